What follows belongs to an exercise in optimizing a design on an open flow for small area and a short achievable clock period; a production flow would make more cautious choices.
Where RTL was checked, it was by simulation tests only, not by an equivalence proof against the original.
Runs are listed by start time; runs that overlapped did not see each other's results, and the first one shown may already differ from the original design.
The series may have gaps, and a smaller design here may also do less where the tests do not look.
Function not checked in run 4: the RTL went through the layout flow alone.

==> flow/design.v <==
module integrator(out,funct,InitialOut,dt,clk,reset);
	output [17:0] out; 		 
	input signed [17:0] funct;       
	input [3:0] dt ;		       
	input clk, reset;
	input signed [17:0] InitialOut;   
	wire signed	[17:0] out, v1new ;
	reg signed	[17:0] v1 ;
	always @ (posedge clk) 
	begin
		if (reset==0)  
			v1 <= InitialOut ; 
		else 
			v1 <= v1new ;	
	end
	assign v1new = v1 + (funct>>>dt) ;
	assign out = v1 ;
endmodule
module signed_mult (out, a, b);
	output 		[17:0]	out;
	input 	signed	[17:0] 	a;
	input 	signed	[17:0] 	b;
	wire	signed	[17:0]	out;
	wire 	signed	[35:0]	mult_out;
	assign mult_out = a * b;
	assign out = {mult_out[35], mult_out[32:16]};
endmodule
module euler_ode_solver
(
  input  signed [17:0] k1, k13, k2, k23, km, km3, D1, D2, 
  input  signed [17:0] init_v1, init_v2,
  input  signed [17:0] init_x1, init_x2,
  input                clk, reset, 
  input          [3:0] dt,
  output signed [17:0] x1, x2 
);
  wire signed [17:0] v1, v2;
  wire signed [17:0] functv1, functv2;
  wire signed [17:0] leftwall, rightwall;
  wire signed [17:0] sp1_f, sp2_f, spm_f;
  wire signed [17:0] k1x1, k13x13, k2x2, k23x23, kmxd, km3xd3;
  wire signed [17:0] x12, x13, x22, x23, xd2, xd3;
  wire signed [17:0] x1left, x2right, temp;
  wire signed [17:0] v1d1, v2d2;
  assign leftwall  = -18'sd65535;             
  assign rightwall =  18'sd65536;             
  assign x1left=x1-leftwall;
  signed_mult k1x1mul   (k1x1,   k1,          x1left); 
  signed_mult k1square  (x12,    x1left,      x1left); 
  signed_mult k1cube    (x13,    x12,         x1left); 
  signed_mult k13x13mul (k13x13, k13,         x13   );
  assign sp1_f = k1x1 + k13x13;
  assign x2right=rightwall-x2;
  signed_mult k2x2mul   (k2x2,   k2,           x2right); 
  signed_mult k2square  (x22,    x2right,      x2right); 
  signed_mult k2cube    (x23,    x22,          x2right); 
  signed_mult k23x23mul (k23x23, k23,          x23    );
  assign sp2_f = k2x2 + k23x23;
  assign temp=x2-x1;
  signed_mult kmxdmul   (kmxd,   km,           temp); 
  signed_mult xdsquare  (xd2,    temp,         temp); 
  signed_mult xdcube    (xd3,    xd2,          temp); 
  signed_mult km3xd3mul (km3xd3, km3,          xd3 );
  assign spm_f = kmxd + km3xd3;
  signed_mult v1damping (v1d1,   v1,           D1);
  signed_mult v2damping (v2d2,   v2,           D2);
  integrator x1int (.out(x1), .funct(v1),      .dt(dt), .clk(clk), .reset(reset), .InitialOut(init_x1));
  assign functv1 = -sp1_f - v1d1 + spm_f;
  integrator v1int (.out(v1), .funct(functv1), .dt(dt), .clk(clk), .reset(reset), .InitialOut(init_v1));
  integrator x2int (.out(x2), .funct(v2),      .dt(dt), .clk(clk), .reset(reset), .InitialOut(init_x2));
  assign functv2 = sp2_f - v2d2 - spm_f;
  integrator v2int (.out(v2), .funct(functv2), .dt(dt), .clk(clk), .reset(reset), .InitialOut(init_v2));
endmodule
==> flow/run.sh <==
#!/bin/bash
# synth_recipe.tcl (not shown) runs the flow's synth.tcl, then flattens the netlist and writes it again
# the make line also repeats each setting of config.mk as NAME=value (left out here)
make -C /OpenROAD-flow-scripts/flow DESIGN_CONFIG=/design/flow/config.mk WORK_HOME=/design/flow/orfs CLKGATE_MAP_FILE= SYNTH_SCRIPT=/design/flow/synth_recipe.tcl finish
==> flow/config.mk <==
export PLATFORM = sky130hd
export DESIGN_NAME = euler_ode_solver
export DESIGN_NICKNAME = euler_ode_solver
export VERILOG_FILES = /design/flow/design.v
export SDC_FILE = /design/flow/constraint.sdc
export NUM_CORES = 4
export LEC_CHECK = 0
export CAP_MARGIN = 20
export CORE_MARGIN = 2
export CORE_UTILIZATION = 40
export SLEW_MARGIN = 20
==> flow/constraint.sdc <==
create_clock -name core_clock -period 30.0 [get_ports {clk}]
set_input_delay 6.0000 -clock core_clock [delete_from_list [all_inputs] [get_ports {clk}]]
set_output_delay 6.0000 -clock core_clock [all_outputs]
set_load 0.01 [all_outputs]
==> notes.md, run 1 <==
CTS Sinks 72; delay-heaviest family, CP adder cells; Worst slew margin 14.2%; gpl congestion 0.943; most used cell, CP fa_1; worst reg2reg startpoint x2int.v1[0]; post-DP HPWL 401 mm; layout cell share with drive strength beyond 1 4.81%; Hold Crit Start x1int.v1[1]; fin crit period a little under 30 ns; Die ar. ~420000 µm²; Post-DRT Antenna Nets 0; core area roughly 420000 µm²; largest net degree at the start of global routing 70; clk slew on worst S/H paths 0.07 ns; DRT Wirelength 477 mm; final number of setup-violating endpoints 0; crit path DAT 29.10 ns; register area share after synthesis 0.862%; Max Slew Vio Count 0; R2R depth 136; port bufs 257; worst-path maximum fanout 4; WL per Instance about 20 µm; vias per cell 4.99; synthesized area 167000 µm²; Tcrit/Tclk final between 90% and 100%; WHS Path Cells 3; worst hold path type flop to flop; TritonRoute pass-1 iters 6; GR Overflow Total 0; drt drc 0; synthesis-stage register bit count 72; crit end category flop; CTS tree built; ys async rst share 0%; final hold viol count 0; routed vias 119000; met3 usage 3.48%; P&R area growth vs syn 7.26%; worst hold slack 0.724 ns; Clock Tree Buf Depth 2; worst path buffer plus inverter count 19; worst hold path endpoint x1int.v1[1]; Yosys top cell area share 54.8%; nets@finish 24500; initial antenna violation count 58; syn_area_per_cell 9.15 µm²; ys flop type dfxtp_1; clock skew 0.0133 ns; Worst setup SP type flop; Starting Density 40.2%; Critical Path Max Stage Delay 0.59 ns; FF-to-FF setup slack 1.19 ns; DRT iter0 DRCs 7552; Clock Latency Late Sink 0.40 ns; Top Ports 258; htree depth 3; gr usage total 23.4%; total CTS buffers 9; Max Cap Viol 0; Worst EP required a little over 30 ns; first-pass GRT wire length 765 mm; fmax roughly 0.035 GHz; reg2reg end v2int.v1[16]; GRT met1 Usage 31.1%; die width 650 µm; GR peak layer met2; Cells after Synth 18300; met2 Use GR 39.4%; Setup CP Type flop to flop; cell taking the most area after synthesis fa_1; Syn. warnings 1; vias in the first global route between 100k and 150k; outcome finished clean; Root Driver clkbuf_16; die height 650 µm; slowest CP cell fa_1; cell row count 237; post-synthesis cell type count 89; largest cells by area after synthesis fa_1, inv_1, ha_1; Worst-Margin Slew between 1 and 1.5 ns; Post-synth EDFFs 0
-- worst max-delay path by stage --
| stage | cells after the start | start | end |
|---|---|---|---|
| 6_report | 136 | x2int.v1[0] | v2int.v1[16] |
| 3_3_place_gp | 133 | x1int.v1[2] | v2int.v1[17] |
| 4_1_cts | 137 | x1int.v1[1] | v2int.v1[16] |
| 2_1_floorplan | 135 | x2int.v1[0] | v2int.v1[17] |
| 3_5_place_dp | 134 | x1int.v1[2] | v2int.v1[16] |
| 5_1_grt | 134 | x2int.v1[0] | v2int.v1[17] |
-- stage by stage --
stage | util (%) | setup TNS (ns) | instance area, µm² | cells | setup WS (ns)
final | 43.1 | 0 | 179000 | 23900 | 1.19
after global routing | 43.1 | -0.722 | 179000 | 23900 | -0.205
after CTS | 42.9 | 0 | 179000 | 23800 | 0.0459
after detailed placement | 42.8 | -0.746 | 178000 | 23800 | -0.260
after global placement | 42.8 | -0.112 | 178000 | 23800 | -0.0562
after floorplan | - | 0 | 167000 | 18300 | 0.543
-- registers in the layout, summed over array words and instances, names as in the netlist --
name,count
v2int.v1,18
x1int.v1,18
v1int.v1,18
x2int.v1,18
-- repair_timing --
action,in CTS,in global routing
hold endpoints to repair,0,0
pin swaps,1,49
endpoints found under the setup margin,6,29
gates resized for setup,10,124
buffers inserted,2,16
hold buffers,0,0
gates cloned,1,1
-- Yosys cell counts (10+ instances only) --
cell and instances:
nor2b_1 104, xor2_1 143, and3_1 37, o21ai_0 167, ha_1 1400, nor4_1 14, buf_1 81, mux4_2 20
mux2_2 85, nand3_1 60, inv_1 4914, o21bai_1 41, a31oi_1 18, nand2b_1 263, and4_1 18, a211oi_1 40
nand2_1 2531, nand4_1 30, o211ai_1 17, nor2_1 760, and2_1 899, xnor2_1 407, clkinv_1 11, or2_2 51
fa_1 4573, o21a_1 85, a21oi_1 302, mux2i_1 56, clkbuf_1 628, dfxtp_1 72, a31o_2 10, nor3_1 98
or3_1 14, a21o_1 171
-- layout make-up --
| class | count | area (µm²) |
|---|---|---|
| Fill cell | 41100 | 237000 |
| Multi-Input combinational cell | 12600 | 146000 |
| Inverter | 4934 | 18500 |
| Tap cell | 5497 | 6880 |
| Timing Repair Buffer | 773 | 6530 |
| Sequential cell | 72 | 1450 |
| Clock buffer | 10 | 229 |
| Clock inverter | 6 | 92.6 |
| Antenna cell | 26 | 65.1 |
-- worst reg2reg max path, delay by kind of cell, from the launching register on --
| family | cells | cell delay, ns |
|---|---|---|
| adder cells (fa/ha/maj) | 29 | 12.24 |
| multiplexers | 2 | 0.80 |
| XOR/XNOR | 10 | 1.84 |
| AND/OR/NAND/NOR | 19 | 2.59 |
| buffers and inverters | 19 | 1.68 |
| flip-flops | 1 | 0.32 |
| AO/OA/AOI/OAI | 57 | 9.19 |
-- layout by cell type (no fill, tap or decap), types with 30 or more instances in the layout --
master	count
nand2_1	2528
mux2_2	85
clkdlybuf4s50_1	252
o21a_1	85
a211oi_1	38
nand4_1	30
inv_1	4908
and2_1	899
nor2b_1	103
a21oi_1	275
xnor2_2	41
buf_4	502
o21ai_0	154
and3_1	36
nand2b_1	263
ha_1	1389
dfxtp_1	70
nand3_1	60
xor2_1	125
nor2_1	755
a21o_1	169
nor3_1	95
mux2i_1	55
fa_1	4570
o21bai_1	38
xnor2_1	366
or2_2	51
-- kinds of logic after synthesis --
kind of cell	count (synthesis)	share of synthesized area, %
and+or+nand+nor	4909	13.4
adders and majority gates	5973	65.2
DFF	72	0.862
xor gates and xnor gates	554	2.93
muxes	161	1.18
AOI/OAI and AO/OA	960	3.70
buffers and inverters	5651	12.7
-- routing by layer --
metal	wire, µm	part of all wire (%)
met5	135	0.028
met4	17600	3.7
met3	31100	6.5
met2	231000	48
met1	198000	41
Power of run 1 is not shown: default switching activity piles up to over one toggle a cycle in this logic, so the estimate is an artifact.
==> run 2: too many edits to list; what changed since run 1 <==
flow/design.v: 73 -> 2647 lines; modules unchanged: 0
  smul18: new, 1088 lines, shown in part
  cube18: new, 1028 lines, not shown
  sq18: new, 484 lines
  euler_ode_solver: edited, 46 -> 47 lines
  removed: integrator, signed_mult
==> module smul18 as of run 2, first 142 of 1088 lines <==
module smul18(input [17:0] a, input [17:0] b, output [17:0] y);
  wire t1;
  wire t2;
  wire t3;
  wire t4;
  wire t5;
  wire t6;
  wire t7;
  wire t8;
  wire t9;
  wire t10;
  wire t11;
  wire t12;
  wire t13;
  wire t14;
  wire t15;
  wire t16;
  wire t17;
  wire t18;
  wire t19;
  wire t20;
  wire t21;
  wire t22;
  wire t23;
  wire t24;
  wire t25;
  wire t26;
  wire t27;
  wire t28;
  wire t29;
  wire t30;
  wire t31;
  wire t32;
  wire t33;
  wire t34;
  wire t35;
  wire t36;
  wire t37;
  wire t38;
  wire t39;
  wire t40;
  wire t41;
  wire t42;
  wire t43;
  wire t44;
  wire t45;
  wire t46;
  wire t47;
  wire t48;
  wire t49;
  wire t50;
  wire t51;
  wire t52;
  wire t53;
  wire t54;
  wire t55;
  wire t56;
  wire t57;
  wire t58;
  wire t59;
  wire t60;
  wire t61;
  wire t62;
  wire t63;
  wire t64;
  wire t65;
  wire t66;
  wire t67;
  wire t68;
  wire t69;
  wire t70;
  wire t71;
  wire t72;
  wire t73;
  wire t74;
  wire t75;
  wire t76;
  wire t77;
  wire t78;
  wire t79;
  wire t80;
  wire t81;
  wire t82;
  wire t83;
  wire t84;
  wire t85;
  wire t86;
  wire t87;
  wire t88;
  wire t89;
  wire t90;
  wire t91;
  wire t92;
  wire t93;
  wire t94;
  wire t95;
  wire t96;
  wire t97;
  wire t98;
  wire t99;
  wire t100;
  wire t101;
  wire t102;
  wire t103;
  wire t104;
  wire t105;
  wire t106;
  wire t107;
  wire t108;
  wire t109;
  wire t110;
  wire t111;
  wire t112;
  wire t113;
  wire t114;
  wire t115;
  wire t116;
  wire t117;
  wire t118;
  wire t119;
  wire t120;
  wire t121;
  wire t122;
  wire t123;
  wire t124;
  wire t125;
  wire t126;
  wire t127;
  wire t128;
  wire t129;
  wire t130;
  wire t131;
  wire t132;
  wire t133;
  wire t134;
  wire t135;
  wire t136;
  wire t137;
  wire t138;
  wire t139;
  wire t140;
  wire t141;
==> module sq18 as of run 2 <==
module sq18(input [17:0] a, output [16:0] y);
  wire t1;
  wire t2;
  wire t3;
  wire t4;
  wire t5;
  wire t6;
  wire t7;
  wire t8;
  wire t9;
  wire t10;
  wire t11;
  wire t12;
  wire t13;
  wire t14;
  wire t15;
  wire t16;
  wire t17;
  wire t18;
  wire t19;
  wire t20;
  wire t21;
  wire t22;
  wire t23;
  wire t24;
  wire t25;
  wire t26;
  wire t27;
  wire t28;
  wire t29;
  wire t30;
  wire t31;
  wire t32;
  wire t33;
  wire t34;
  wire t35;
  wire t36;
  wire t37;
  wire t38;
  wire t39;
  wire t40;
  wire t41;
  wire t42;
  wire t43;
  wire t44;
  wire t45;
  wire t46;
  wire t47;
  wire t48;
  wire t49;
  wire t50;
  wire t51;
  wire t52;
  wire t53;
  wire t54;
  wire t55;
  wire t56;
  wire t57;
  wire t58;
  wire t59;
  wire t60;
  wire t61;
  wire t62;
  wire t63;
  wire t64;
  wire t65;
  wire t66;
  wire t67;
  wire t68;
  wire t69;
  wire t70;
  wire t71;
  wire t72;
  wire t73;
  wire t74;
  wire t75;
  wire t76;
  wire t77;
  wire t78;
  wire t79;
  wire t80;
  wire t81;
  wire t82;
  wire t83;
  wire t84;
  wire t85;
  wire t86;
  wire t87;
  wire t88;
  wire t89;
  wire t90;
  wire t91;
  wire t92;
  wire t93;
  wire t94;
  wire t95;
  wire t96;
  wire t97;
  wire t98;
  wire t99;
  wire t100;
  wire t101;
  wire t102;
  wire t103;
  wire t104;
  wire t105;
  wire t106;
  wire t107;
  wire t108;
  wire t109;
  wire t110;
  wire t111;
  wire t112;
  wire t113;
  wire t114;
  wire t115;
  wire t116;
  wire t117;
  wire t118;
  wire t119;
  wire t120;
  wire t121;
  wire t122;
  wire t123;
  wire t124;
  wire t125;
  wire t126;
  wire t127;
  wire t128;
  wire t129;
  wire t130;
  wire t131;
  wire t132;
  wire t133;
  wire t134;
  wire t135;
  wire t136;
  wire t137;
  wire t138;
  wire t139;
  wire t140;
  wire t141;
  wire t142;
  wire t143;
  wire t144;
  wire t145;
  wire t146;
  wire t147;
  wire t148;
  wire t149;
  wire t150;
  wire t151;
  wire t152;
  wire t153;
  wire t154;
  wire t155;
  wire t156;
  wire t157;
  wire t158;
  wire t159;
  wire t160;
  wire t161;
  wire t162;
  wire t163;
  wire t164;
  wire t165;
  wire t166;
  wire t167;
  wire t168;
  wire t169;
  wire t170;
  wire t171;
  wire t172;
  wire t173;
  wire t174;
  wire t175;
  wire t176;
  wire t177;
  wire t178;
  wire t179;
  wire t180;
  wire t181;
  wire t182;
  wire t183;
  wire t184;
  wire t185;
  wire t186;
  wire t187;
  wire t188;
  wire t189;
  wire t190;
  wire t191;
  wire t192;
  wire t193;
  wire t194;
  wire t195;
  wire t196;
  wire t197;
  wire t198;
  wire t199;
  wire t200;
  wire t201;
  wire t202;
  wire t203;
  wire t204;
  wire t205;
  wire t206;
  wire t207;
  wire t208;
  wire t209;
  wire t210;
  wire t211;
  wire t212;
  wire t213;
  wire t214;
  wire t215;
  wire t216;
  wire t217;
  wire t218;
  wire t219;
  wire t220;
  wire t221;
  wire t222;
  wire t223;
  wire t224;
  wire t225;
  wire t226;
  wire t227;
  wire t228;
  wire t229;
  wire t230;
  wire t231;
  wire t232;
  wire t233;
  wire t234;
  wire t235;
  wire t236;
  wire t237;
  wire t238;
  wire t239;
  wire t240;
  assign t1 = 1'b1 ^ ~(a[0] & a[17]) ^ (a[1] & a[16]);
  assign t2 = (1'b1 & ~(a[0] & a[17])) | (1'b1 & (a[1] & a[16])) | (~(a[0] & a[17]) & (a[1] & a[16]));
  assign t3 = (a[0] & a[11]) ^ (a[1] & a[10]);
  assign t4 = (a[0] & a[11]) & (a[1] & a[10]);
  assign t5 = (a[0] & a[12]) ^ (a[1] & a[11]);
  assign t6 = (a[0] & a[12]) & (a[1] & a[11]);
  assign t7 = (a[0] & a[13]) ^ (a[1] & a[12]) ^ (a[2] & a[11]);
  assign t8 = ((a[0] & a[13]) & (a[1] & a[12])) | ((a[0] & a[13]) & (a[2] & a[11])) | ((a[1] & a[12]) & (a[2] & a[11]));
  assign t9 = (a[3] & a[10]) ^ (a[4] & a[9]);
  assign t10 = (a[3] & a[10]) & (a[4] & a[9]);
  assign t11 = (a[0] & a[14]) ^ (a[1] & a[13]) ^ (a[2] & a[12]);
  assign t12 = ((a[0] & a[14]) & (a[1] & a[13])) | ((a[0] & a[14]) & (a[2] & a[12])) | ((a[1] & a[13]) & (a[2] & a[12]));
  assign t13 = (a[3] & a[11]) ^ (a[4] & a[10]);
  assign t14 = (a[3] & a[11]) & (a[4] & a[10]);
  assign t15 = (a[0] & a[15]) ^ (a[1] & a[14]) ^ (a[2] & a[13]);
  assign t16 = ((a[0] & a[15]) & (a[1] & a[14])) | ((a[0] & a[15]) & (a[2] & a[13])) | ((a[1] & a[14]) & (a[2] & a[13]));
  assign t17 = (a[3] & a[12]) ^ (a[4] & a[11]) ^ (a[5] & a[10]);
  assign t18 = ((a[3] & a[12]) & (a[4] & a[11])) | ((a[3] & a[12]) & (a[5] & a[10])) | ((a[4] & a[11]) & (a[5] & a[10]));
  assign t19 = (a[6] & a[9]) ^ (a[7] & a[8]);
  assign t20 = (a[6] & a[9]) & (a[7] & a[8]);
  assign t21 = (a[0] & a[16]) ^ (a[1] & a[15]) ^ (a[2] & a[14]);
  assign t22 = ((a[0] & a[16]) & (a[1] & a[15])) | ((a[0] & a[16]) & (a[2] & a[14])) | ((a[1] & a[15]) & (a[2] & a[14]));
  assign t23 = (a[3] & a[13]) ^ (a[4] & a[12]) ^ (a[5] & a[11]);
  assign t24 = ((a[3] & a[13]) & (a[4] & a[12])) | ((a[3] & a[13]) & (a[5] & a[11])) | ((a[4] & a[12]) & (a[5] & a[11]));
  assign t25 = (a[6] & a[10]) ^ (a[7] & a[9]);
  assign t26 = (a[6] & a[10]) & (a[7] & a[9]);
  assign t27 = (a[2] & a[15]) ^ (a[3] & a[14]) ^ (a[4] & a[13]);
  assign t28 = ((a[2] & a[15]) & (a[3] & a[14])) | ((a[2] & a[15]) & (a[4] & a[13])) | ((a[3] & a[14]) & (a[4] & a[13]));
  assign t29 = (a[5] & a[12]) ^ (a[6] & a[11]) ^ (a[7] & a[10]);
  assign t30 = ((a[5] & a[12]) & (a[6] & a[11])) | ((a[5] & a[12]) & (a[7] & a[10])) | ((a[6] & a[11]) & (a[7] & a[10]));
  assign t31 = (a[8] & a[9]) ^ a[9] ^ t1;
  assign t32 = ((a[8] & a[9]) & a[9]) | ((a[8] & a[9]) & t1) | (a[9] & t1);
  assign t33 = ~(a[1] & a[17]) ^ (a[2] & a[16]) ^ (a[3] & a[15]);
  assign t34 = (~(a[1] & a[17]) & (a[2] & a[16])) | (~(a[1] & a[17]) & (a[3] & a[15])) | ((a[2] & a[16]) & (a[3] & a[15]));
  assign t35 = (a[4] & a[14]) ^ (a[5] & a[13]) ^ (a[6] & a[12]);
  assign t36 = ((a[4] & a[14]) & (a[5] & a[13])) | ((a[4] & a[14]) & (a[6] & a[12])) | ((a[5] & a[13]) & (a[6] & a[12]));
  assign t37 = (a[7] & a[11]) ^ (a[8] & a[10]) ^ t2;
  assign t38 = ((a[7] & a[11]) & (a[8] & a[10])) | ((a[7] & a[11]) & t2) | ((a[8] & a[10]) & t2);
  assign t39 = ~(a[2] & a[17]) ^ (a[3] & a[16]) ^ (a[4] & a[15]);
  assign t40 = (~(a[2] & a[17]) & (a[3] & a[16])) | (~(a[2] & a[17]) & (a[4] & a[15])) | ((a[3] & a[16]) & (a[4] & a[15]));
  assign t41 = (a[5] & a[14]) ^ (a[6] & a[13]) ^ (a[7] & a[12]);
  assign t42 = ((a[5] & a[14]) & (a[6] & a[13])) | ((a[5] & a[14]) & (a[7] & a[12])) | ((a[6] & a[13]) & (a[7] & a[12]));
  assign t43 = (a[8] & a[11]) ^ (a[9] & a[10]) ^ a[10];
  assign t44 = ((a[8] & a[11]) & (a[9] & a[10])) | ((a[8] & a[11]) & a[10]) | ((a[9] & a[10]) & a[10]);
  assign t45 = ~(a[3] & a[17]) ^ (a[4] & a[16]) ^ (a[5] & a[15]);
  assign t46 = (~(a[3] & a[17]) & (a[4] & a[16])) | (~(a[3] & a[17]) & (a[5] & a[15])) | ((a[4] & a[16]) & (a[5] & a[15]));
  assign t47 = (a[6] & a[14]) ^ (a[7] & a[13]) ^ (a[8] & a[12]);
  assign t48 = ((a[6] & a[14]) & (a[7] & a[13])) | ((a[6] & a[14]) & (a[8] & a[12])) | ((a[7] & a[13]) & (a[8] & a[12]));
  assign t49 = ~(a[4] & a[17]) ^ (a[5] & a[16]) ^ (a[6] & a[15]);
  assign t50 = (~(a[4] & a[17]) & (a[5] & a[16])) | (~(a[4] & a[17]) & (a[6] & a[15])) | ((a[5] & a[16]) & (a[6] & a[15]));
  assign t51 = (a[7] & a[14]) ^ (a[8] & a[13]) ^ (a[9] & a[12]);
  assign t52 = ((a[7] & a[14]) & (a[8] & a[13])) | ((a[7] & a[14]) & (a[9] & a[12])) | ((a[8] & a[13]) & (a[9] & a[12]));
  assign t53 = ~(a[5] & a[17]) ^ (a[6] & a[16]) ^ (a[7] & a[15]);
  assign t54 = (~(a[5] & a[17]) & (a[6] & a[16])) | (~(a[5] & a[17]) & (a[7] & a[15])) | ((a[6] & a[16]) & (a[7] & a[15]));
  assign t55 = ~(a[6] & a[17]) ^ (a[7] & a[16]) ^ (a[8] & a[15]);
  assign t56 = (~(a[6] & a[17]) & (a[7] & a[16])) | (~(a[6] & a[17]) & (a[8] & a[15])) | ((a[7] & a[16]) & (a[8] & a[15]));
  assign t57 = (a[0] & a[7]) ^ (a[1] & a[6]);
  assign t58 = (a[0] & a[7]) & (a[1] & a[6]);
  assign t59 = (a[0] & a[8]) ^ (a[1] & a[7]);
  assign t60 = (a[0] & a[8]) & (a[1] & a[7]);
  assign t61 = (a[0] & a[9]) ^ (a[1] & a[8]) ^ (a[2] & a[7]);
  assign t62 = ((a[0] & a[9]) & (a[1] & a[8])) | ((a[0] & a[9]) & (a[2] & a[7])) | ((a[1] & a[8]) & (a[2] & a[7]));
  assign t63 = (a[3] & a[6]) ^ (a[4] & a[5]);
  assign t64 = (a[3] & a[6]) & (a[4] & a[5]);
  assign t65 = (a[0] & a[10]) ^ (a[1] & a[9]) ^ (a[2] & a[8]);
  assign t66 = ((a[0] & a[10]) & (a[1] & a[9])) | ((a[0] & a[10]) & (a[2] & a[8])) | ((a[1] & a[9]) & (a[2] & a[8]));
  assign t67 = (a[3] & a[7]) ^ (a[4] & a[6]);
  assign t68 = (a[3] & a[7]) & (a[4] & a[6]);
  assign t69 = (a[2] & a[9]) ^ (a[3] & a[8]) ^ (a[4] & a[7]);
  assign t70 = ((a[2] & a[9]) & (a[3] & a[8])) | ((a[2] & a[9]) & (a[4] & a[7])) | ((a[3] & a[8]) & (a[4] & a[7]));
  assign t71 = (a[5] & a[6]) ^ a[6] ^ t3;
  assign t72 = ((a[5] & a[6]) & a[6]) | ((a[5] & a[6]) & t3) | (a[6] & t3);
  assign t73 = (a[2] & a[10]) ^ (a[3] & a[9]) ^ (a[4] & a[8]);
  assign t74 = ((a[2] & a[10]) & (a[3] & a[9])) | ((a[2] & a[10]) & (a[4] & a[8])) | ((a[3] & a[9]) & (a[4] & a[8]));
  assign t75 = (a[5] & a[7]) ^ t5 ^ t4;
  assign t76 = ((a[5] & a[7]) & t5) | ((a[5] & a[7]) & t4) | (t5 & t4);
  assign t77 = (a[5] & a[8]) ^ (a[6] & a[7]) ^ a[7];
  assign t78 = ((a[5] & a[8]) & (a[6] & a[7])) | ((a[5] & a[8]) & a[7]) | ((a[6] & a[7]) & a[7]);
  assign t79 = t7 ^ t9 ^ t6;
  assign t80 = (t7 & t9) | (t7 & t6) | (t9 & t6);
  assign t81 = (a[5] & a[9]) ^ (a[6] & a[8]) ^ t11;
  assign t82 = ((a[5] & a[9]) & (a[6] & a[8])) | ((a[5] & a[9]) & t11) | ((a[6] & a[8]) & t11);
  assign t83 = t13 ^ t8 ^ t10;
  assign t84 = (t13 & t8) | (t13 & t10) | (t8 & t10);
  assign t85 = a[8] ^ t15 ^ t17;
  assign t86 = (a[8] & t15) | (a[8] & t17) | (t15 & t17);
  assign t87 = t19 ^ t12 ^ t14;
  assign t88 = (t19 & t12) | (t19 & t14) | (t12 & t14);
  assign t89 = t21 ^ t23 ^ t25;
  assign t90 = (t21 & t23) | (t21 & t25) | (t23 & t25);
  assign t91 = t16 ^ t18 ^ t20;
  assign t92 = (t16 & t18) | (t16 & t20) | (t18 & t20);
  assign t93 = t27 ^ t29 ^ t31;
  assign t94 = (t27 & t29) | (t27 & t31) | (t29 & t31);
  assign t95 = t22 ^ t24 ^ t26;
  assign t96 = (t22 & t24) | (t22 & t26) | (t24 & t26);
  assign t97 = t33 ^ t35 ^ t37;
  assign t98 = (t33 & t35) | (t33 & t37) | (t35 & t37);
  assign t99 = t28 ^ t30 ^ t32;
  assign t100 = (t28 & t30) | (t28 & t32) | (t30 & t32);
  assign t101 = t39 ^ t41 ^ t43;
  assign t102 = (t39 & t41) | (t39 & t43) | (t41 & t43);
  assign t103 = t34 ^ t36 ^ t38;
  assign t104 = (t34 & t36) | (t34 & t38) | (t36 & t38);
  assign t105 = (a[9] & a[11]) ^ t45 ^ t47;
  assign t106 = ((a[9] & a[11]) & t45) | ((a[9] & a[11]) & t47) | (t45 & t47);
  assign t107 = t40 ^ t42 ^ t44;
  assign t108 = (t40 & t42) | (t40 & t44) | (t42 & t44);
  assign t109 = (a[10] & a[11]) ^ a[11] ^ t49;
  assign t110 = ((a[10] & a[11]) & a[11]) | ((a[10] & a[11]) & t49) | (a[11] & t49);
  assign t111 = t51 ^ t46 ^ t48;
  assign t112 = (t51 & t46) | (t51 & t48) | (t46 & t48);
  assign t113 = (a[8] & a[14]) ^ (a[9] & a[13]) ^ (a[10] & a[12]);
  assign t114 = ((a[8] & a[14]) & (a[9] & a[13])) | ((a[8] & a[14]) & (a[10] & a[12])) | ((a[9] & a[13]) & (a[10] & a[12]));
  assign t115 = t53 ^ t50 ^ t52;
  assign t116 = (t53 & t50) | (t53 & t52) | (t50 & t52);
  assign t117 = (a[9] & a[14]) ^ (a[10] & a[13]) ^ (a[11] & a[12]);
  assign t118 = ((a[9] & a[14]) & (a[10] & a[13])) | ((a[9] & a[14]) & (a[11] & a[12])) | ((a[10] & a[13]) & (a[11] & a[12]));
  assign t119 = a[12] ^ t55 ^ t54;
  assign t120 = (a[12] & t55) | (a[12] & t54) | (t55 & t54);
  assign t121 = ~(a[7] & a[17]) ^ (a[8] & a[16]) ^ (a[9] & a[15]);
  assign t122 = (~(a[7] & a[17]) & (a[8] & a[16])) | (~(a[7] & a[17]) & (a[9] & a[15])) | ((a[8] & a[16]) & (a[9] & a[15]));
  assign t123 = (a[10] & a[14]) ^ (a[11] & a[13]) ^ t56;
  assign t124 = ((a[10] & a[14]) & (a[11] & a[13])) | ((a[10] & a[14]) & t56) | ((a[11] & a[13]) & t56);
  assign t125 = ~(a[8] & a[17]) ^ (a[9] & a[16]) ^ (a[10] & a[15]);
  assign t126 = (~(a[8] & a[17]) & (a[9] & a[16])) | (~(a[8] & a[17]) & (a[10] & a[15])) | ((a[9] & a[16]) & (a[10] & a[15]));
  assign t127 = (a[11] & a[14]) ^ (a[12] & a[13]) ^ a[13];
  assign t128 = ((a[11] & a[14]) & (a[12] & a[13])) | ((a[11] & a[14]) & a[13]) | ((a[12] & a[13]) & a[13]);
  assign t129 = ~(a[9] & a[17]) ^ (a[10] & a[16]) ^ (a[11] & a[15]);
  assign t130 = (~(a[9] & a[17]) & (a[10] & a[16])) | (~(a[9] & a[17]) & (a[11] & a[15])) | ((a[10] & a[16]) & (a[11] & a[15]));
  assign t131 = ~(a[10] & a[17]) ^ (a[11] & a[16]) ^ (a[12] & a[15]);
  assign t132 = (~(a[10] & a[17]) & (a[11] & a[16])) | (~(a[10] & a[17]) & (a[12] & a[15])) | ((a[11] & a[16]) & (a[12] & a[15]));
  assign t133 = (a[0] & a[5]) ^ (a[1] & a[4]);
  assign t134 = (a[0] & a[5]) & (a[1] & a[4]);
  assign t135 = (a[0] & a[6]) ^ (a[1] & a[5]);
  assign t136 = (a[0] & a[6]) & (a[1] & a[5]);
  assign t137 = (a[2] & a[5]) ^ (a[3] & a[4]) ^ a[4];
  assign t138 = ((a[2] & a[5]) & (a[3] & a[4])) | ((a[2] & a[5]) & a[4]) | ((a[3] & a[4]) & a[4]);
  assign t139 = (a[2] & a[6]) ^ (a[3] & a[5]) ^ t59;
  assign t140 = ((a[2] & a[6]) & (a[3] & a[5])) | ((a[2] & a[6]) & t59) | ((a[3] & a[5]) & t59);
  assign t141 = a[5] ^ t61 ^ t63;
  assign t142 = (a[5] & t61) | (a[5] & t63) | (t61 & t63);
  assign t143 = t65 ^ t67 ^ t62;
  assign t144 = (t65 & t67) | (t65 & t62) | (t67 & t62);
  assign t145 = t69 ^ t71 ^ t66;
  assign t146 = (t69 & t71) | (t69 & t66) | (t71 & t66);
  assign t147 = t73 ^ t75 ^ t70;
  assign t148 = (t73 & t75) | (t73 & t70) | (t75 & t70);
  assign t149 = t77 ^ t79 ^ t74;
  assign t150 = (t77 & t79) | (t77 & t74) | (t79 & t74);
  assign t151 = t81 ^ t83 ^ t78;
  assign t152 = (t81 & t83) | (t81 & t78) | (t83 & t78);
  assign t153 = t85 ^ t87 ^ t82;
  assign t154 = (t85 & t87) | (t85 & t82) | (t87 & t82);
  assign t155 = t89 ^ t91 ^ t86;
  assign t156 = (t89 & t91) | (t89 & t86) | (t91 & t86);
  assign t157 = t93 ^ t95 ^ t90;
  assign t158 = (t93 & t95) | (t93 & t90) | (t95 & t90);
  assign t159 = t97 ^ t99 ^ t94;
  assign t160 = (t97 & t99) | (t97 & t94) | (t99 & t94);
  assign t161 = t101 ^ t103 ^ t98;
  assign t162 = (t101 & t103) | (t101 & t98) | (t103 & t98);
  assign t163 = t105 ^ t107 ^ t102;
  assign t164 = (t105 & t107) | (t105 & t102) | (t107 & t102);
  assign t165 = t109 ^ t111 ^ t106;
  assign t166 = (t109 & t111) | (t109 & t106) | (t111 & t106);
  assign t167 = t113 ^ t115 ^ t110;
  assign t168 = (t113 & t115) | (t113 & t110) | (t115 & t110);
  assign t169 = t117 ^ t119 ^ t114;
  assign t170 = (t117 & t119) | (t117 & t114) | (t119 & t114);
  assign t171 = t121 ^ t123 ^ t118;
  assign t172 = (t121 & t123) | (t121 & t118) | (t123 & t118);
  assign t173 = t125 ^ t127 ^ t122;
  assign t174 = (t125 & t127) | (t125 & t122) | (t127 & t122);
  assign t175 = (a[12] & a[14]) ^ t129 ^ t126;
  assign t176 = ((a[12] & a[14]) & t129) | ((a[12] & a[14]) & t126) | (t129 & t126);
  assign t177 = (a[13] & a[14]) ^ a[14] ^ t131;
  assign t178 = ((a[13] & a[14]) & a[14]) | ((a[13] & a[14]) & t131) | (a[14] & t131);
  assign t179 = ~(a[11] & a[17]) ^ (a[12] & a[16]) ^ (a[13] & a[15]);
  assign t180 = (~(a[11] & a[17]) & (a[12] & a[16])) | (~(a[11] & a[17]) & (a[13] & a[15])) | ((a[12] & a[16]) & (a[13] & a[15]));
  assign t181 = ~(a[12] & a[17]) ^ (a[13] & a[16]) ^ (a[14] & a[15]);
  assign t182 = (~(a[12] & a[17]) & (a[13] & a[16])) | (~(a[12] & a[17]) & (a[14] & a[15])) | ((a[13] & a[16]) & (a[14] & a[15]));
  assign t183 = (a[0] & a[3]) ^ (a[1] & a[2]);
  assign t184 = (a[0] & a[3]) & (a[1] & a[2]);
  assign t185 = (a[0] & a[4]) ^ (a[1] & a[3]);
  assign t186 = (a[0] & a[4]) & (a[1] & a[3]);
  assign t187 = (a[2] & a[3]) ^ a[3] ^ t133;
  assign t188 = ((a[2] & a[3]) & a[3]) | ((a[2] & a[3]) & t133) | (a[3] & t133);
  assign t189 = (a[2] & a[4]) ^ t135 ^ t134;
  assign t190 = ((a[2] & a[4]) & t135) | ((a[2] & a[4]) & t134) | (t135 & t134);
  assign t191 = t57 ^ t137 ^ t136;
  assign t192 = (t57 & t137) | (t57 & t136) | (t137 & t136);
  assign t193 = t58 ^ t139 ^ t138;
  assign t194 = (t58 & t139) | (t58 & t138) | (t139 & t138);
  assign t195 = t60 ^ t141 ^ t140;
  assign t196 = (t60 & t141) | (t60 & t140) | (t141 & t140);
  assign t197 = t64 ^ t143 ^ t142;
  assign t198 = (t64 & t143) | (t64 & t142) | (t143 & t142);
  assign t199 = t68 ^ t145 ^ t144;
  assign t200 = (t68 & t145) | (t68 & t144) | (t145 & t144);
  assign t201 = t72 ^ t147 ^ t146;
  assign t202 = (t72 & t147) | (t72 & t146) | (t147 & t146);
  assign t203 = t76 ^ t149 ^ t148;
  assign t204 = (t76 & t149) | (t76 & t148) | (t149 & t148);
  assign t205 = t80 ^ t151 ^ t150;
  assign t206 = (t80 & t151) | (t80 & t150) | (t151 & t150);
  assign t207 = t84 ^ t153 ^ t152;
  assign t208 = (t84 & t153) | (t84 & t152) | (t153 & t152);
  assign t209 = t88 ^ t155 ^ t154;
  assign t210 = (t88 & t155) | (t88 & t154) | (t155 & t154);
  assign t211 = t92 ^ t157 ^ t156;
  assign t212 = (t92 & t157) | (t92 & t156) | (t157 & t156);
  assign t213 = t96 ^ t159 ^ t158;
  assign t214 = (t96 & t159) | (t96 & t158) | (t159 & t158);
  assign t215 = t100 ^ t161 ^ t160;
  assign t216 = (t100 & t161) | (t100 & t160) | (t161 & t160);
  assign t217 = t104 ^ t163 ^ t162;
  assign t218 = (t104 & t163) | (t104 & t162) | (t163 & t162);
  assign t219 = t108 ^ t165 ^ t164;
  assign t220 = (t108 & t165) | (t108 & t164) | (t165 & t164);
  assign t221 = t112 ^ t167 ^ t166;
  assign t222 = (t112 & t167) | (t112 & t166) | (t167 & t166);
  assign t223 = t116 ^ t169 ^ t168;
  assign t224 = (t116 & t169) | (t116 & t168) | (t169 & t168);
  assign t225 = t120 ^ t171 ^ t170;
  assign t226 = (t120 & t171) | (t120 & t170) | (t171 & t170);
  assign t227 = t124 ^ t173 ^ t172;
  assign t228 = (t124 & t173) | (t124 & t172) | (t173 & t172);
  assign t229 = t128 ^ t175 ^ t174;
  assign t230 = (t128 & t175) | (t128 & t174) | (t175 & t174);
  assign t231 = t130 ^ t177 ^ t176;
  assign t232 = (t130 & t177) | (t130 & t176) | (t177 & t176);
  assign t233 = t132 ^ t179 ^ t178;
  assign t234 = (t132 & t179) | (t132 & t178) | (t179 & t178);
  assign t235 = a[15] ^ t181 ^ t180;
  assign t236 = (a[15] & t181) | (a[15] & t180) | (t181 & t180);
  assign t237 = ~(a[13] & a[17]) ^ (a[14] & a[16]) ^ t182;
  assign t238 = (~(a[13] & a[17]) & (a[14] & a[16])) | (~(a[13] & a[17]) & t182) | ((a[14] & a[16]) & t182);
  assign t239 = ~(a[14] & a[17]) ^ (a[15] & a[16]) ^ a[16];
  assign t240 = (~(a[14] & a[17]) & (a[15] & a[16])) | (~(a[14] & a[17]) & a[16]) | ((a[15] & a[16]) & a[16]);
  wire [32:0] p = {t239, t237, t235, t233, t231, t229, t227, t225, t223, t221, t219, t217, t215, t213, t211, t209, t207, t205, t203, t201, t199, t197, t195, t193, t191, t189, t187, t185, a[2], (a[0] & a[2]), (a[0] & a[1]), 1'b0, a[0]} + {t238, t236, t234, t232, t230, t228, t226, t224, t222, t220, t218, t216, t214, t212, t210, t208, t206, t204, t202, t200, t198, t196, t194, t192, t190, t188, t186, t184, t183, 1'b0, a[1], 1'b0, 1'b0};
  assign y = p[32:16];
endmodule
==> module euler_ode_solver as of run 2 <==
module euler_ode_solver
(
  input  signed [17:0] k1, k13, k2, k23, km, km3, D1, D2,
  input  signed [17:0] init_v1, init_v2,
  input  signed [17:0] init_x1, init_x2,
  input                clk, reset,
  input          [3:0] dt,
  output signed [17:0] x1, x2
);
  reg signed [17:0] x1r, x2r, v1, v2, l, r, d;
  reg        [16:0] l2, r2, d2;
  assign x1 = x1r;
  assign x2 = x2r;
  wire signed [17:0] dx1 = v1 >>> dt;
  wire signed [17:0] dx2 = v2 >>> dt;
  wire signed [17:0] x1n = reset ? x1r + dx1 : init_x1;
  wire signed [17:0] x2n = reset ? x2r + dx2 : init_x2;
  wire signed [17:0] ln  = reset ? l + dx1 : init_x1 + 18'sd65535;
  wire signed [17:0] rn  = reset ? r - dx2 : 18'sd65536 - init_x2;
  wire signed [17:0] dn  = reset ? d + dx2 - dx1 : init_x2 - init_x1;
  wire [16:0] l2n, r2n, d2n;
  sq18 sql (.a(ln), .y(l2n));
  sq18 sqr (.a(rn), .y(r2n));
  sq18 sqd (.a(dn), .y(d2n));
  wire signed [17:0] l3, r3, d3;
  cube18 cbl (.a(l2), .b(l), .y(l3));
  cube18 cbr (.a(r2), .b(r), .y(r3));
  cube18 cbd (.a(d2), .b(d), .y(d3));
  wire signed [17:0] k1l, k13l3, k2r, k23r3, kmd, km3d3, d1v1, d2v2;
  smul18 m0 (.a(k1),  .b(l),  .y(k1l));
  smul18 m1 (.a(k13), .b(l3), .y(k13l3));
  smul18 m2 (.a(k2),  .b(r),  .y(k2r));
  smul18 m3 (.a(k23), .b(r3), .y(k23r3));
  smul18 m4 (.a(km),  .b(d),  .y(kmd));
  smul18 m5 (.a(km3), .b(d3), .y(km3d3));
  smul18 m6 (.a(v1),  .b(D1), .y(d1v1));
  smul18 m7 (.a(v2),  .b(D2), .y(d2v2));
  wire signed [17:0] f1 = kmd + km3d3 - k1l - k13l3 - d1v1;
  wire signed [17:0] f2 = k2r + k23r3 - d2v2 - kmd - km3d3;
  wire signed [17:0] v1n = reset ? v1 + (f1 >>> dt) : init_v1;
  wire signed [17:0] v2n = reset ? v2 + (f2 >>> dt) : init_v2;
  always @(posedge clk) begin
    x1r <= x1n; x2r <= x2n; v1 <= v1n; v2 <= v2n;
    l <= ln; r <= rn; d <= dn;
    l2 <= l2n; r2 <= r2n; d2 <= d2n;
  end
endmodule
==> notes.md, run 2 <==
main combinational cell family by area after synthesis adder cells (unchanged); DRT iter0 DRCs 6672 (was 7552); Starting Density 40.2% (about the same); Critical Path Max Stage Delay 0.88 ns (was 0.59 ns); fin cells 19100 (was 23900); Syn. warnings 1 (unchanged); Worst-Margin Slew 1.21 ns (was 1.28 ns); Synth Area in Simple Gates 19.3% (was 13.4%); die width 574 µm (was 650 µm); Root Driver clkbuf_16 (unchanged); most common cell after layout, fill and taps aside inv_1 (unchanged); worst hold slack 0.629 ns (was 0.724 ns); Top Ports 258 (unchanged); outcome finished clean (unchanged); most used cell, CP fa_1 (unchanged); setup TNS 0 ns (unchanged); Tcrit/Tclk final 70.1% (was 96.0%); compound-cell area share of the yosys netlist 5.81% (was 3.69%); gpl congestion 0.923 (was 0.943); post-DP HPWL 309 mm (was 401 mm); cell row count 209 (was 237); Placed Cells 19000 (was 23800); largest cells by area after synthesis fa_1, and2_1, inv_1 (was fa_1, inv_1, ha_1); Yosys top cell area share 48.3% (was 54.8%); most frequent cells in the layout inv_1, fa_1, and2_1, nand2_1, ha_1 (was inv_1, fa_1, nand2_1, ha_1, and2_1); clock skew 0.0361 ns (was 0.0133 ns); Cells after Synth 14900 (was 18300); vias per cell 5.19 (was 4.99); cell taking the most area after synthesis fa_1 (unchanged); layout cell share with drive strength beyond 1 3.68% (was 4.81%); Worst setup SP type flop (unchanged); Max Cap Viol 0 (unchanged); CTS tree built (unchanged); CTS-repair resized insts 0 (was 10); Post CTS Setup Buffer Count 0 (was 2); CTS Sinks 177 (was 72); layout filler cell count 32300 (was 41100); core area 324000 µm² (was 416000 µm²); fmax 0.0476 GHz (was 0.0347 GHz); DRT Wirelength 406 mm (was 477 mm); placed inst area 138000 µm² (was 178000 µm²); fin crit period 21.02 ns (was 28.81 ns); first-pass GRT wire length 643 mm (was 765 mm); crit path DAT 21.49 ns (was 29.10 ns); TritonRoute pass-1 iters 24 (was 6); largest net degree at the start of global routing 89 (was 70); port bufs 257 (unchanged); clk slew on worst S/H paths 0.11 ns (was 0.07 ns); worst hold path type flop to flop (unchanged); register area share after synthesis 2.72% (was 0.862%); vias in the first global route 108000 (was 130000); nets@finish 18900 (was 24500); ys flop type dfxtp_1 (unchanged); drt drc 0 (unchanged); Synth Area in XOR/XNOR 3.04% (was 2.93%); Post-synth EDFFs 0 (unchanged); Clock Tree Buf Depth 2 (unchanged); GR Overflow Total 0 (unchanged); htree depth 4 (was 3); P&R area growth vs syn 6.55% (was 7.26%); RSZ-0062 raised after global routing false; Setup CP Type flop to flop (unchanged); final hold viol count 0 (unchanged); post-route cell area 139000 µm² (was 179000 µm²); routed vias 99200 (was 119000); Post-DRT Antenna Nets 0 (unchanged); hold_buf cts 0 (unchanged); Worst slew margin 19.0% (was 14.2%); total CTS buffers 17 (was 9); slowest CP cell dfxtp_1 (was fa_1); gr usage total 25.4% (was 23.4%); mux share of post-synthesis cell area 1.35% (was 1.18%); synthesis-stage register bit count 177 (was 72); crit end category flop (unchanged); final number of setup-violating endpoints 0 (unchanged); initial antenna violation count 60 (was 58); post-synthesis cell type count 94 (was 89); syn_area_per_cell 8.75 µm² (was 9.15 µm²); worst-path maximum fanout 19 (was 4); synthesized area 130000 µm² (was 167000 µm²); die height 574 µm (was 650 µm); ys async rst share 0% (unchanged); top-count cell post-synth inv_1 (unchanged); Synth Area in Adders 56.3% (was 65.2%); Clock Latency Late Sink 0.60 ns (was 0.40 ns); Worst EP required 30.47 ns (was 30.29 ns); commonest cells in the netlist inv_1, fa_1, and2_1 (was inv_1, fa_1, nand2_1); Max Slew Vio Count 0 (unchanged); WL per Instance 21.3 µm (was 20.0 µm); Die ar. 330000 µm² (was 423000 µm²)
-- run 2: per-stage QoR --
stage / util (%) / worst slack, ns
after global placement: 42.6 / 8.99
after detailed placement: 42.6 / 8.77
after floorplan: - / 10.66
final: 42.8 / 8.98
after global routing: 42.8 / 7.51
after CTS: 42.8 / 9.13
-- run 2: final cells by class --
class                      count  area, µm²  share of cell area, %
antenna                       23       57.6                 0.0415
clock buffer                  17        425                  0.307
clock inverter                15        215                  0.155
inverter                    3200      12000                   8.67
multi-input combinational  10700     112000                   80.6
sequential                   177       3560                   2.57
tap                         4325       5410                   3.90
timing repair buffer         606       5180                   3.74
-- run 2: worst max-delay path, delay by kind of cell (launching register included) --
family / cells / cell delay (ns)
compound gates: 30 / 6.94
xor+xnor: 3 / 0.70
fa+ha+maj: 19 / 9.08
buf+inv: 5 / 0.51
flops: 1 / 0.88
mux: 3 / 0.77
simple gates: 9 / 1.96
-- run 2: metal layers --
layer / vias to the layer above / wire (µm) / GRT usage (%)
li1: 43800 / - / -
met1: 51200 / 166000 / 32.8
met2: 3424 / 192000 / 42.2
met3: 696 / 31400 / 4.66
met4: 60 / 17200 / 9.52
met5: - / 366 / 0
-- run 2: cells by family after synthesis --
family | Yosys count
buf+inv | 3961
mux | 161
simple gates | 5004
xor+xnor | 445
flops | 177
compound gates | 1155
fa+ha+maj | 3974
-- run 2: final timing paths --
path | start | to | slack (ns) | cells past startpoint
hold / removal | x2r[0] | x2r[0] | 0.63 | 2
setup reg to reg | l2[7] | v1[16] | 8.98 | 69
hold reg to reg | x2r[0] | x2r[0] | 0.63 | 2
setup / recovery | l2[7] | v1[16] | 8.98 | 69
Power of run 2 is left out for the same reason.
==> run 3: changes to the inputs <==
--- a/flow/design.v
+++ b/flow/design.v
@@ -2607,10 +2607,15 @@
   input          [3:0] dt,
   output signed [17:0] x1, x2
 );
-  reg signed [17:0] x1r, x2r, v1, v2, l, r, d;
+  reg signed [17:0] x1r, x2r, l, r, d;
   reg        [16:0] l2, r2, d2;
+  reg signed [17:0] vb1, vb2, f1r, f2r;
+  reg         [3:0] dtr;
+  reg               rr;
   assign x1 = x1r;
   assign x2 = x2r;
+  wire signed [17:0] v1 = vb1 + (rr ? (f1r >>> dtr) : 18'sd0);
+  wire signed [17:0] v2 = vb2 + (rr ? (f2r >>> dtr) : 18'sd0);
   wire signed [17:0] dx1 = v1 >>> dt;
   wire signed [17:0] dx2 = v2 >>> dt;
   wire signed [17:0] x1n = reset ? x1r + dx1 : init_x1;
@@ -2637,10 +2642,11 @@
   smul18 m7 (.a(v2),  .b(D2), .y(d2v2));
   wire signed [17:0] f1 = kmd + km3d3 - k1l - k13l3 - d1v1;
   wire signed [17:0] f2 = k2r + k23r3 - d2v2 - kmd - km3d3;
-  wire signed [17:0] v1n = reset ? v1 + (f1 >>> dt) : init_v1;
-  wire signed [17:0] v2n = reset ? v2 + (f2 >>> dt) : init_v2;
+  wire signed [17:0] vb1n = reset ? v1 : init_v1;
+  wire signed [17:0] vb2n = reset ? v2 : init_v2;
   always @(posedge clk) begin
-    x1r <= x1n; x2r <= x2n; v1 <= v1n; v2 <= v2n;
+    x1r <= x1n; x2r <= x2n;
+    vb1 <= vb1n; vb2 <= vb2n; f1r <= f1; f2r <= f2; dtr <= dt; rr <= reset;
     l <= ln; r <= rn; d <= dn;
     l2 <= l2n; r2 <= r2n; d2 <= d2n;
   end
==> flow/flow/run.sh (new file) <==
#!/bin/bash
# Standard ORFS layout, except that Yosys's generic synth skips its internal
# "abc -fast" step (synth -noabc), so the explicit full-adder trees in the RTL
# reach extract_fa unchanged. Technology mapping (final abc), flip-flop mapping,
# flattening and renaming are exactly as in synth_recipe.tcl.
set -euo pipefail
here=$(pwd)
sed 's/^proc synth {args} { yosys synth -nofsm -noshare {\*}\$args }$/proc synth {args} { yosys synth -nofsm -noshare -noabc {*}$args }/' \
  synth_recipe.tcl > flow_synth.tcl
grep -q -- '-noabc' flow_synth.tcl
bash standard.sh SYNTH_SCRIPT="$here/flow_synth.tcl" finish > flow_make.log 2>&1
test -f out/final.def
==> flow/standard.sh (new file) <==
#!/bin/bash
# synth_recipe.tcl (not shown) runs the flow's synth.tcl, then flattens the netlist and writes it again
# the make line also repeats each setting of config.mk as NAME=value (left out here)
make -C /OpenROAD-flow-scripts/flow DESIGN_CONFIG=/design/flow/config.mk WORK_HOME=/design/flow/orfs CLKGATE_MAP_FILE= SYNTH_SCRIPT=/design/flow/synth_recipe.tcl "${@:-finish}"
removed: flow/run.sh
==> notes.md, run 3 <==
synthesis-stage register bit count 218 (was 177); worst hold path type flop to flop (unchanged); fmax 0.0562 GHz (was 0.0476 GHz); Worst-Margin Slew 1.16 ns (was 1.21 ns); post-route setup slack 12.20 ns (was 8.98 ns); syn_area_per_cell 9.99 µm² (was 8.75 µm²); most frequent cells in the layout fa_1, and2_1, ha_1, inv_1, nand2_1 (was inv_1, fa_1, and2_1, nand2_1, ha_1); ys async rst share 0% (unchanged); Post-DRT Antenna Nets 0 (unchanged); gpl congestion 0.927 (was 0.923); port bufs 257 (unchanged); delay-heaviest family, CP adder cells (unchanged); Worst slew margin 22.8% (was 19.0%); most common cell after layout, fill and taps aside fa_1 (was inv_1); TritonRoute pass-1 iters 6 (was 24); Clock Latency Late Sink 0.62 ns (was 0.60 ns); cell row count 205 (was 209); CTS tree built (unchanged); die height 563 µm (was 574 µm); Clock Tree Buf Depth 3 (was 2); Starting Density 40.1% (was 40.2%); drt drc 0 (unchanged); routed vias 91900 (was 99200); gr usage total 25.5% (was 25.4%); Setup CP Type flop to flop (unchanged); cell taking the most area after synthesis fa_1 (unchanged); layout filler cell count 30100 (was 32300); Worst EP required 30.46 ns (was 30.47 ns); register area share after synthesis 3.49% (was 2.72%); CTS-repair resized insts 0 (unchanged); top-count cell post-synth fa_1 (was inv_1); core area 312000 µm² (was 324000 µm²); Post-synth EDFFs 0 (unchanged); crit path DAT 18.25 ns (was 21.49 ns); crit end category flop (unchanged); fin crit period 17.80 ns (was 21.02 ns); placed inst area 133000 µm² (was 138000 µm²); worst-path maximum fanout 27 (was 19); post-synthesis cell type count 95 (was 94); htree depth 2 (was 4); die width 563 µm (was 574 µm); post-route cell area 134000 µm² (was 139000 µm²); ys flop type dfxtp_1 (unchanged); layout cell share with drive strength beyond 1 4.57% (was 3.68%); final number of setup-violating endpoints 0 (unchanged); final hold viol count 0 (unchanged); most used cell, CP fa_1 (unchanged); Place WS 12.44 ns (was 8.77 ns); P&R area growth vs syn 7.48% (was 6.55%); Post CTS Setup Buffer Count 0 (unchanged); Yosys top cell area share 50.7% (was 48.3%); clock skew 0.0490 ns (was 0.0361 ns); vias in the first global route 99500 (was 108000); largest net degree at the start of global routing 72 (was 89); nets@finish 16700 (was 18900); RSZ-0062 raised after global routing false (unchanged); DRT Wirelength 396 mm (was 406 mm); Worst setup SP type flop (unchanged); commonest cells in the netlist fa_1, and2_1, ha_1 (was inv_1, fa_1, and2_1); CTS Sinks 218 (was 177); Syn. warnings 1 (unchanged); initial antenna violation count 41 (was 60); Max Slew Vio Count 0 (unchanged); GR Overflow Total 0 (unchanged); synthesized area 125000 µm² (was 130000 µm²); Die ar. 317000 µm² (was 330000 µm²); WL per Instance 23.7 µm (was 21.3 µm); worst path buffer plus inverter count 2 (was 5); post-DP HPWL 296 mm (was 309 mm); Tcrit/Tclk final 59.3% (was 70.1%); first-pass GRT wire length 617 mm (was 643 mm); total CTS buffers 34 (was 17); DRT iter0 DRCs 6350 (was 6672); Cells after Synth 12500 (was 14900); largest cells by area after synthesis fa_1, and2_1, ha_1 (was fa_1, and2_1, inv_1); setup TNS 0 ns (unchanged); Top Ports 258 (unchanged); outcome finished clean (unchanged); hold_buf cts 0 (unchanged); vias per cell 5.51 (was 5.19); Max Cap Viol 0 (unchanged); clk slew on worst S/H paths 0.06 ns (was 0.11 ns); Root Driver clkbuf_16 (unchanged); Critical Path Max Stage Delay 0.79 ns (was 0.88 ns); slowest CP cell a21boi_0 (was dfxtp_1)
## run 3: final timing paths
path,from,to,slack (ns),depth (start not counted)
hold / removal,x1r[17],x1r[17],0.69,3
hold reg to reg,x1r[17],x1r[17],0.69,3
setup / recovery,l[10],f1r[17],12.20,51
setup reg to reg,l[10],f1r[17],12.20,51
## run 3: final cells by class
class	instances	area, µm²	area share [%]
Inverter	817	3070	2.28
Sequential cell	218	4370	3.25
Clock inverter	14	220	0.164
Multi-Input combinational cell	10800	116000	86.0
Clock buffer	48	973	0.724
Antenna cell	20	50.0	0.0372
Tap cell	4140	5180	3.85
Timing Repair Buffer	580	4990	3.71
## run 3: layer usage
layer  track usage (%)  routed length [µm]
met5                 0                 136
met4              8.56               15400
met3              3.80               26900
met2              41.7              186000
met1              34.7              167000
## run 3: per-stage QoR
step / util, % / hold WS (ns) / cells
global placement: 42.7 / 0.675 / 16600
floorplan: - / 0.620 / 12500
finish: 43.1 / 0.693 / 16700
global route: 43.1 / 0.767 / 16700
detailed placement: 42.7 / 0.682 / 16600
CTS: 43.1 / 0.702 / 16700
## run 3: cells by family (layout without fill, tap and decap cells)
group,Yosys count,in the layout,share of synthesized area [%]
AND/OR/NAND/NOR,5094,5094,22.5
adder cells (fa/ha/maj),3995,3995,59.0
buffers and inverters,1457,1459,4.40
AO/OA/AOI/OAI,1186,1186,6.21
XOR/XNOR,409,409,2.93
flip-flops,218,218,3.49
multiplexers,162,162,1.56
other,0,20,0
## run 3: worst register-to-register path: cells and delay by family, from the launching register on
kind	cells	cell delay (ns)
simple gates	6	1.35
fa+ha+maj	18	8.29
buf+inv	2	0.46
flops	1	0.58
xor+xnor	4	0.63
compound gates	21	6.32
Power of run 3 is left out for the same reason.
==> run 4: too many edits to list; what changed since run 3 <==
flow/design.v: 2653 -> 4662 lines; modules unchanged: 0
  a21oi_cell: new, 3 lines
  o21ai_cell: new, 3 lines
  nand2_cell: new, 3 lines
  nor2_cell: new, 3 lines
  inv_cell: new, 3 lines
  xor2_cell: new, 3 lines
  xnor2_cell: new, 3 lines
  fa_cell: new, 4 lines
  ha_cell: new, 4 lines
  smul18: edited, 1088 -> 1213 lines, not shown
  cube18: edited, 1028 -> 1168 lines, not shown
  sq18: edited, 484 -> 760 lines, not shown
  euler_ode_solver: edited, 53 -> 1492 lines, shown in part
==> module a21oi_cell as of run 4 <==
module a21oi_cell (input a1, input a2, input b1, output y);
  assign y = ~((a1 & a2) | b1);
endmodule
==> module o21ai_cell as of run 4 <==
module o21ai_cell (input a1, input a2, input b1, output y);
  assign y = ~((a1 | a2) & b1);
endmodule
==> module nand2_cell as of run 4 <==
module nand2_cell (input a, input b, output y);
  assign y = ~(a & b);
endmodule
==> module nor2_cell as of run 4 <==
module nor2_cell (input a, input b, output y);
  assign y = ~(a | b);
endmodule
==> module inv_cell as of run 4 <==
module inv_cell (input a, output y);
  assign y = ~a;
endmodule
==> module xor2_cell as of run 4 <==
module xor2_cell (input a, input b, output y);
  assign y = a ^ b;
endmodule
==> module xnor2_cell as of run 4 <==
module xnor2_cell (input a, input b, output y);
  assign y = ~(a ^ b);
endmodule
==> module fa_cell as of run 4 <==
module fa_cell (input a, input b, input c, output s, output co);
  assign s = a ^ b ^ c;
  assign co = (a & b) | (a & c) | (b & c);
endmodule
==> module ha_cell as of run 4 <==
module ha_cell (input a, input b, output s, output co);
  assign s = a ^ b;
  assign co = a & b;
endmodule
==> module euler_ode_solver, changes in run 4, first 82 of 1463 lines <==
@@ -20,9 +20,868 @@
   wire signed [17:0] dx2 = v2 >>> dt;
   wire signed [17:0] x1n = reset ? x1r + dx1 : init_x1;
   wire signed [17:0] x2n = reset ? x2r + dx2 : init_x2;
-  wire signed [17:0] ln  = reset ? l + dx1 : init_x1 + 18'sd65535;
-  wire signed [17:0] rn  = reset ? r - dx2 : 18'sd65536 - init_x2;
-  wire signed [17:0] dn  = reset ? d + dx2 - dx1 : init_x2 - init_x1;
+  wire signed [17:0] sx1 = reset ? dx1 : 18'sd0;
+  wire signed [17:0] sx2 = reset ? dx2 : 18'sd0;
+  wire signed [17:0] lb  = reset ? l : init_x1 + 18'sd65535;
+  wire signed [17:0] rb  = reset ? r : 18'sd65536 - init_x2;
+  wire signed [17:0] db  = reset ? d : init_x2 - init_x1;
+  wire [17:0] nsx1 = ~sx1, nsx2 = ~sx2;
+  wire [17:0] sd, cd;
+  genvar gj;
+  generate for (gj = 0; gj < 18; gj = gj + 1) begin : csd
+    fa_cell ad (.a(db[gj]), .b(sx2[gj]), .c(nsx1[gj]), .s(sd[gj]), .co(cd[gj]));
+  end endgenerate
+  wire xa1;
+  wire xa2;
+  wire xa3;
+  wire xa4;
+  wire xa5;
+  wire xa6;
+  wire xa7;
+  wire xa8;
+  wire xa9;
+  wire xa10;
+  wire xa11;
+  wire xa12;
+  wire xa13;
+  wire xa14;
+  wire xa15;
+  wire xa16;
+  wire xa17;
+  wire xa18;
+  wire xa19;
+  wire xa20;
+  wire xa21;
+  wire xa22;
+  wire xa23;
+  wire xa24;
+  wire xa25;
+  wire xa26;
+  wire xa27;
+  wire xa28;
+  wire xa29;
+  wire xa30;
+  wire xa31;
+  wire xa32;
+  wire xa33;
+  wire xa34;
+  wire xa35;
+  wire xa36;
+  wire xa37;
+  wire xa38;
+  wire xa39;
+  wire xa40;
+  wire xa41;
+  wire xa42;
+  wire xa43;
+  wire xa44;
+  wire xa45;
+  wire xa46;
+  wire xa47;
+  wire xa48;
+  wire xa49;
+  wire xa50;
+  wire xa51;
+  wire xa52;
+  wire xa53;
+  wire xa54;
+  wire xa55;
+  wire xa56;
+  wire xa57;
+  wire xa58;
+  wire xa59;
+  wire xa60;
+  wire xa61;
+  wire xa62;
+  wire xa63;
+  wire xa64;
==> flow/flow/run.sh (replaced) <==
#!/bin/bash
# Standard ORFS layout (standard.sh) with two changes to synthesis only:
#  * Yosys's generic synth skips its internal "abc -fast" (synth -noabc), so the
#    explicit adder trees of the RTL are not restructured before mapping;
#  * instances of the RTL's cell wrapper modules (fa_cell, ha_cell, a21oi_cell, ...:
#    plain gates with behavioural bodies) are mapped straight onto the same library cells
#    (flow/cells_map.v), right after elaboration.
# Everything else (flip-flop mapping, final abc, flattening, renaming, and all
# later steps) is the standard flow.
# Timing repair (after CTS and after global routing) aims for 18 ns of setup
# slack on the worst 5% of endpoints, so critical paths get upsized/buffered.
set -euo pipefail
here=$(pwd)
map="$here/flow/cells_map.v"
sed "0,/^hierarchy -check -top \$::env(DESIGN_NAME)\$/s||hierarchy -check -top \$::env(DESIGN_NAME)\ntechmap -map $map|" \
  "$FLOW_HOME/scripts/synth.tcl" > orfs_synth.tcl
grep -q "^techmap -map $map\$" orfs_synth.tcl
sed -e 's/^proc synth {args} { yosys synth -nofsm -noshare {\*}\$args }$/proc synth {args} { yosys synth -nofsm -noshare -noabc {*}$args }/' \
    -e "s|^source \$::env(SCRIPTS_DIR)/synth.tcl\$|source $here/orfs_synth.tcl|" synth_recipe.tcl > flow_synth.tcl
grep -q -- '-noabc' flow_synth.tcl
grep -q "^source $here/orfs_synth.tcl\$" flow_synth.tcl
bash standard.sh SYNTH_SCRIPT="$here/flow_synth.tcl" SETUP_SLACK_MARGIN=18 TNS_END_PERCENT=5 finish > flow_make.log 2>&1
test -f out/final.def
==> flow/flow/cells_map.v (new file) <==
module fa_cell (input a, input b, input c, output s, output co);
  sky130_fd_sc_hd__fa_1 _TECHMAP_REPLACE_ (.A(a), .B(b), .CIN(c), .SUM(s), .COUT(co));
endmodule
module ha_cell (input a, input b, output s, output co);
  sky130_fd_sc_hd__ha_1 _TECHMAP_REPLACE_ (.A(a), .B(b), .SUM(s), .COUT(co));
endmodule
module a21oi_cell (input a1, input a2, input b1, output y);
  sky130_fd_sc_hd__a21oi_1 _TECHMAP_REPLACE_ (.A1(a1), .A2(a2), .B1(b1), .Y(y));
endmodule

module o21ai_cell (input a1, input a2, input b1, output y);
  sky130_fd_sc_hd__o21ai_1 _TECHMAP_REPLACE_ (.A1(a1), .A2(a2), .B1(b1), .Y(y));
endmodule

module nand2_cell (input a, input b, output y);
  sky130_fd_sc_hd__nand2_1 _TECHMAP_REPLACE_ (.A(a), .B(b), .Y(y));
endmodule

module nor2_cell (input a, input b, output y);
  sky130_fd_sc_hd__nor2_1 _TECHMAP_REPLACE_ (.A(a), .B(b), .Y(y));
endmodule

module inv_cell (input a, output y);
  sky130_fd_sc_hd__inv_1 _TECHMAP_REPLACE_ (.A(a), .Y(y));
endmodule

module xor2_cell (input a, input b, output y);
  sky130_fd_sc_hd__xor2_1 _TECHMAP_REPLACE_ (.A(a), .B(b), .X(y));
endmodule

module xnor2_cell (input a, input b, output y);
  sky130_fd_sc_hd__xnor2_1 _TECHMAP_REPLACE_ (.A(a), .B(b), .Y(y));
endmodule
==> notes.md, run 4 <==
worst-path maximum fanout 8 (was 27); final number of setup-violating endpoints 0 (unchanged); TritonRoute pass-1 iters 8 (was 6); vias in the first global route 110000 (was 99500); Root Driver clkbuf_16 (unchanged); vias per cell 5.72 (was 5.51); worst hold path type flop to flop (unchanged); worst path buffer plus inverter count 4 (was 2); crit path DAT 13.70 ns (was 18.25 ns); layout cell share with drive strength beyond 1 14.4% (was 4.57%); ys async rst share 0% (unchanged); first-pass GRT wire length 685 mm (was 617 mm); register area share after synthesis 3.54% (was 3.49%); post-synthesis cell type count 80 (was 95); port bufs 257 (unchanged); largest net degree at the start of global routing 71 (was 72); htree depth 2 (unchanged); gpl congestion 0.983 (was 0.927); post-DP HPWL 324 mm (was 296 mm); Setup CP Type primary input to flop (was flop to flop); ys flop type dfxtp_1 (unchanged); Max Cap Viol 0 (unchanged); GR Overflow Total 0 (unchanged); RSZ-0062 raised after global routing true (was false); Starting Density 40.2% (was 40.1%); delay-heaviest family, CP adder cells (unchanged); Post-synth EDFFs 0 (unchanged); Top Ports 258 (unchanged); Critical Path Max Stage Delay 0.58 ns (was 0.79 ns); Max Slew Vio Count 0 (unchanged); most common cell after layout, fill and taps aside nand2_1 (was fa_1); routed vias 103000 (was 91900); setup TNS 0 ns (unchanged); Worst EP required 30.48 ns (was 30.46 ns); commonest cells in the netlist nand2_1, fa_1, ha_1 (was fa_1, and2_1, ha_1); crit end category flop (unchanged); nets@finish 18100 (was 16700); Cells after Synth 13700 (was 12500); die width 559 µm (was 563 µm); hold_buf cts 0 (unchanged); cell row count 203 (was 205); Worst setup SP type primary input (was flop); synthesis-stage register bit count 218 (unchanged); slowest CP cell fa_1 (was a21boi_0); outcome finished clean (unchanged); most frequent cells in the layout nand2_1, fa_1, and2_1, ha_1, inv_1 (was fa_1, and2_1, ha_1, inv_1, nand2_1); syn_area_per_cell 9.02 µm² (was 9.99 µm²); Post-DRT Antenna Nets 0 (unchanged); Placed Cells 17500 (was 16600); CTS Sinks 218 (unchanged); drt drc 0 (unchanged); total CTS buffers 34 (unchanged); Worst-Margin Slew 1.18 ns (was 1.16 ns); top-count cell post-synth nand2_1 (was fa_1); clk slew on worst S/H paths 0.06 ns (about the same); Tcrit/Tclk final 44.0% (was 59.3%); fin crit period 13.21 ns (was 17.80 ns); cell taking the most area after synthesis fa_1 (unchanged); Worst slew margin 21.2% (was 22.8%); gr usage total 28.6% (was 25.5%); Clock Tree Buf Depth 3 (unchanged); WL per Instance 24.8 µm (was 23.7 µm); Yosys top cell area share 51.9% (was 50.7%); initial antenna violation count 46 (was 41); Die ar. 313000 µm² (was 317000 µm²); Clock Latency Late Sink 0.64 ns (was 0.62 ns); CTS tree built (unchanged); DRT iter0 DRCs 9070 (was 6350); Syn. warnings 1 (unchanged); fin cells 18000 (was 16700); synthesized area 123000 µm² (was 125000 µm²); largest cells by area after synthesis fa_1, nand2_1, ha_1 (was fa_1, and2_1, ha_1); DRT Wirelength 446 mm (was 396 mm); P&R area growth vs syn 15.8% (was 7.48%); clock skew 0.0477 ns (was 0.0490 ns); die height 559 µm (was 563 µm); core area 306000 µm² (was 312000 µm²); final hold viol count 0 (unchanged); fmax 0.0757 GHz (was 0.0562 GHz)
-- run 4: changes by cell type after synthesis, sizes merged, moves of 50 or more --
cell / previous run / this run
o21ai: 225 / 640
and3: 73 / 16
nor2b: 112 / 11
nand3: 83 / 33
nor3: 115 / 45
buf: 16 / 146
a21o: 131 / 33
a21oi: 345 / 808
and2: 2991 / 753
nor2: 694 / 510
o21a: 73 / 20
inv: 815 / 740
nand2: 764 / 3906
clkbuf: 623 / 785
-- run 4: per-layer routing --
metal / GRT usage, % / up-vias / wire (µm)
met1: 38.0 / 53600 / 175000
met4: 13.7 / 24 / 25200
li1: - / 43300 / -
met3: 5.47 / 1028 / 41500
met2: 45.1 / 4977 / 204000
met5: 0 / - / 150
-- run 4: worst paths after layout --
check	startpoint	endpoint	slack, ns	cells past startpoint
setup / recovery	init_x2[4]	d2[16]	16.79	32
hold / removal	x2r[0]	x2r[0]	0.60	2
setup reg to reg	r[14]	f2r[17]	17.07	43
hold reg to reg	x2r[0]	x2r[0]	0.60	2
-- run 4: logic make-up (layout without fill, tap and decap cells) --
kind of cell             after synthesis  count (layout)  synth area share, %
AND/OR/NAND/NOR                     5450            5450                 18.7
flip-flops                           218             218                 3.54
XOR/XNOR                             413             413                 2.94
AO/OA/AOI/OAI                       1720            1720                 7.68
buffers and inverters               1677            1879                 5.11
multiplexers                         140             140                 1.55
other                                  2              45              0.00609
adder cells (fa/ha/maj)             4043            4043                 60.5
-- run 4: final cells by class --
type                       count  area, µm²
multi-input combinational  11800     118000
timing repair buffer        1070      10900
timing repair inverter         2       12.5
tap                         4100       5130
antenna                       21       52.6
fill                       29200     164000
clock inverter                20        263
clock buffer                  41        897
inverter                     746       2850
sequential                   218       4460
-- run 4: tightest hold or removal path: stages, from the launching register on --
cell and delay (ns):
dfxtp_1 0.34, ha_1 0.13, a21o_1 0.10
-- run 4: repair_timing --
action	4_1_cts	5_1_grt
pin swaps	348	327
resized for setup	1171	558
setup endpoints to repair	87	87
cloned	14	10
setup buffers	303	142
-- run 4: stage by stage --
stage	area, µm²	setup WS [ns]	hold WS (ns)	utilization, %
6_report	143000	16.79	0.602	46.6
4_1_cts	139000	16.81	0.604	45.5
3_5_place_dp	131000	14.76	0.581	42.9
5_1_grt	143000	16.59	0.655	46.6
3_3_place_gp	131000	14.79	0.584	42.9
2_1_floorplan	124000	16.84	0.620	-
Power of run 4 is left out for the same reason.
## Run 5: large edit since run 4, in outline
flow/design.v: 4662 -> 5457 lines; modules unchanged: 9
  a22oi_cell: new, 3 lines
  or2_cell: new, 3 lines
  smul18: edited, 1213 -> 1585 lines, shown in part
  cube18: edited, 1168 -> 1585 lines, not shown
  sq18: edited, 760 -> 760 lines
  euler_ode_solver: edited, 1492 -> 1492 lines
==> module a22oi_cell as of run 5 <==
module a22oi_cell (input a1, input a2, input b1, input b2, output y);
  assign y = ~((a1 & a2) | (b1 & b2));
endmodule
==> module or2_cell as of run 5 <==
module or2_cell (input a, input b, output y);
  assign y = a | b;
endmodule
==> module smul18 as of run 5, first 142 of 1585 lines <==
module smul18(input [17:0] a, input [17:0] b, output [17:0] y);
  wire t1;
  wire t2;
  wire t3;
  wire t4;
  wire t5;
  wire t6;
  wire t7;
  wire t8;
  wire t9;
  wire t10;
  wire t11;
  wire t12;
  wire t13;
  wire t14;
  wire t15;
  wire t16;
  wire t17;
  wire t18;
  wire t19;
  wire t20;
  wire t21;
  wire t22;
  wire t23;
  wire t24;
  wire t25;
  wire t26;
  wire t27;
  wire t28;
  wire t29;
  wire t30;
  wire t31;
  wire t32;
  wire t33;
  wire t34;
  wire t35;
  wire t36;
  wire t37;
  wire t38;
  wire t39;
  wire t40;
  wire t41;
  wire t42;
  wire t43;
  wire t44;
  wire t45;
  wire t46;
  wire t47;
  wire t48;
  wire t49;
  wire t50;
  wire t51;
  wire t52;
  wire t53;
  wire t54;
  wire t55;
  wire t56;
  wire t57;
  wire t58;
  wire t59;
  wire t60;
  wire t61;
  wire t62;
  wire t63;
  wire t64;
  wire t65;
  wire t66;
  wire t67;
  wire t68;
  wire t69;
  wire t70;
  wire t71;
  wire t72;
  wire t73;
  wire t74;
  wire t75;
  wire t76;
  wire t77;
  wire t78;
  wire t79;
  wire t80;
  wire t81;
  wire t82;
  wire t83;
  wire t84;
  wire t85;
  wire t86;
  wire t87;
  wire t88;
  wire t89;
  wire t90;
  wire t91;
  wire t92;
  wire t93;
  wire t94;
  wire t95;
  wire t96;
  wire t97;
  wire t98;
  wire t99;
  wire t100;
  wire t101;
  wire t102;
  wire t103;
  wire t104;
  wire t105;
  wire t106;
  wire t107;
  wire t108;
  wire t109;
  wire t110;
  wire t111;
  wire t112;
  wire t113;
  wire t114;
  wire t115;
  wire t116;
  wire t117;
  wire t118;
  wire t119;
  wire t120;
  wire t121;
  wire t122;
  wire t123;
  wire t124;
  wire t125;
  wire t126;
  wire t127;
  wire t128;
  wire t129;
  wire t130;
  wire t131;
  wire t132;
  wire t133;
  wire t134;
  wire t135;
  wire t136;
  wire t137;
  wire t138;
  wire t139;
  wire t140;
  wire t141;
==> module sq18, changes in run 5 <==
@@ -446,24 +446,24 @@
   wire t445;
   wire t446;
   ha_cell ut1 (.a((a[0] & a[17])), .b(~(a[1] & a[16])), .s(t1), .co(t2));
-  assign t3 = ~(~(a[0] & a[11]) ^ ~(a[1] & a[10]));
-  assign t4 = ~(a[0] & a[11]) | ~(a[1] & a[10]);
-  assign t5 = ~(~(a[0] & a[12]) ^ ~(a[1] & a[11]));
-  assign t6 = ~(a[0] & a[12]) | ~(a[1] & a[11]);
+  xnor2_cell ut3 (.a(~(a[0] & a[11])), .b(~(a[1] & a[10])), .y(t3));
+  or2_cell ut4 (.a(~(a[0] & a[11])), .b(~(a[1] & a[10])), .y(t4));
+  xnor2_cell ut5 (.a(~(a[0] & a[12])), .b(~(a[1] & a[11])), .y(t5));
+  or2_cell ut6 (.a(~(a[0] & a[12])), .b(~(a[1] & a[11])), .y(t6));
   fa_cell ut7 (.a(~(a[0] & a[13])), .b(~(a[1] & a[12])), .c(~(a[2] & a[11])), .s(t7), .co(t8));
-  assign t9 = ~(~(a[3] & a[10]) ^ ~(a[4] & a[9]));
-  assign t10 = ~(a[3] & a[10]) | ~(a[4] & a[9]);
+  xnor2_cell ut9 (.a(~(a[3] & a[10])), .b(~(a[4] & a[9])), .y(t9));
+  or2_cell ut10 (.a(~(a[3] & a[10])), .b(~(a[4] & a[9])), .y(t10));
   fa_cell ut11 (.a(~(a[0] & a[14])), .b(~(a[1] & a[13])), .c(~(a[2] & a[12])), .s(t11), .co(t12));
-  assign t13 = ~(~(a[3] & a[11]) ^ ~(a[4] & a[10]));
-  assign t14 = ~(a[3] & a[11]) | ~(a[4] & a[10]);
+  xnor2_cell ut13 (.a(~(a[3] & a[11])), .b(~(a[4] & a[10])), .y(t13));
+  or2_cell ut14 (.a(~(a[3] & a[11])), .b(~(a[4] & a[10])), .y(t14));
   fa_cell ut15 (.a(~(a[0] & a[15])), .b(~(a[1] & a[14])), .c(~(a[2] & a[13])), .s(t15), .co(t16));
   fa_cell ut17 (.a(~(a[3] & a[12])), .b(~(a[4] & a[11])), .c(~(a[5] & a[10])), .s(t17), .co(t18));
-  assign t19 = ~(~(a[6] & a[9]) ^ ~(a[7] & a[8]));
-  assign t20 = ~(a[6] & a[9]) | ~(a[7] & a[8]);
+  xnor2_cell ut19 (.a(~(a[6] & a[9])), .b(~(a[7] & a[8])), .y(t19));
+  or2_cell ut20 (.a(~(a[6] & a[9])), .b(~(a[7] & a[8])), .y(t20));
   fa_cell ut21 (.a(~(a[0] & a[16])), .b(~(a[1] & a[15])), .c(~(a[2] & a[14])), .s(t21), .co(t22));
   fa_cell ut23 (.a(~(a[3] & a[13])), .b(~(a[4] & a[12])), .c(~(a[5] & a[11])), .s(t23), .co(t24));
-  assign t25 = ~(~(a[6] & a[10]) ^ ~(a[7] & a[9]));
-  assign t26 = ~(a[6] & a[10]) | ~(a[7] & a[9]);
+  xnor2_cell ut25 (.a(~(a[6] & a[10])), .b(~(a[7] & a[9])), .y(t25));
+  or2_cell ut26 (.a(~(a[6] & a[10])), .b(~(a[7] & a[9])), .y(t26));
   fa_cell ut27 (.a(~(a[2] & a[15])), .b(~(a[3] & a[14])), .c(~(a[4] & a[13])), .s(t27), .co(t28));
   fa_cell ut29 (.a(~(a[5] & a[12])), .b(~(a[6] & a[11])), .c(~(a[7] & a[10])), .s(t29), .co(t30));
   fa_cell ut31 (.a(~(a[8] & a[9])), .b(~a[9]), .c(t1), .s(t31), .co(t32));
@@ -479,16 +479,16 @@
   fa_cell ut51 (.a(~(a[7] & a[14])), .b(~(a[8] & a[13])), .c(~(a[9] & a[12])), .s(t51), .co(t52));
   fa_cell ut53 (.a((a[5] & a[17])), .b(~(a[6] & a[16])), .c(~(a[7] & a[15])), .s(t53), .co(t54));
   fa_cell ut55 (.a((a[6] & a[17])), .b(~(a[7] & a[16])), .c(~(a[8] & a[15])), .s(t55), .co(t56));
-  assign t57 = ~(~(a[0] & a[7]) ^ ~(a[1] & a[6]));
-  assign t58 = ~(a[0] & a[7]) | ~(a[1] & a[6]);
-  assign t59 = ~(~(a[0] & a[8]) ^ ~(a[1] & a[7]));
-  assign t60 = ~(a[0] & a[8]) | ~(a[1] & a[7]);
+  xnor2_cell ut57 (.a(~(a[0] & a[7])), .b(~(a[1] & a[6])), .y(t57));
+  or2_cell ut58 (.a(~(a[0] & a[7])), .b(~(a[1] & a[6])), .y(t58));
+  xnor2_cell ut59 (.a(~(a[0] & a[8])), .b(~(a[1] & a[7])), .y(t59));
+  or2_cell ut60 (.a(~(a[0] & a[8])), .b(~(a[1] & a[7])), .y(t60));
   fa_cell ut61 (.a(~(a[0] & a[9])), .b(~(a[1] & a[8])), .c(~(a[2] & a[7])), .s(t61), .co(t62));
-  assign t63 = ~(~(a[3] & a[6]) ^ ~(a[4] & a[5]));
-  assign t64 = ~(a[3] & a[6]) | ~(a[4] & a[5]);
+  xnor2_cell ut63 (.a(~(a[3] & a[6])), .b(~(a[4] & a[5])), .y(t63));
+  or2_cell ut64 (.a(~(a[3] & a[6])), .b(~(a[4] & a[5])), .y(t64));
   fa_cell ut65 (.a(~(a[0] & a[10])), .b(~(a[1] & a[9])), .c(~(a[2] & a[8])), .s(t65), .co(t66));
-  assign t67 = ~(~(a[3] & a[7]) ^ ~(a[4] & a[6]));
-  assign t68 = ~(a[3] & a[7]) | ~(a[4] & a[6]);
+  xnor2_cell ut67 (.a(~(a[3] & a[7])), .b(~(a[4] & a[6])), .y(t67));
+  or2_cell ut68 (.a(~(a[3] & a[7])), .b(~(a[4] & a[6])), .y(t68));
   fa_cell ut69 (.a(~(a[2] & a[9])), .b(~(a[3] & a[8])), .c(~(a[4] & a[7])), .s(t69), .co(t70));
   fa_cell ut71 (.a(~(a[5] & a[6])), .b(~a[6]), .c(t3), .s(t71), .co(t72));
   fa_cell ut73 (.a(~(a[2] & a[10])), .b(~(a[3] & a[9])), .c(~(a[4] & a[8])), .s(t73), .co(t74));
@@ -521,10 +521,10 @@
   fa_cell ut127 (.a(~(a[11] & a[14])), .b(~(a[12] & a[13])), .c(~a[13]), .s(t127), .co(t128));
   fa_cell ut129 (.a((a[9] & a[17])), .b(~(a[10] & a[16])), .c(~(a[11] & a[15])), .s(t129), .co(t130));
   fa_cell ut131 (.a((a[10] & a[17])), .b(~(a[11] & a[16])), .c(~(a[12] & a[15])), .s(t131), .co(t132));
-  assign t133 = ~(~(a[0] & a[5]) ^ ~(a[1] & a[4]));
-  assign t134 = ~(a[0] & a[5]) | ~(a[1] & a[4]);
-  assign t135 = ~(~(a[0] & a[6]) ^ ~(a[1] & a[5]));
-  assign t136 = ~(a[0] & a[6]) | ~(a[1] & a[5]);
+  xnor2_cell ut133 (.a(~(a[0] & a[5])), .b(~(a[1] & a[4])), .y(t133));
+  or2_cell ut134 (.a(~(a[0] & a[5])), .b(~(a[1] & a[4])), .y(t134));
+  xnor2_cell ut135 (.a(~(a[0] & a[6])), .b(~(a[1] & a[5])), .y(t135));
+  or2_cell ut136 (.a(~(a[0] & a[6])), .b(~(a[1] & a[5])), .y(t136));
   fa_cell ut137 (.a(~(a[2] & a[5])), .b(~(a[3] & a[4])), .c(~a[4]), .s(t137), .co(t138));
   fa_cell ut139 (.a(~(a[2] & a[6])), .b(~(a[3] & a[5])), .c(t59), .s(t139), .co(t140));
   fa_cell ut141 (.a(~a[5]), .b(t61), .c(t63), .s(t141), .co(t142));
@@ -548,10 +548,10 @@
   fa_cell ut177 (.a(~(a[13] & a[14])), .b(~a[14]), .c(t131), .s(t177), .co(t178));
   fa_cell ut179 (.a((a[11] & a[17])), .b(~(a[12] & a[16])), .c(~(a[13] & a[15])), .s(t179), .co(t180));
   fa_cell ut181 (.a((a[12] & a[17])), .b(~(a[13] & a[16])), .c(~(a[14] & a[15])), .s(t181), .co(t182));
-  assign t183 = ~(~(a[0] & a[3]) ^ ~(a[1] & a[2]));
-  assign t184 = ~(a[0] & a[3]) | ~(a[1] & a[2]);
-  assign t185 = ~(~(a[0] & a[4]) ^ ~(a[1] & a[3]));
-  assign t186 = ~(a[0] & a[4]) | ~(a[1] & a[3]);
+  xnor2_cell ut183 (.a(~(a[0] & a[3])), .b(~(a[1] & a[2])), .y(t183));
+  or2_cell ut184 (.a(~(a[0] & a[3])), .b(~(a[1] & a[2])), .y(t184));
+  xnor2_cell ut185 (.a(~(a[0] & a[4])), .b(~(a[1] & a[3])), .y(t185));
+  or2_cell ut186 (.a(~(a[0] & a[4])), .b(~(a[1] & a[3])), .y(t186));
   fa_cell ut187 (.a(~(a[2] & a[3])), .b(~a[3]), .c(t133), .s(t187), .co(t188));
   fa_cell ut189 (.a(~(a[2] & a[4])), .b(t135), .c(t134), .s(t189), .co(t190));
   fa_cell ut191 (.a(t57), .b(t137), .c(t136), .s(t191), .co(t192));
==> module euler_ode_solver, changes in run 5 <==
@@ -892,13 +892,13 @@
   cube18 cbd (.a(d2), .b(d), .y(d3));
   wire signed [17:0] k1l, k13l3, k2r, k23r3, kmd, km3d3, d1v1, d2v2;
   smul18 m0 (.a(k1),  .b(l),  .y(k1l));
-  smul18 m1 (.a(k13), .b(l3), .y(k13l3));
+  smul18 m1 (.a(l3),  .b(k13), .y(k13l3));
   smul18 m2 (.a(k2),  .b(r),  .y(k2r));
-  smul18 m3 (.a(k23), .b(r3), .y(k23r3));
+  smul18 m3 (.a(r3),  .b(k23), .y(k23r3));
   smul18 m4 (.a(km),  .b(d),  .y(kmd));
-  smul18 m5 (.a(km3), .b(d3), .y(km3d3));
-  smul18 m6 (.a(v1),  .b(D1), .y(d1v1));
-  smul18 m7 (.a(v2),  .b(D2), .y(d2v2));
+  smul18 m5 (.a(d3),  .b(km3), .y(km3d3));
+  smul18 m6 (.a(D1),  .b(v1), .y(d1v1));
+  smul18 m7 (.a(D2),  .b(v2), .y(d2v2));
   wire [17:0] nk1l = ~k1l, nd1v1 = ~d1v1, nd2v2 = ~d2v2, nkmd = ~kmd;
   wire [17:0] n13 = ~k13l3, nm3 = ~km3d3;
   wire [17:0] sa1, ca1, sb1, cb1, sc1, cc1, sa2, ca2, sb2, cb2, sc2, cc2;
--- a/flow/flow/cells_map.v
+++ b/flow/flow/cells_map.v
@@ -10,6 +10,14 @@
 
 module o21ai_cell (input a1, input a2, input b1, output y);
   sky130_fd_sc_hd__o21ai_1 _TECHMAP_REPLACE_ (.A1(a1), .A2(a2), .B1(b1), .Y(y));
+endmodule
+
+module a22oi_cell (input a1, input a2, input b1, input b2, output y);
+  sky130_fd_sc_hd__a22oi_1 _TECHMAP_REPLACE_ (.A1(a1), .A2(a2), .B1(b1), .B2(b2), .Y(y));
+endmodule
+
+module or2_cell (input a, input b, output y);
+  sky130_fd_sc_hd__or2_1 _TECHMAP_REPLACE_ (.A(a), .B(b), .X(y));
 endmodule
 
 module nand2_cell (input a, input b, output y);
==> notes.md, run 5 <==
synthesized area 109000 µm² (was 123000 µm²); Synth Area in Simple Gates 10.5% (was 18.7%); gr usage total 31.2% (was 28.6%); ys async rst share 0% (unchanged); synthesis-stage register bit count 218 (unchanged); CTS tree built (unchanged); largest cells by area after synthesis fa_1, xor2_1, a22oi_1 (was fa_1, nand2_1, ha_1); outcome finished clean (unchanged); WL per Instance 26.3 µm (was 24.8 µm); Top Ports 258 (unchanged); ys flop type dfxtp_1 (unchanged); Syn. warnings 1 (unchanged); worst-path maximum fanout 5 (was 8); cell taking the most area after synthesis fa_1 (unchanged); Reg area 4400 µm² (was 4460 µm²); total CTS buffers 35 (was 34); RSZ-0062 raised after global routing true (unchanged); Clock Latency Late Sink 0.66 ns (was 0.64 ns); vias in the first global route 105000 (was 110000); Setup CP Type primary input to flop (unchanged); crit path launch init_x2[0] (was init_x2[4]); core area 273000 µm² (was 306000 µm²); layout cell share with drive strength beyond 1 16.0% (was 14.4%); worst reg2reg startpoint d2[1] (was r[14]); cell row count 192 (was 203); clk slew on worst S/H paths 0.06 ns (about the same); largest net degree at the start of global routing 93 (was 71); compound-cell area share of the yosys netlist 21.9% (was 7.68%); Setup crit end d2[16] (unchanged); Post-DRT Antenna Nets 0 (unchanged); final hold viol count 0 (unchanged); final core occ 48.4% (was 46.6%); syn_area_per_cell 8.93 µm² (was 9.02 µm²); layout filler cell count 26100 (was 29200); DRT iter0 DRCs 11600 (was 9070); hold_buf cts 0 (unchanged); Max Slew Vio Count 0 (unchanged); htree depth 2 (unchanged); die width 527 µm (was 559 µm); mux share of post-synthesis cell area 1.44% (was 1.55%); TritonRoute pass-1 iters 7 (was 8); Yosys top cell area share 31.5% (was 51.9%); Synth Area in XOR/XNOR 20.8% (was 2.94%); slowest CP cell fa_1 (unchanged); P&R area growth vs syn 20.5% (was 15.8%); area of the multi-input gates 109000 µm² (was 118000 µm²); GR Overflow Total 0 (unchanged); first-pass GRT wire length 670 mm (was 685 mm); routed vias 104000 (was 103000); Clock Tree Buf Depth 3 (unchanged); Max Cap Viol 0 (unchanged); Cells after Synth 12300 (was 13700); register area share after synthesis 3.99% (was 3.54%); crit end category flop (unchanged); port bufs 257 (unchanged); Worst setup SP type primary input (unchanged); FF-to-FF setup slack 17.60 ns (was 17.07 ns); die height 527 µm (was 559 µm); initial antenna violation count 42 (was 46); Synth Area in Adders 39.0% (was 60.5%); reg2reg end f1r[17] (was f2r[17]); commonest cells in the netlist xor2_1, a22oi_1, fa_1 (was nand2_1, fa_1, ha_1); R2R depth 47 (was 43); DRT Wirelength 444 mm (was 446 mm); drt drc 0 (unchanged); Starting Density 40.1% (was 40.2%); most frequent cells in the layout xor2_1, a22oi_1, fa_1, nand2_1, buf_4 (was nand2_1, fa_1, and2_1, ha_1, inv_1); vias per cell 6.16 (was 5.72); fin cells 16900 (was 18000); Worst slew margin 24.5% (was 21.2%); post-DP HPWL 307 mm (was 324 mm); Die ar. 278000 µm² (was 313000 µm²); most common cell after layout, fill and taps aside xor2_1 (was nand2_1); top-count cell post-synth xor2_1 (was nand2_1); final number of setup-violating endpoints 0 (unchanged); Post-synth EDFFs 0 (unchanged); gpl congestion 1.02 (was 0.983); worst hold path type flop to flop (unchanged); main combinational cell family by area after synthesis adder cells (unchanged); Worst EP required 30.57 ns (was 30.48 ns); CTS Sinks 218 (unchanged); clock skew 0.0560 ns (was 0.0477 ns); Worst-Margin Slew 1.12 ns (was 1.18 ns); Tcrit/Tclk final 43.0% (was 44.0%); Root Driver clkbuf_16 (unchanged); setup TNS 0 ns (unchanged); fin crit period 12.89 ns (was 13.21 ns); Placed Cells 16400 (was 17500); post-synthesis cell type count 97 (was 80); fmax 0.0776 GHz (was 0.0757 GHz); crit path DAT 13.46 ns (was 13.70 ns); Critical Path Max Stage Delay 0.60 ns (was 0.58 ns); nets@finish 15800 (was 18100)
-- run 5: final cells by class --
class | instances | share of cell area, %
multi-input combinational | 11400 | 82.6
timing repair buffer | 1122 | 8.39
tap | 3589 | 3.40
sequential | 218 | 3.34
inverter | 452 | 1.32
clock buffer | 40 | 0.686
clock inverter | 23 | 0.217
antenna | 24 | 0.0455
timing repair inverter | 3 | 0.0152
-- run 5: cells by family after synthesis --
| group | count (synthesis) |
|---|---|
| fa+ha+maj | 2377 |
| buf+inv | 689 |
| mux | 120 |
| xor+xnor | 2602 |
| flops | 218 |
| simple gates | 2587 |
| compound gates | 3659 |
| other cells | 2 |
-- run 5: worst max-delay path: cells and delay by family --
kind	cells	cell delay, ns
compound gates	16	2.58
fa+ha+maj	10	3.81
buf+inv	3	0.34
xor+xnor	2	0.30
simple gates	3	0.39
-- run 5: repair_timing --
action,CTS,global route
endpoints found under the setup margin,87,87
resized for setup,1385,407
buffers inserted,296,88
gates cloned,35,6
pin swaps,363,277
-- run 5: stage by stage --
stage | hold slack, ns | area, µm² | setup slack (ns)
after floorplan | 0.619 | 110000 | 17.24
after global placement | 0.640 | 120000 | 14.65
after detailed placement | 0.646 | 120000 | 14.63
after CTS | 0.661 | 130000 | 17.29
after global routing | 0.713 | 132000 | 16.88
final | 0.655 | 132000 | 17.11
-- run 5: routing by layer --
layer	GRT usage, %	part of all wire, %
met1	41.1	39
met2	48.5	45
met3	5.98	9.7
met4	16.4	5.9
met5	0	0.021
-- run 5: worst min-delay path by stage --
stage,depth (start not counted),startpoint,endpoint
floorplan,3,x2r[0],x2r[0]
global placement,3,x2r[17],x2r[17]
detailed placement,3,x2r[17],x2r[17]
CTS,3,x2r[17],x2r[17]
global route,3,x2r[17],x2r[17]
finish,3,x2r[17],x2r[17]
Power of run 5 is left out for the same reason.
==> run 6: changes to the inputs <==
--- a/flow/flow/run.sh
+++ b/flow/flow/run.sh
@@ -7,8 +7,8 @@
 #    (flow/cells_map.v), right after elaboration.
 # Everything else (flip-flop mapping, final abc, flattening, renaming, and all
 # later steps) is the standard flow.
-# Timing repair (after CTS and after global routing) aims for 18 ns of setup
-# slack on the worst 5% of endpoints, so critical paths get upsized/buffered.
+# Timing repair (after CTS and after global routing) aims for 20 ns of setup
+# slack on the worst 10% of endpoints, so critical paths get upsized/buffered.
 set -euo pipefail
 here=$(pwd)
 map="$here/flow/cells_map.v"
@@ -19,5 +19,5 @@
     -e "s|^source \$::env(SCRIPTS_DIR)/synth.tcl\$|source $here/orfs_synth.tcl|" synth_recipe.tcl > flow_synth.tcl
 grep -q -- '-noabc' flow_synth.tcl
 grep -q "^source $here/orfs_synth.tcl\$" flow_synth.tcl
-bash standard.sh SYNTH_SCRIPT="$here/flow_synth.tcl" SETUP_SLACK_MARGIN=18 TNS_END_PERCENT=5 finish > flow_make.log 2>&1
+bash standard.sh SYNTH_SCRIPT="$here/flow_synth.tcl" SETUP_SLACK_MARGIN=20 TNS_END_PERCENT=10 finish > flow_make.log 2>&1
 test -f out/final.def
--- a/flow/config.mk
+++ b/flow/config.mk
@@ -7,5 +7,5 @@
 export LEC_CHECK = 0
 export CAP_MARGIN = 20
 export CORE_MARGIN = 2
-export CORE_UTILIZATION = 40
+export CORE_UTILIZATION = 55
 export SLEW_MARGIN = 20
==> notes.md, run 6 <==
mux share of post-synthesis cell area 1.44% (unchanged); Syn. warnings 1 (unchanged); Synth Area in XOR/XNOR 20.8% (unchanged); total CTS buffers 34 (was 35); fmax 0.0775 GHz (was 0.0776 GHz); Worst setup SP type primary input (unchanged); Worst-Margin Slew 1.24 ns (was 1.12 ns); top-count cell post-synth xor2_1 (unchanged); outcome finished clean (unchanged); CTS Sinks 218 (unchanged); worst reg2reg startpoint dtr[1] (was d2[1]); DRT Wirelength 435 mm (was 444 mm); nets@finish 15900 (was 15800); WL per Instance 27.3 µm (was 26.3 µm); Placed Cells 15400 (was 16400); drt drc 0 (unchanged); most common cell after layout, fill and taps aside xor2_1 (unchanged); setup TNS 0 ns (unchanged); synthesis-stage register bit count 218 (unchanged); Yosys top cell area share 31.5% (unchanged); synthesized area 109000 µm² (unchanged); R2R depth 42 (was 47); Die ar. 203000 µm² (was 278000 µm²); GR Overflow Total 0 (unchanged); Setup CP Type primary input to flop (unchanged); Top Ports 258 (unchanged); crit path DAT 13.43 ns (was 13.46 ns); die height 450 µm (was 527 µm); Post-synth EDFFs 0 (unchanged); cell row count 163 (was 192); Max Slew Vio Count 0 (unchanged); Max Cap Viol 0 (unchanged); ys async rst share 0% (unchanged); port bufs 257 (unchanged); final core occ 66.1% (was 48.4%); die width 450 µm (was 527 µm); Critical Path Max Stage Delay 0.55 ns (was 0.60 ns); Clock Tree Buf Depth 3 (unchanged); routed vias 107000 (was 104000); most frequent cells in the layout xor2_1, a22oi_1, fa_1, nand2_1, buf_4 (unchanged); RSZ-0062 raised after global routing true (unchanged); Root Driver clkbuf_16 (unchanged); TritonRoute pass-1 iters 7 (unchanged); register area share after synthesis 3.99% (unchanged); Cells after Synth 12300 (unchanged); cell taking the most area after synthesis fa_1 (unchanged); final hold viol count 0 (unchanged); Clock Latency Late Sink 0.65 ns (was 0.66 ns); Post-DRT Antenna Nets 0 (unchanged); worst-path maximum fanout 5 (unchanged); post-DP HPWL 308 mm (was 307 mm); reg2reg end f2r[10] (was f1r[17]); Worst EP required 30.52 ns (was 30.57 ns); post-synthesis cell type count 97 (unchanged); post-route cell area 131000 µm² (was 132000 µm²); crit end category flop (unchanged); final number of setup-violating endpoints 0 (unchanged); layout filler cell count 16300 (was 26100); main combinational cell family by area after synthesis adder cells (unchanged); DRT iter0 DRCs 13500 (was 11600); Starting Density 55.4% (was 40.1%); fin crit period 12.91 ns (was 12.89 ns); largest net degree at the start of global routing 93 (unchanged); vias in the first global route 111000 (was 105000); worst hold path type flop to flop (unchanged); Hold Crit Start x2r[0] (was x2r[17]); Synth Area in Simple Gates 10.5% (unchanged); core area 198000 µm² (was 273000 µm²); initial antenna violation count 24 (was 42); gpl congestion 1.02 (about the same); fin cells 15900 (was 16900); ys flop type dfxtp_1 (unchanged); FF-to-FF setup slack 17.50 ns (was 17.60 ns); Worst slew margin 17.1% (was 24.5%); largest cells by area after synthesis fa_1, xor2_1, a22oi_1 (unchanged); placed inst area 119000 µm² (was 120000 µm²); CTS tree built (unchanged); syn_area_per_cell 8.93 µm² (unchanged); clk slew on worst S/H paths 0.06 ns (about the same); Synth Area in Adders 39.0% (unchanged); first-pass GRT wire length 667 mm (was 670 mm); vias per cell 6.73 (was 6.16); gr usage total 42.1% (was 31.2%); P&R area growth vs syn 19.4% (was 20.5%); Tcrit/Tclk final 43.0% (about the same); commonest cells in the netlist xor2_1, a22oi_1, fa_1 (unchanged); worst hold path endpoint x2r[0] (was x2r[17]); clock skew 0.0571 ns (was 0.0560 ns); slowest CP cell fa_2 (was fa_1); htree depth 2 (unchanged); layout cell share with drive strength beyond 1 16.4% (was 16.0%); compound-cell area share of the yosys netlist 21.9% (unchanged); WHS Path Cells 3 (unchanged)
[run 6: cell counts after synthesis]
No cell type changed its count.
[run 6: worst max path at each step]
| stage | to | slack [ns] | cells after the start | startpoint |
|---|---|---|---|---|
| floorplan | d2[16] | 17.24 | 32 | init_x2[0] |
| global placement | f2r[16] | 14.59 | 27 | k23[11] |
| detailed placement | f1r[16] | 14.78 | 26 | km3[7] |
| CTS | d2[16] | 17.25 | 33 | init_x1[0] |
| global route | r2[16] | 16.90 | 28 | init_x2[5] |
| finish | d2[14] | 17.09 | 30 | init_x2[5] |
[run 6: logic make-up after synthesis]
| group | after synthesis |
|---|---|
| compound gates | 3659 |
| xor+xnor | 2602 |
| simple gates | 2587 |
| fa+ha+maj | 2377 |
| buf+inv | 689 |
| flops | 218 |
| mux | 120 |
| other cells | 2 |
[run 6: metrics by stage]
| stage | hold slack, ns | setup slack [ns] |
|---|---|---|
| 2_1_floorplan | 0.619 | 17.24 |
| 3_3_place_gp | 0.629 | 14.59 |
| 3_5_place_dp | 0.662 | 14.78 |
| 4_1_cts | 0.676 | 17.25 |
| 5_1_grt | 0.705 | 16.90 |
| 6_report | 0.673 | 17.09 |
[run 6: timing repair]
item / CTS / global route
hold buffers: 0 / 0
endpoints found under the setup margin: 119 / 90
buffers inserted: 335 / 84
gates resized for setup: 1640 / 274
pin swaps: 531 / 122
cloned: 36 / 2
[run 6: area by class of cell]
type	instances	area, µm²	share of cell area, %
diodes	12	30.0	0.0230
clock buffers	42	951	0.728
clock inverters	15	198	0.151
inverters	452	1740	1.33
multi-input cells	11400	109000	83.2
flip-flops and latches	218	4400	3.37
well taps	2640	3300	2.53
repair buffers	1144	11300	8.66
repair inverters	1	7.51	0.00574
[run 6: layer usage]
metal  share of wire, %  global-route usage (%)  routed length [µm]
met1                 37                    53.7              162000
met2                 45                    66.1              197000
met3                 11                    9.56               47000
met4                6.6                    23.3               28700
met5              0.030                       0                 129
[run 6: worst max-delay path: cells and delay by family]
family	cells	cell delay [ns]
adders and majority gates	9	3.65
buffers and inverters	2	0.59
and+or+nand+nor	6	1.16
AOI/OAI and AO/OA	11	1.73
xor gates and xnor gates	2	0.27
Power of run 6 is left out for the same reason.
==> run 7: changes to the inputs <==
--- a/flow/flow/run.sh
+++ b/flow/flow/run.sh
@@ -7,8 +7,8 @@
 #    (flow/cells_map.v), right after elaboration.
 # Everything else (flip-flop mapping, final abc, flattening, renaming, and all
 # later steps) is the standard flow.
-# Timing repair (after CTS and after global routing) aims for 20 ns of setup
-# slack on the worst 10% of endpoints, so critical paths get upsized/buffered.
+# Timing repair (after CTS and after global routing) aims for 18 ns of setup
+# slack on the worst 5% of endpoints, so critical paths get upsized/buffered.
 set -euo pipefail
 here=$(pwd)
 map="$here/flow/cells_map.v"
@@ -19,5 +19,5 @@
     -e "s|^source \$::env(SCRIPTS_DIR)/synth.tcl\$|source $here/orfs_synth.tcl|" synth_recipe.tcl > flow_synth.tcl
 grep -q -- '-noabc' flow_synth.tcl
 grep -q "^source $here/orfs_synth.tcl\$" flow_synth.tcl
-bash standard.sh SYNTH_SCRIPT="$here/flow_synth.tcl" SETUP_SLACK_MARGIN=20 TNS_END_PERCENT=10 finish > flow_make.log 2>&1
+bash standard.sh SYNTH_SCRIPT="$here/flow_synth.tcl" SETUP_SLACK_MARGIN=18 TNS_END_PERCENT=5 finish > flow_make.log 2>&1
 test -f out/final.def
--- a/flow/config.mk
+++ b/flow/config.mk
@@ -5,7 +5,7 @@
 export SDC_FILE = /design/flow/constraint.sdc
 export NUM_CORES = 4
 export LEC_CHECK = 0
-export CAP_MARGIN = 20
+export CAP_MARGIN = 0
 export CORE_MARGIN = 2
-export CORE_UTILIZATION = 55
-export SLEW_MARGIN = 20
+export CORE_UTILIZATION = 40
+export SLEW_MARGIN = 0
==> notes.md, run 7 <==
met3 usage 6.11% (was 9.56%); GRT met1 Usage 40.8% (was 53.7%); ys async rst share 0% (unchanged); Worst-Margin Slew 1.17 ns (was 1.24 ns); first-pass GRT wire length 667 mm (about the same); Root Driver clkbuf_16 (unchanged); Starting Density 40.1% (was 55.4%); Setup CP Type primary input to flop (unchanged); drt drc 0 (unchanged); hold_buf cts 0 (unchanged); Post-DRT Antenna Nets 0 (unchanged); top-count cell post-synth xor2_1 (unchanged); Max Slew Vio Count 0 (unchanged); RSZ-0062 raised after global routing true (unchanged); outcome finished clean (unchanged); crit end category flop (unchanged); GR peak layer met2 (unchanged); Max Cap Viol 0 (unchanged); most frequent cells in the layout xor2_1, a22oi_1, fa_1, nand2_1, buf_4 (unchanged); clk slew on worst S/H paths 0.06 ns (about the same); Die ar. 278000 µm² (was 203000 µm²); Critical Path Max Stage Delay 0.57 ns (was 0.55 ns); crit path DAT 13.39 ns (was 13.43 ns); met2 Use GR 47.9% (was 66.1%); slowest CP cell fa_2 (unchanged); register area share after synthesis 3.99% (unchanged); P&R area growth vs syn 21.6% (was 19.4%); routed vias 104000 (was 107000); Syn. warnings 1 (unchanged); clock skew 0.0523 ns (was 0.0571 ns); Clock Latency Late Sink 0.65 ns (about the same); TritonRoute pass-1 iters 7 (unchanged); Yosys top cell area share 31.5% (unchanged); Top Ports 258 (unchanged); fin crit period 12.87 ns (was 12.91 ns); cell taking the most area after synthesis fa_1 (unchanged); Post-synth EDFFs 0 (unchanged); most used cell, CP ha_4; total CTS buffers 35 (was 34); final hold viol count 0 (unchanged); Worst slew margin 21.6% (was 17.1%); DRT iter0 DRCs 11000 (was 13500); post-synthesis cell type count 97 (unchanged); most common cell after layout, fill and taps aside xor2_1 (unchanged); final number of setup-violating endpoints 0 (unchanged); synthesized area 109000 µm² (unchanged); area of the multi-input gates 110000 µm² (was 109000 µm²); ys flop type dfxtp_1 (unchanged); vias per cell 6.16 (was 6.73); core area 273000 µm² (was 198000 µm²); layout filler cell count 25900 (was 16300); worst hold path type flop to flop (unchanged); gr usage total 31.0% (was 42.1%); CTS tree built (unchanged); fmax 0.0777 GHz (was 0.0775 GHz); Clock Tree Buf Depth 3 (unchanged); layout cell share with drive strength beyond 1 17.3% (was 16.4%); Worst EP required 30.53 ns (was 30.52 ns); largest net degree at the start of global routing 93 (unchanged); DRT Wirelength 444 mm (was 435 mm); vias in the first global route 105000 (was 111000); cell row count 192 (was 163); setup TNS 0 ns (unchanged); commonest cells in the netlist xor2_1, a22oi_1, fa_1 (unchanged); Reg area 4400 µm² (unchanged); nets@finish 15900 (about the same); WL per Instance 26.2 µm (was 27.3 µm); syn_area_per_cell 8.93 µm² (unchanged); die height 527 µm (was 450 µm); htree depth 2 (unchanged); post-DP HPWL 307 mm (was 308 mm); largest cells by area after synthesis fa_1, xor2_1, a22oi_1 (unchanged); Tcrit/Tclk final 42.9% (was 43.0%); GR Overflow Total 0 (unchanged); port bufs 257 (unchanged); initial antenna violation count 37 (was 24); gpl congestion 1.02 (about the same); CTS Sinks 218 (unchanged); Cells after Synth 12300 (unchanged); die width 527 µm (was 450 µm); synthesis-stage register bit count 218 (unchanged); Worst setup SP type primary input (unchanged); worst-path maximum fanout 6 (was 5)
-- run 7: repair_timing --
item,in CTS,in global routing
setup buffers,279,163
gates resized for setup,1368,668
setup endpoints to repair,87,87
gates cloned,30,13
pin swaps,383,424
-- run 7: final timing paths --
path / from / end / slack (ns) / depth (start not counted)
worst min register to register: x2r[17] / x2r[17] / 0.66 / 3
worst max-delay path: init_x2[2] / d2[15] / 17.13 / 31
worst max register to register: r2[5] / f2r[17] / 17.66 / 48
worst min-delay path: x2r[17] / x2r[17] / 0.66 / 3
-- run 7: cell type report --
class,count,area share [%]
multi-input cells,11400,82.3
repair buffers,1182,8.75
diodes,25,0.0470
clock buffers,44,0.713
flip-flops and latches,218,3.31
inverters,452,1.31
clock inverters,19,0.174
well taps,3589,3.37
repair inverters,3,0.0169
-- run 7: critical path: cells and delay by family --
kind	cells	cell delay (ns)
AOI/OAI and AO/OA	15	2.50
xor gates and xnor gates	2	0.26
and+or+nand+nor	3	0.30
adders and majority gates	9	3.75
buffers and inverters	2	0.54
-- run 7: per-stage QoR --
step	hold slack (ns)	worst slack, ns	util, %	area (µm²)	std cells
global route	0.709	16.96	48.8	133000	16900
global placement	0.640	14.65	44.0	120000	16400
detailed placement	0.644	14.63	44.0	120000	16400
CTS	0.661	17.31	47.4	129000	16700
floorplan	0.619	17.24	-	110000	12300
finish	0.657	17.13	48.8	133000	16900
-- run 7: logic make-up after synthesis --
family                     count (synthesis)  share of synthesized area, %
other                                      2                       0.00686
and+or+nand+nor                         2587                          10.5
xor gates and xnor gates                2602                          20.8
AOI/OAI and AO/OA                       3659                          21.9
adders and majority gates               2377                          39.0
muxes                                    120                          1.44
DFF                                      218                          3.99
buffers and inverters                    689                          2.43
-- run 7: routing by layer --
metal,up-vias,part of all wire [%]
met2,5802,45
met4,16,6.2
met3,1166,9.8
li1,45600,-
met5,-,0.024
met1,51800,39
Power of run 7 is left out for the same reason.
==> run 8: changes to the inputs <==
--- a/flow/config.mk
+++ b/flow/config.mk
@@ -5,7 +5,7 @@
 export SDC_FILE = /design/flow/constraint.sdc
 export NUM_CORES = 4
 export LEC_CHECK = 0
-export CAP_MARGIN = 0
+export CAP_MARGIN = 10
 export CORE_MARGIN = 2
 export CORE_UTILIZATION = 40
-export SLEW_MARGIN = 0
+export SLEW_MARGIN = 10
==> notes.md, run 8 <==
outcome finished clean (unchanged); hold_buf cts 0 (unchanged); Post-DRT Antenna Nets 0 (unchanged); Die ar. 278000 µm² (unchanged); DRT iter0 DRCs 12100 (was 11000); register area share after synthesis 3.99% (unchanged); vias per cell 6.16 (about the same); core area 273000 µm² (unchanged); routed vias 105000 (was 104000); Syn. warnings 1 (unchanged); Post-synth EDFFs 0 (unchanged); total CTS buffers 34 (was 35); RSZ-0062 raised after global routing true (unchanged); ys flop type dfxtp_1 (unchanged); ys async rst share 0% (unchanged); drt drc 0 (unchanged); syn_area_per_cell 8.93 µm² (unchanged); final hold viol count 0 (unchanged); fmax 0.0770 GHz (was 0.0777 GHz); R2R depth 46 (was 48); Worst EP required 30.49 ns (was 30.53 ns); setup TNS 0 ns (unchanged); Max Cap Viol 0 (unchanged); slowest CP cell fa_2 (unchanged); layout cell share with drive strength beyond 1 17.6% (was 17.3%); commonest cells in the netlist xor2_1, a22oi_1, fa_1 (unchanged); Clock Tree Buf Depth 3 (unchanged); Max Slew Vio Count 0 (unchanged); post-synthesis cell type count 97 (unchanged); most frequent cells in the layout xor2_1, a22oi_1, fa_1, nand2_1, buf_4 (unchanged); largest net degree at the start of global routing 93 (unchanged); GR peak layer met2 (unchanged); Cells after Synth 12300 (unchanged); htree depth 2 (unchanged); GRT met1 Usage 40.7% (was 40.8%); P&R area growth vs syn 22.1% (was 21.6%); port bufs 257 (unchanged); Clock Latency Late Sink 0.65 ns (about the same); crit end category flop (unchanged); final number of setup-violating endpoints 0 (unchanged); nets@finish 15900 (about the same); WL per Instance 26.3 µm (was 26.2 µm); Worst-Margin Slew 1.22 ns (was 1.17 ns); synthesized area 109000 µm² (unchanged); DRT Wirelength 447 mm (was 444 mm); Tcrit/Tclk final 43.3% (was 42.9%); Worst setup SP type primary input (unchanged); initial antenna violation count 36 (was 37); GR Overflow Total 0 (unchanged); Yosys top cell area share 31.5% (unchanged); crit path DAT 13.48 ns (was 13.39 ns); Worst slew margin 18.1% (was 21.6%); clk slew on worst S/H paths 0.06 ns (about the same); Setup CP Type primary input to flop (unchanged); worst hold path type flop to flop (unchanged); vias in the first global route 104000 (was 105000); largest cells by area after synthesis fa_1, xor2_1, a22oi_1 (unchanged); die width 527 µm (unchanged); clock skew 0.0619 ns (was 0.0523 ns); WHS Path Cells 3 (unchanged); TritonRoute pass-1 iters 7 (unchanged); CTS Sinks 218 (unchanged); Root Driver clkbuf_16 (unchanged); synthesis-stage register bit count 218 (unchanged); fin crit period 12.99 ns (was 12.87 ns); Top Ports 258 (unchanged); met2 Use GR 48.2% (was 47.9%); most common cell after layout, fill and taps aside xor2_1 (unchanged); met3 usage 6.15% (was 6.11%); top-count cell post-synth xor2_1 (unchanged); CTS tree built (unchanged); cell taking the most area after synthesis fa_1 (unchanged); final core occ 49.0% (was 48.8%); post-DP HPWL 308 mm (was 307 mm); first-pass GRT wire length 664 mm (was 667 mm); Critical Path Max Stage Delay 0.57 ns (about the same); cell row count 192 (unchanged); gr usage total 30.9% (was 31.0%); gpl congestion 1.02 (unchanged); worst-path maximum fanout 6 (unchanged); die height 527 µm (unchanged); Starting Density 40.1% (unchanged)
run 8: cell counts after synthesis:
Identical to the previous run, type by type.
run 8: layout make-up:
class | instances | area [µm²]
Antenna cell | 20 | 50.0
Clock buffer | 38 | 907
Clock inverter | 22 | 243
Fill cell | 25900 | 139000
Inverter | 452 | 1740
Multi-Input combinational cell | 11400 | 110000
Sequential cell | 218 | 4400
Tap cell | 3589 | 4490
Timing Repair Buffer | 1217 | 12300
Timing Repair inverter | 3 | 20.0
run 8: worst paths after layout:
kind                                 start  endpoint  slack, ns
worst min register to register     x2r[17]   x2r[17]       0.65
worst max-delay path            init_x2[2]    d2[16]      17.01
worst max register to register       d2[9]   f1r[17]      17.65
worst min-delay path               x2r[17]   x2r[17]       0.65
run 8: timing repair:
action | in CTS | in global routing
resized for setup | 1188 | 907
pin swaps | 291 | 468
buffers inserted | 241 | 219
setup endpoints to repair | 87 | 87
cloned | 24 | 35
run 8: critical path, delay by kind of cell:
family          cells  cell delay, ns
xor+xnor            2            0.29
fa+ha+maj           8            3.68
compound gates     11            1.96
buf+inv             3            0.69
simple gates        8            0.82
run 8: metrics by stage:
step                      cells  cell area, µm²  worst slack (ns)  hold slack [ns]
after floorplan           12300          110000             17.24            0.619
after global placement    16400          120000             14.65            0.640
after detailed placement  16400          120000             14.67            0.646
after CTS                 16700          129000             17.18            0.660
after global routing      17000          134000             16.80            0.712
final                     17000          134000             17.01            0.654
run 8: cells by family after synthesis:
kind of cell / synth area share [%]
buffers and inverters: 2.43
AO/OA/AOI/OAI: 21.9
flip-flops: 3.99
adder cells (fa/ha/maj): 39.0
AND/OR/NAND/NOR: 10.5
other: 0.00686
XOR/XNOR: 20.8
multiplexers: 1.44
run 8: routing by layer:
layer	wire, µm	part of all wire [%]
met4	26500	5.9
met5	103	0.023
met1	175000	39
met2	200000	45
met3	44800	10
Power of run 8 is left out for the same reason.
==> run 9: changes to the inputs <==
==> flow/run.sh (new file) <==
#!/bin/bash
# synth_recipe.tcl (not shown) runs the flow's synth.tcl, then flattens the netlist and writes it again
# the make line also repeats each setting of config.mk as NAME=value (left out here)
make -C /OpenROAD-flow-scripts/flow DESIGN_CONFIG=/design/flow/config.mk WORK_HOME=/design/flow/orfs CLKGATE_MAP_FILE= SYNTH_SCRIPT=/design/flow/synth_recipe.tcl finish
--- a/flow/config.mk
+++ b/flow/config.mk
@@ -5,7 +5,8 @@
 export SDC_FILE = /design/flow/constraint.sdc
 export NUM_CORES = 4
 export LEC_CHECK = 0
-export CAP_MARGIN = 10
+export CAP_MARGIN = 20
 export CORE_MARGIN = 2
 export CORE_UTILIZATION = 40
-export SLEW_MARGIN = 10
+export SETUP_SLACK_MARGIN = 5
+export SLEW_MARGIN = 20
removed: flow/flow/run.sh
removed: flow/flow/cells_map.v
removed: flow/standard.sh
==> notes.md, run 9 <==
outcome finished clean (unchanged); CTS-repair resized insts 0 (was 1188); Hold Crit Start x1r[17] (was x2r[17]); die height 595 µm (was 527 µm); Place WS 11.22 ns (was 14.67 ns); CTS Sinks 218 (unchanged); R2R depth 65 (was 46); most common cell after layout, fill and taps aside inv_1 (was xor2_1); placed inst area 145000 µm² (was 120000 µm²); Root Driver clkbuf_16 (unchanged); most frequent cells in the layout inv_1, nand2_1, nor2_1, a21oi_1, fa_1 (was xor2_1, a22oi_1, fa_1, nand2_1, buf_4); ys flop type dfxtp_1 (unchanged); WHS Path Cells 3 (unchanged); gr usage total 29.4% (was 30.9%); Worst EP required 30.57 ns (was 30.49 ns); nets@finish 21800 (was 15900); gpl congestion 0.985 (was 1.02); syn_area_per_cell 6.91 µm² (was 8.93 µm²); reg2reg end f2r[17] (was f1r[17]); Max Cap Viol 0 (unchanged); GR Overflow Total 0 (unchanged); Top Ports 258 (unchanged); setup TNS 0 ns (unchanged); die width 595 µm (was 527 µm); final hold viol count 0 (unchanged); worst hold path type flop to flop (unchanged); clock skew 0.0645 ns (was 0.0619 ns); fin crit period 18.28 ns (was 12.99 ns); synthesis-stage register bit count 218 (unchanged); P&R area growth vs syn 4.55% (was 22.1%); worst-path maximum fanout 37 (was 6); core area 349000 µm² (was 273000 µm²); Worst slew margin 14.5% (was 18.1%); fin cells 23600 (was 17000); Cells after Synth 20200 (was 12300); fmax 0.0547 GHz (was 0.0770 GHz); Yosys top cell area share 23.6% (was 31.5%); worst reg2reg startpoint r2[3] (was d2[9]); first-pass GRT wire length 819 mm (was 664 mm); Die ar. 354000 µm² (was 278000 µm²); vias per cell 6.01 (was 6.16); CTS tree built (unchanged); Syn. warnings 1 (unchanged); Max Slew Vio Count 0 (unchanged); slowest CP cell clkinv_1 (was fa_2); Post-synth EDFFs 0 (unchanged); FF-to-FF setup slack 12.00 ns (was 17.65 ns); synthesized area 140000 µm² (was 109000 µm²); WL per Instance 22.8 µm (was 26.3 µm); final number of setup-violating endpoints 0 (unchanged); largest cells by area after synthesis fa_1, ha_1, inv_1 (was fa_1, xor2_1, a22oi_1); crit end category flop (unchanged); cell taking the most area after synthesis fa_1 (unchanged); drt drc 0 (unchanged); RSZ-0062 raised after global routing false (was true); initial antenna violation count 34 (was 36); post-route setup slack 11.72 ns (was 17.01 ns); TritonRoute pass-1 iters 9 (was 7); largest net degree at the start of global routing 152 (was 93); commonest cells in the netlist inv_1, nand2_1, nor2_1 (was xor2_1, a22oi_1, fa_1); ys async rst share 0% (unchanged); Clock Tree Buf Depth 3 (unchanged); Post CTS Setup Buffer Count 0 (was 241); post-synthesis cell type count 89 (was 97); vias in the first global route 130000 (was 104000); Critical Path Max Stage Delay 0.83 ns (was 0.57 ns); total CTS buffers 30 (was 34); hold_buf cts 0 (unchanged); crit path DAT 18.85 ns (was 13.48 ns); htree depth 1 (was 2); Worst-Margin Slew 1.27 ns (was 1.22 ns); most used cell, CP fa_1; routed vias 142000 (was 105000); clk slew on worst S/H paths 0.07 ns (was 0.06 ns); post-route cell area 146000 µm² (was 134000 µm²); post-DP HPWL 395 mm (was 308 mm); layout cell share with drive strength beyond 1 5.16% (was 17.6%); DRT iter0 DRCs 17200 (was 12100); port bufs 257 (unchanged); Tcrit/Tclk final 60.9% (was 43.3%); Post-DRT Antenna Nets 0 (unchanged); Setup CP Type primary input to flop (unchanged); register area share after synthesis 3.12% (was 3.99%); Starting Density 40.1% (about the same); top-count cell post-synth inv_1 (was xor2_1); cell row count 217 (was 192); Clock Latency Late Sink 0.69 ns (was 0.65 ns); Worst setup SP type primary input (unchanged); DRT Wirelength 538 mm (was 447 mm); Placed Cells 23600 (was 16400); worst hold path endpoint x1r[17] (was x2r[17])
## run 9: cell types whose count changed in the layout (fill, tap and decap cells not counted), moves of 251 or more
| cell | before | now |
|---|---|---|
| o21ai_0 | 120 | 1291 |
| or2_1 | 252 | 1 |
| xor2_1 | 1955 | 259 |
| o21ai_1 | 443 | 17 |
| ha_1 | 516 | 892 |
| a22oi_1 | 1675 | 393 |
| nand2_1 | 1312 | 2418 |
| a221oi_1 | 5 | 573 |
| o22ai_1 | 10 | 423 |
| a21oi_1 | 587 | 1750 |
| a211oi_1 | 46 | 449 |
| inv_1 | 372 | 2517 |
| nor2_1 | 397 | 2123 |
| maj3_1 | 0 | 387 |
## run 9: cell type report
class                      instances  area, µm²
timing repair buffer             789       6370
fill                           36500     203000
clock buffer                      34        786
clock inverter                    22        314
sequential                       218       4450
multi-input combinational      15400     119000
tap                             4599       5750
inverter                        2553       9580
antenna                           16       40.0
## run 9: cell families after synthesis
| family | count (synthesis) | share of synthesized area (%) |
|---|---|---|
| adder cells (fa/ha/maj) | 2925 | 34.4 |
| AND/OR/NAND/NOR | 5581 | 16.5 |
| XOR/XNOR | 724 | 4.64 |
| buffers and inverters | 4589 | 12.3 |
| flip-flops | 218 | 3.12 |
| AO/OA/AOI/OAI | 5870 | 26.7 |
| multiplexers | 302 | 2.33 |
## run 9: worst max path at each step
stage          slack [ns]     end   from  cells past startpoint
2_1_floorplan       14.01  d2[15]  dt[0]                     44
3_3_place_gp        11.39  d2[15]  dt[0]                     42
4_1_cts             11.89  d2[15]  dt[0]                     42
3_5_place_dp        11.22  d2[15]  dt[0]                     42
5_1_grt             10.68  d2[15]  dt[0]                     42
6_report            11.72  d2[15]  dt[0]                     42
## run 9: critical path: cells and delay by family
family | cells | cell delay, ns
adders and majority gates | 8 | 3.76
AOI/OAI and AO/OA | 21 | 5.02
xor gates and xnor gates | 1 | 0.74
buffers and inverters | 6 | 2.19
muxes | 1 | 0.14
and+or+nand+nor | 5 | 0.93
## run 9: through the flow
step / utilization, % / hold WS, ns
detailed placement: 41.6 / 0.714
global route: 41.9 / 0.800
finish: 41.9 / 0.728
floorplan: - / 0.621
CTS: 41.9 / 0.735
global placement: 41.6 / 0.706
## run 9: layer usage
layer | vias up | track usage [%] | share of wire, %
li1 | 65600 | - | -
met1 | 68400 | 41.6 | 43
met2 | 7129 | 44.1 | 43
met3 | 998 | 4.19 | 9.2
met4 | 22 | 12.9 | 5.1
met5 | - | 0 | 0.026
Power of run 9 is left out for the same reason.

## separate check: timing with driven ports
How much do the figures lean on ideal ports? The routed layouts below were timed once more, with nothing changed but the port constraints.
Step 1 assumes that a clkbuf_16 drives the clock port and a buf_2 every other input.
Step 2 moves the port delays by t, midway between the first and last clock arrival at a register: inputs arrive t later, outputs are due t later. That takes back most of the time a late clock gives input paths.
Three values: ideal, step 1, step 2; two values: the first two.
| run | t (ns) | setup WS [ns] | worst data-port slew with drivers (ns) |
|---|---|---|---|
| run 1 | 0.473 | 1.188 / 1.188 / 1.188 | 0.28 |
| run 2 | 0.653 | 8.978 / 8.978 / 8.559 | 0.26 |
| run 3 | 0.672 | 12.204 / 12.204 / 12.204 | 0.22 |
| run 4 | 0.705 | 16.788 / 16.708 / 16.004 | 0.21 |
| run 5 | 0.725 | 17.113 / 17.050 / 16.325 | 0.23 |
| run 6 | 0.700 | 17.091 / 17.103 / 16.404 | 0.22 |
| run 7 | 0.716 | 17.133 / 17.110 / 16.394 | 0.25 |
| run 8 | 0.711 | 17.013 / 16.965 / 16.255 | 0.25 |
| run 9 | 0.738 | 11.724 / 11.768 / 11.029 | 0.32 |
After both steps setup and hold are still met in every run listed. For run 5, which loses most, drivers alone change the setup slack by -0.063 ns; drivers and shift together by -0.788 ns.
